Source: an optimization exercise on an open RTL-to-GDS flow (aim: small area). Production flows keep margins and buffers that such runs may drop. The RTL was checked by simulation tests, not by an equivalence proof against the original design. Runs are listed by start time; runs that overlapped did not see each other's results, and the first one shown may already differ from the original design. Not every run is shown, and edits may drop behaviour that the tests do not exercise. The clock cells of runs 4 to 7 come from the design's own scripts or RTL, not from TritonCTS. The clock input has no modelled driver; a real chip could not lean on it and would need a root buffer or a full tree.

## design/flow/config.mk

```make
export PLATFORM = sky130hd
export DESIGN_NAME = lab7
export DESIGN_NICKNAME = lab7
export VERILOG_FILES = /design/flow/design.v
export SDC_FILE = /design/flow/constraint.sdc
export NUM_CORES = 4
export LEC_CHECK = 0
export CAP_MARGIN = 20
export CORE_MARGIN = 2
export CORE_UTILIZATION = 40
export SLEW_MARGIN = 20
```

## design/flow/design.v

```verilog
module SEG(
    input      [2:0] HEX,
    input      [3:0] num,
    output reg [6:0] HEX0_D,
    output reg [6:0] HEX1_D,
    output reg [6:0] HEX2_D,
    output reg [6:0] HEX3_D
);
    always @(*) begin
        HEX0_D = 7'b1111111;
        HEX1_D = 7'b1111111;
        HEX2_D = 7'b1111111;
        HEX3_D = 7'b1111111;
        case(HEX)
        0 : begin
            HEX1_D = 7'b1111111;
            HEX2_D = 7'b1111111;
            HEX3_D = 7'b1111111;
            case(num[3:0])
            4'h0 : HEX0_D = 7'b1000000;
            4'h1 : HEX0_D = 7'b1111001;
            4'h2 : HEX0_D = 7'b0100100;
            4'h3 : HEX0_D = 7'b0110000;
            4'h4 : HEX0_D = 7'b0011001;
            4'h5 : HEX0_D = 7'b0010010;
            4'h6 : HEX0_D = 7'b0000010;
            4'h7 : HEX0_D = 7'b1111000;
            4'h8 : HEX0_D = 7'b0000000;
            4'h9 : HEX0_D = 7'b0010000;
            4'hA : HEX0_D = 7'b0001000;
            4'hB : HEX0_D = 7'b0000011;
            4'hC : HEX0_D = 7'b1000110;
            4'hD : HEX0_D = 7'b0100001;
            4'hE : HEX0_D = 7'b0000110;
            4'hF : HEX0_D = 7'b0001110;
            endcase 
        end
        1 : begin
            HEX0_D = 7'b1111111;
            HEX2_D = 7'b1111111;
            HEX3_D = 7'b1111111;
            case(num[3:0])
            4'h0 : HEX1_D = 7'b1000000;
            4'h1 : HEX1_D = 7'b1111001;
            4'h2 : HEX1_D = 7'b0100100;
            4'h3 : HEX1_D = 7'b0110000;
            4'h4 : HEX1_D = 7'b0011001;
            4'h5 : HEX1_D = 7'b0010010;
            4'h6 : HEX1_D = 7'b0000010;
            4'h7 : HEX1_D = 7'b1111000;
            4'h8 : HEX1_D = 7'b0000000;
            4'h9 : HEX1_D = 7'b0010000;
            4'hA : HEX1_D = 7'b0001000;
            4'hB : HEX1_D = 7'b0000011;
            4'hC : HEX1_D = 7'b1000110;
            4'hD : HEX1_D = 7'b0100001;
            4'hE : HEX1_D = 7'b0000110;
            4'hF : HEX1_D = 7'b0001110;
            endcase 
        end
        2 : begin
            HEX0_D = 7'b1111111;
            HEX1_D = 7'b1111111;
            HEX3_D = 7'b1111111;
            case(num[3:0])
            4'h0 : HEX2_D = 7'b1000000;
            4'h1 : HEX2_D = 7'b1111001;
            4'h2 : HEX2_D = 7'b0100100;
            4'h3 : HEX2_D = 7'b0110000;
            4'h4 : HEX2_D = 7'b0011001;
            4'h5 : HEX2_D = 7'b0010010;
            4'h6 : HEX2_D = 7'b0000010;
            4'h7 : HEX2_D = 7'b1111000;
            4'h8 : HEX2_D = 7'b0000000;
            4'h9 : HEX2_D = 7'b0010000;
            4'hA : HEX2_D = 7'b0001000;
            4'hB : HEX2_D = 7'b0000011;
            4'hC : HEX2_D = 7'b1000110;
            4'hD : HEX2_D = 7'b0100001;
            4'hE : HEX2_D = 7'b0000110;
            4'hF : HEX2_D = 7'b0001110;
            endcase 
        end
        3 : begin
            HEX0_D = 7'b1111111;
            HEX1_D = 7'b1111111;
            HEX2_D = 7'b1111111;
            case(num[3:0])
            4'h0 : HEX3_D = 7'b1000000;
            4'h1 : HEX3_D = 7'b1111001;
            4'h2 : HEX3_D = 7'b0100100;
            4'h3 : HEX3_D = 7'b0110000;
            4'h4 : HEX3_D = 7'b0011001;
            4'h5 : HEX3_D = 7'b0010010;
            4'h6 : HEX3_D = 7'b0000010;
            4'h7 : HEX3_D = 7'b1111000;
            4'h8 : HEX3_D = 7'b0000000;
            4'h9 : HEX3_D = 7'b0010000;
            4'hA : HEX3_D = 7'b0001000;
            4'hB : HEX3_D = 7'b0000011;
            4'hC : HEX3_D = 7'b1000110;
            4'hD : HEX3_D = 7'b0100001;
            4'hE : HEX3_D = 7'b0000110;
            4'hF : HEX3_D = 7'b0001110;
            endcase 
        end
        default : ;
        endcase
    end
endmodule
module pulseKey (
    input       btn,
    input       clk,
    input       reset,
    output reg  keyPulse
);
    reg q_DFF, out;
    always @(posedge clk) begin
        if (reset) q_DFF <= 0;
        else       q_DFF <= btn;
    end
    always @(posedge clk) begin
        if (reset) keyPulse <= 0;
        else       keyPulse <= (q_DFF == 0) && (btn == 1);
    end
endmodule
module presclaer(
    input				CLK,
    input               rst,
    input      [31:0]	target,
	output reg [31:0]	cnt,
    output reg         	presclaerFlag,
	output reg			preCLK
);
	always @(posedge CLK) begin
        if (rst == 1) begin
            cnt <= 0;
            presclaerFlag <= 0;
        end
        else begin
            if(target > cnt) begin
                cnt <= cnt + 1;
                presclaerFlag <= 0;
            end
            else if (cnt >= target) begin
                cnt <= 0;
                presclaerFlag <= 1;
            end
        end
	end
	always @(posedge CLK) begin
		if (rst == 1) preCLK <= 0;
		else if (presclaerFlag == 1) preCLK <= preCLK ^ 1;
	end
endmodule
module lab7(
    input				CLOCK_50_2,
    input				RESET,
    input      [9:0]	SW,
    input 	   [9:0]    BUTTON,
    output          	presclaerFlag,
	output          	Alarm_flag,
	output reg [8:0]	smallSec,
	output reg [8:0]	sec,
	output reg [8:0]	min,
    output     [6:0] 	HEX0_D,
    output     [6:0] 	HEX1_D,
    output     [6:0] 	HEX2_D,
    output     [6:0] 	HEX3_D,
    output reg [9:0]    LEDG
);
	parameter target = 49;
	reg [10:0] Alr;
	reg [1:0] FSM_flag;
	reg [8:0] alr_sec, alr_min;
	reg [3:0] min_hex, secH_hex, secL_hex, smallSec_hex;
    wire [9:0] keyPulse;
    pulseKey i_pulseKey1(
        .btn        (BUTTON[1]),
        .clk        (CLOCK_50_2),
		.reset      (RESET),
        .keyPulse   (keyPulse[1])
    );
    pulseKey i_pulseKey2(
        .btn        (BUTTON[2]),
        .clk        (CLOCK_50_2),
		.reset      (RESET),
        .keyPulse   (keyPulse[2])
    );
	presclaer i_presclaer(
		.CLK			(CLOCK_50_2),
		.rst			(SW[9] | RESET),
		.target			(target),
		.cnt			(),
		.presclaerFlag	(presclaerFlag),
		.preCLK			()
	);
    SEG i_seg0(
        .HEX        (3'd0),
        .num        (smallSec_hex),
        .HEX0_D     (HEX0_D),
        .HEX1_D     (),
        .HEX2_D     (),
        .HEX3_D     ()
    );
    SEG i_seg1(
        .HEX        (3'd1),
        .num        (secL_hex),
        .HEX0_D     (),
        .HEX1_D     (HEX1_D),
        .HEX2_D     (),
        .HEX3_D     ()
    );
    SEG i_seg2(
        .HEX        (3'd2),
        .num        (secH_hex),
        .HEX0_D     (),
        .HEX1_D     (),
        .HEX2_D     (HEX2_D),
        .HEX3_D     ()
    );
    SEG i_seg3(
        .HEX        (3'd3),
        .num        (min_hex),
        .HEX0_D     (),
        .HEX1_D     (),
        .HEX2_D     (),
        .HEX3_D     (HEX3_D)
    );
	always @(posedge CLOCK_50_2) begin
		if (RESET) FSM_flag <= 3;
		else if (SW[8] == 1) FSM_flag <= 0;		 
		else if (SW[9] == 1) FSM_flag <= 1;	 
		else if ((min == alr_min) && (sec == alr_sec)) FSM_flag <= 2;
		else FSM_flag <= 3;
	end
	assign Alarm_flag = 1'b0;
	always @(posedge CLOCK_50_2) begin
		if (RESET) begin
			Alr = 11'h0;
			smallSec     <= 0;
			sec          <= 0;
			min          <= 0;
			alr_sec      <= 0;
			alr_min      <= 0;
			min_hex      <= 0;
			secH_hex     <= 0;
			secL_hex     <= 0;
			smallSec_hex <= 0;
		end
		else case (FSM_flag)
			0: begin
				Alr = 10'h0;
				if (keyPulse[2]) alr_min <= alr_min + 1;
				if (keyPulse[1]) alr_sec <= alr_sec + 1;
				if (alr_min >= 10) alr_min <= 0;
				if (alr_sec >= 60) alr_sec <= 0;
				min_hex		 <= alr_min;
				secH_hex	 <=	(alr_sec/10) % 10;
				secL_hex	 <=	alr_sec % 10;
			end
			1: begin
				Alr = 10'h0;
				if (keyPulse[2]) min <= min + 1;
				if (keyPulse[1]) sec <= sec + 1;
				if (min >= 10) min <= 0;
				if (sec >= 60) sec <= 0;
				min_hex		 <= min;
				secH_hex	 <=	(sec/10) % 10;
				secL_hex	 <=	sec % 10;
			end
			2 : begin
				Alr = 10'h3FF;
				sec <= alr_sec;
				min <= alr_min;
				min_hex		 <= min;
				secH_hex	 <=	(sec/10) % 10;
				secL_hex	 <=	sec % 10;
			end
			default: begin
				Alr = 10'h0;
				if (presclaerFlag == 1) smallSec <= smallSec + 1;
				if(smallSec >= 10) begin
					smallSec <= 0;
					sec <= sec + 1;
				end
				if (sec >= 60) begin
					sec <= 0;
					min <= min + 1;
				end
				if (min >= 10) min <= 0;
				min_hex		 <= min;
				secH_hex	 <=	(sec/10) % 10;
				secL_hex	 <=	sec % 10;
				smallSec_hex <=	smallSec;
			end
		endcase
		LEDG <= Alr[9:0];
	end
endmodule
```

## design/flow/constraint.sdc

```tcl
create_clock -name core_clock -period 8.0 [get_ports {CLOCK_50_2}]
set_input_delay 1.6000 -clock core_clock [delete_from_list [all_inputs] [get_ports {CLOCK_50_2}]]
set_output_delay 1.6000 -clock core_clock [all_outputs]
set_load 0.01 [all_outputs]
```

## design/flow/run.sh

```bash
#!/bin/bash
# synth_recipe.tcl (not shown) runs the flow's synth.tcl, then flattens the netlist and writes it again
# the make line also repeats each setting of config.mk as NAME=value (left out here)
make -C /OpenROAD-flow-scripts/flow DESIGN_CONFIG=/design/flow/config.mk WORK_HOME=/design/flow/orfs CLKGATE_MAP_FILE= SYNTH_SCRIPT=/design/flow/synth_recipe.tcl finish
```

==> summary.md, run 1 <==
| Metric | Value |
|---|---|
| Slew Limit Fails | `0` |
| Ys flop type | `dfxtp_1` |
| Clock tree buffer depth | `2` |
| I/O pin count | `between 80 and 90` |
| Post-cts sizing count | `0` |
| Clk Latency, worst-skew pair | `approximately 0.42 ns` |
| Setup TNS | `0 ns` |
| Min Tclk post-route | `about 7.4 ns` |
| Residual DRC | `0` |
| CTS tree | `built` |
| Synth Cell Area | `between 7000 and 8000 um2` |
| RePlAce Congestion | `roughly 0.84` |
| Post-CTS Setup Inserts | `0` |
| CP Capture Type | `register` |
| Total grt overflow | `0` |
| Fmax | `around 0.14 GHz` |
| Root Buffer | `clkbuf_16` |
| Clock Sinks | `117` |
| Cts hold-fix bufs | `0` |
| Sequential element share of the synthesized area | `between 20 and 30%` |
| Dpl ws | `a little over 0.7 ns` |
| Crit path kind | `register to register` |
| Final Hold Slack | `roughly 0.39 ns` |
| H-tree depth | `4` |
| Setup slack after layout | `0.633 ns` |
| CP peak stage delay | `approximately 0.50 ns` |
| CTS clk-pin slew, worst paths | `approximately 0.06 ns` |
| Starting DRT DRC Count | `~380` |
| Rows | `51` |
| Async SR Flop Fraction | `0%` |
| Critical path fanouts, max | `12` |
| Number of fill cells | `roughly 1900` |
| Pin count of the biggest net entering global routing | `between 50 and 60` |
| Ys Warns | `4` |
| Core ar. | `between 15000 and 20000 um2` |
| Most common cell after layout, fill and taps aside | `dfxtp_1` |
| Final worst path period share | `between 90% and 100%` |
| Vias/cell | `~5.5` |
| MaxCap Viol Count | `0` |
| Worst EP arrival | `7.66 ns` |
| Die H | `roughly 140 um` |
| Status | `complete, no violations` |
| Worst slew pin tran | `about 0.83 ns` |
| Final HPWL from detailed placement | `14400 um` |
| RSZ-0062 raised after global routing | `false` |
| Yosys reg bits | `roughly 120` |
| Syn_area_per_cell | `between 7 and 8 um2` |
| Net count, final | `around 1100` |
| Vias | `approximately 7300` |
| Layout area overhead | `20.4%` |
| Unique masters post-synth | `slightly above 90` |
| Die area | `about 21000 um2` |
| Number of synthesized flops with an enable pin | `0` |
| Routed WL per cell | `between 15 and 20 um` |
| Port-buffer cells | `71` |
| Vias in the first global route | `about 6700` |
| Starting density of the core | `roughly two fifths` |
| Crit start category | `register` |
| Max Used Layer | `met4` |
| DRT antenna net count | `0` |
| Most frequent cells in the layout | `dfxtp_1 (117), nor2_1 (105), nand2_1 (88)` |
| Master of the slowest instance on the critical path | `mux2_2` |
| HP Class | `register to register` |
| Post-Syn Instances | `about 990` |
| Routed wire length | `~20000 um` |
| DRT Pass-1 Iters | `5` |
| Relative slew slack | `around 44%` |
| Hold Vio Cnt, Final | `0` |
| Most used cell along the critical path | `inv_1` |
| Met3 Routed Length | `1040 um` |
| Met1 WL | `between 9000 and 10000 um` |
| Setup violators final | `0` |
| Initial antenna violation count | `0` |
| Ant diodes | `0` |
| Routed wire length on met2 | `a little over 9000 um` |
| Post-Route Skew | `0.0113 ns` |
| Share of layout cells above drive strength 1 | `8.90%` |
| First-pass GRT wire length | `roughly 33000 um` |
| Req. time, crit path | `between 8 and 9 ns` |
| TritonCTS Buffers | `17` |
| Worst reg-to-reg setup slack | `about 0.63 ns` |
| GRT Total Usage | `slightly below 20%` |
| Die width | `approximately 140 um` |
path summary, 6_finish.rpt:
kind	from	end	cells past startpoint
hold reg to reg	i_pulseKey2.q_DFF$_SDFF_PP0_	i_pulseKey2.keyPulse$_SDFF_PP0_	1
setup reg to reg	FSM_flag[0]$_SDFF_PP1_	HEX2_D[3]$_DFF_P_	32
setup / recovery	FSM_flag[0]$_SDFF_PP1_	HEX2_D[3]$_DFF_P_	32
hold / removal	i_pulseKey2.q_DFF$_SDFF_PP0_	i_pulseKey2.keyPulse$_SDFF_PP0_	1
worst max-delay path, delay by kind of cell (launching register included):
family,cells,cell delay [ns]
buffers and inverters,6,0.69
multiplexers,2,0.68
AO/OA/AOI/OAI,11,2.51
adder cells (fa/ha/maj),5,1.40
flip-flops,1,0.32
XOR/XNOR,2,0.34
AND/OR/NAND/NOR,6,1.28
through the flow:
| step | cells | utilization, % | cell area (um2) |
|---|---|---|---|
| after floorplan | 1014 | - | 7950 |
| after global placement | 1301 | 45.4 | 8770 |
| after detailed placement | 1301 | 45.4 | 8770 |
| after CTS | 1333 | 48.8 | 9440 |
| after global routing | 1333 | 48.9 | 9450 |
| final | 1333 | 48.9 | 9450 |
registers in the layout (all words and copies together) (netlist names):
register and cells:
smallSec 9, i_presclaer.cnt 32, smallSec_hex 4, i_pulseKey1.keyPulse 1, i_pulseKey2.keyPulse 1, LEDG 1
i_presclaer.presclaerFlag 1, i_pulseKey1.q_DFF 1, alr_sec 9, HEX2_D 7, i_pulseKey2.q_DFF 1, FSM_flag 2
min 9, alr_min 9, HEX0_D 7, sec 9, HEX3_D 7, HEX1_D 7
layer usage:
| metal | global-route usage [%] | vias to the layer above |
|---|---|---|
| li1 | - | 3677 |
| met1 | 26.0 | 3384 |
| met2 | 32.5 | 184 |
| met3 | 4.60 | 24 |
| met4 | 4.80 | 0 |
| met5 | 0 | - |
area by class of cell:
type	instances	area [um2]	share of cell area, %
clock inverter	13	220	2.33
sequential	117	2340	24.8
clock buffer	19	443	4.69
inverter	51	191	2.03
multi-input combinational	785	5120	54.2
tap	265	332	3.51
timing repair buffer	83	796	8.42
cells in the mapped netlist, drive strengths merged (6+ instances only):
cell type / number / area, um2
dfxtp: 117 / 2340
nor2: 105 / 394
nand2: 89 / 337
a21oi: 64 / 324
o21ai: 58 / 302
ha: 52 / 651
inv: 51 / 191
clkbuf: 35 / 131
nand3: 35 / 175
nor3: 29 / 150
mux2i: 28 / 313
xnor2: 27 / 236
buf: 26 / 170
o22ai: 21 / 138
a31oi: 19 / 119
nor4: 15 / 106
nand2b: 13 / 81.3
or2: 13 / 81.3
xor2: 13 / 114
nand4: 12 / 75.1
a22oi: 11 / 82.6
a211oi: 10 / 90.1
a311oi: 10 / 93.8
a21o: 8 / 60.1
and3: 8 / 50.1
nor2b: 7 / 43.8
and2: 6 / 37.5
mux2: 6 / 75.1
o211ai: 6 / 45.0
cells by family (layout without fill, tap and decap cells):
group                    Yosys count  after routing  synth area share (%)
AND/OR/NAND/NOR                  354            354                  21.7
adder cells (fa/ha/maj)           57             57                  8.94
multiplexers                      34             34                  4.94
buffers and inverters            112            166                  6.28
AO/OA/AOI/OAI                    273            273                  23.7
XOR/XNOR                          40             40                  4.46
flip-flops                       117            117                  29.8
other                              1             27                0.0478
Power of run 1 is not shown: the default activity estimate is doubtful for this run.
==> inputs of run 2 (changes only) <==
==> design/flow/design.v (replaced) <==
module SEG(
    input  [3:0] num,
    output [6:0] seg
);
    assign seg[0] = (~num[3] & ~num[2] & ~num[1] & num[0]) | (num[2] & ~num[1] & ~num[0]);
    assign seg[1] = (num[2] & ~num[1] & num[0]) | (num[2] & num[1] & ~num[0]);
    assign seg[2] = (~num[3] & ~num[2] & num[1] & ~num[0]);
    assign seg[3] = (~num[3] & ~num[2] & ~num[1] & num[0]) | (num[3] & num[1]) | (num[2] & ~num[1] & ~num[0]) | (num[2] & num[1] & num[0]);
    assign seg[4] = (num[0]) | (num[2] & ~num[1]);
    assign seg[5] = (~num[3] & ~num[2] & num[0]) | (~num[3] & ~num[2] & num[1]) | (num[1] & num[0]);
    assign seg[6] = (~num[3] & ~num[2] & ~num[1]) | (num[2] & num[1] & num[0]);
endmodule
module DIV5(
    input  [4:0] h,
    output [5:0] q
);
    assign q[0] = ~((h[3] & ~h[2] & ~h[1] & h[0]) | (h[4] & ~h[2] & h[0]) | (h[4] & h[3] & ~h[2] & ~h[1]) | (h[4] & h[3] & h[0]) | (~h[4] & ~h[3] & ~h[1] & ~h[0]) | (h[4] & ~h[3] & h[2] & ~h[0]) | (h[3] & h[2] & h[1]) | (~h[4] & ~h[3] & h[2] & h[0]) | (~h[4] & h[3] & h[2] & ~h[0]) | (~h[4] & ~h[2] & h[1] & ~h[0]));
    assign q[1] = (~h[4] & h[3] & ~h[1] & ~h[0]) | (~h[4] & h[3] & h[2] & ~h[1]) | (h[4] & ~h[3] & ~h[2] & ~h[1] & h[0]) | (h[4] & h[3] & h[1] & h[0]) | (h[3] & h[2] & ~h[1] & ~h[0]) | (h[4] & ~h[3] & h[1] & ~h[0]) | (~h[4] & ~h[3] & ~h[2] & h[1]) | (~h[3] & h[2] & h[1] & h[0]);
    assign q[2] = (~h[4] & ~h[3] & h[2] & ~h[1] & ~h[0]) | (~h[4] & h[3] & ~h[2] & ~h[1] & h[0]) | (h[4] & h[3] & ~h[2] & ~h[1] & ~h[0]) | (h[4] & ~h[3] & ~h[2] & h[1] & h[0]) | (h[4] & h[3] & h[2] & h[0]) | (~h[4] & h[3] & h[2] & h[1] & ~h[0]);
    assign q[3] = ~((~h[4] & ~h[3] & ~h[2]) | (~h[4] & ~h[2] & h[1]) | (~h[4] & h[3] & h[2] & ~h[1]) | (h[4] & ~h[3] & h[2]) | (h[4] & h[3] & ~h[2] & ~h[1] & ~h[0]) | (~h[3] & h[2] & ~h[1] & ~h[0]) | (h[3] & h[2] & h[1] & ~h[0]));
    assign q[4] = (~h[4] & h[3] & h[1]) | (~h[4] & h[3] & h[2]) | (h[4] & ~h[3] & ~h[2]) | (h[3] & h[2] & h[1]);
    assign q[5] = ~((~h[4]) | (~h[3] & ~h[2]));
endmodule
module SEGT(
    input  [2:0] num,
    output [6:0] seg
);
    assign seg[0] = (~num[2] & ~num[1] & num[0]) | (num[2] & ~num[1] & ~num[0]);
    assign seg[1] = ~((~num[2]) | (~num[1] & ~num[0]));
    assign seg[2] = (~num[2] & num[1] & ~num[0]);
    assign seg[3] = (~num[2] & ~num[1] & num[0]) | (num[2] & ~num[1] & ~num[0]);
    assign seg[4] = (num[0]) | (num[2] & ~num[1]);
    assign seg[5] = ~((~num[1] & ~num[0]) | (num[2]));
    assign seg[6] = (~num[2] & ~num[1]);
endmodule
module SEGO(
    input  [3:0] num,
    output [6:0] seg
);
    assign seg[0] = (~num[3] & ~num[2] & ~num[1] & num[0]) | (num[2] & ~num[1] & ~num[0]);
    assign seg[1] = (num[2] & ~num[1] & num[0]) | (num[2] & num[1] & ~num[0]);
    assign seg[2] = (~num[2] & num[1] & ~num[0]);
    assign seg[3] = (~num[3] & ~num[2] & ~num[1] & num[0]) | (num[2] & ~num[1] & ~num[0]) | (num[2] & num[1] & num[0]);
    assign seg[4] = (num[0]) | (num[2] & ~num[1]);
    assign seg[5] = (~num[3] & ~num[2] & num[0]) | (~num[2] & num[1]) | (num[1] & num[0]);
    assign seg[6] = (~num[3] & ~num[2] & ~num[1]) | (num[2] & num[1] & num[0]);
endmodule
module SECSEG(
    input  [5:0]  num,
    output [13:0] seg
);
    wire [5:0] q;
    DIV5 i_div5(.h(num[5:1]), .q(q));
    SEGO i_ones(.num({q[2:0], num[0]}), .seg(seg[6:0]));
    SEGT i_tens(.num(q[5:3]), .seg(seg[13:7]));
endmodule
module pulseKey (
    input       btn,
    input       clk,
    input       reset,
    output reg  keyPulse
);
    reg q_DFF;
    always @(posedge clk) begin
        if (reset) begin
            q_DFF    <= 1'b0;
            keyPulse <= 1'b0;
        end else begin
            q_DFF    <= btn;
            keyPulse <= ~q_DFF & btn;
        end
    end
endmodule
module presclaer(
    input       CLK,
    input       rst,
    output      presclaerFlag
);
    reg  [5:0] cnt;
    assign presclaerFlag = cnt[5] & cnt[4] & cnt[1];
    always @(posedge CLK) begin
        if (rst)                cnt <= 6'd0;
        else if (presclaerFlag) cnt <= 6'd1;
        else                    cnt <= cnt + 6'd1;
    end
endmodule
module lab7(
    input               CLOCK_50_2,
    input               RESET,
    input      [9:0]    SW,
    input      [9:0]    BUTTON,
    output              presclaerFlag,
    output              Alarm_flag,
    output     [8:0]    smallSec,
    output     [8:0]    sec,
    output     [8:0]    min,
    output     [6:0]    HEX0_D,
    output     [6:0]    HEX1_D,
    output     [6:0]    HEX2_D,
    output     [6:0]    HEX3_D,
    output     [9:0]    LEDG
);
    localparam [1:0] M_COUNT = 2'd0, M_ASET = 2'd1, M_TSET = 2'd2, M_ALARM = 2'd3;
    wire kp1, kp2;
    pulseKey i_pulseKey1(.btn(BUTTON[1]), .clk(CLOCK_50_2), .reset(RESET), .keyPulse(kp1));
    pulseKey i_pulseKey2(.btn(BUTTON[2]), .clk(CLOCK_50_2), .reset(RESET), .keyPulse(kp2));
    wire tick;
    presclaer i_presclaer(.CLK(CLOCK_50_2), .rst(SW[9] | RESET), .presclaerFlag(tick));
    assign presclaerFlag = tick;
    reg [1:0] mode;
    reg [3:0] ss, m, am;
    reg [2:0] st, ast;       
    reg [3:0] so, aso;       
    reg [3:0] ss_d, m_d;     
    reg [2:0] st_d;
    reg [3:0] so_d;
    reg       led;
    wire aset  = (mode == M_ASET);
    wire cnt   = (mode == M_COUNT);
    wire alarm = (mode == M_ALARM);
    wire [3:0] srcm  = aset ? am  : m;
    wire [2:0] srcst = aset ? ast : st;
    wire [3:0] srcso = aset ? aso : so;
    wire ss_wrap = ss[3] & ss[1];
    wire m_wrap  = srcm[3] & srcm[1];
    wire s_wrap  = srcst[2] & srcst[1];
    wire o_wrap  = srcso[3] & srcso[0];
    wire inc_s = cnt ? ss_wrap : kp1;
    wire inc_m = cnt ? s_wrap  : kp2;
    wire [3:0] nm  = m_wrap ? 4'd0 : srcm + inc_m;
    wire [2:0] nst = s_wrap ? 3'd0 : srcst + (inc_s & o_wrap);
    wire [3:0] nso = s_wrap ? 4'd0 : (inc_s ? (o_wrap ? 4'd0 : srcso + 4'd1) : srcso);
    always @(posedge CLOCK_50_2) begin
        if (RESET) mode <= M_COUNT;
        else if (SW[8]) mode <= M_ASET;
        else if (SW[9]) mode <= M_TSET;
        else if (m == am && st == ast && so == aso) mode <= M_ALARM;
        else mode <= M_COUNT;
    end
    always @(posedge CLOCK_50_2) begin
        if (RESET) begin
            ss <= 0; m <= 0; am <= 0; st <= 0; so <= 0; ast <= 0; aso <= 0;
            ss_d <= 0; m_d <= 0; st_d <= 0; so_d <= 0; led <= 0;
        end else begin
            led  <= alarm;
            m_d  <= srcm;
            st_d <= srcst;
            so_d <= srcso;
            case (mode)
            M_ASET: begin
                am  <= nm;
                ast <= nst;
                aso <= nso;
            end
            M_ALARM: begin
                m  <= am;
                st <= ast;
                so <= aso;
            end
            default: begin
                m  <= nm;
                st <= nst;
                so <= nso;
            end
            endcase
            if (cnt) begin
                ss   <= ss_wrap ? 4'd0 : ss + tick;
                ss_d <= ss;
            end
        end
    end
    SEG  i_seg0(.num(ss_d), .seg(HEX0_D));
    SEGO i_seg1(.num(so_d), .seg(HEX1_D));
    SEGT i_seg2(.num(st_d), .seg(HEX2_D));
    SEG  i_seg3(.num(m_d),  .seg(HEX3_D));
    wire [4:0] half = {st, 2'b00} + st + so[3:1];
    assign sec        = {3'd0, half, so[0]};
    assign smallSec   = {5'd0, ss};
    assign min        = {5'd0, m};
    assign LEDG       = {10{led}};
    assign Alarm_flag = 1'b0;
endmodule
--- a/design/flow/config.mk
+++ b/design/flow/config.mk
@@ -5,6 +5,7 @@
 export SDC_FILE = /design/flow/constraint.sdc
 export NUM_CORES = 4
 export LEC_CHECK = 0
+export ABC_AREA = 1
 export CAP_MARGIN = 20
 export CORE_MARGIN = 2
 export CORE_UTILIZATION = 40
==> run 2 against run 1 <==
First-iteration DRC count down 69%. Non-clock buffer count is 24 lower. Sequential share of layout area up 4.8 points.
==> summary.md, run 2 <==
| Metric | Value |
|---|---|
| DRT Pass-1 Iters | `4` |
| Routed wire length | `6650 um` |
| Yosys reg bits | `54` |
| CTS tree | `built` |
| Most common cell after layout, fill and taps aside | `nand2_1` |
| GRT Total Usage | `between 10% and 20%` |
| CP Capture Type | `output port` |
| Worst slew pin tran | `around 0.64 ns` |
| Fmax | `0.248 GHz` |
| Most common cell in the synthesized netlist | `nand2_1` |
| Clk Latency, worst-skew pair | `roughly 0.3 ns` |
| Worst Path Buf+Inv | `2` |
| Area of the multi-input gates | `between 1500 and 2000 um2` |
| Ant diodes | `0` |
| Master of the slowest instance on the critical path | `fa_1` |
| Placed cell area | `~3600 um2` |
| Core ar. | `around 7300 um2` |
| Vias | `roughly 2700` |
| Synth top cells by count | `nand2_1 (78), inv_1 (61), dfxtp_1 (54)` |
| I/O pin count | `a little under 90` |
| Final worst path period share | `between 50% and 60%` |
| Setup violators final | `0` |
| Synth Cell Area | `3070 um2` |
| Net count, final | `~510` |
| Post-synth top area cell | `dfxtp_1` |
| Share of layout cells above drive strength 1 | `4.00%` |
| Largest register FFs | `6` |
| Ys flop type | `dfxtp_1` |
| Total grt overflow | `0` |
| Post-Route Skew | `about 0.0075 ns` |
| Crit path kind | `register to output port` |
| Layout area overhead | `19.1%` |
| GRT met3 Usage | `a little under 3%` |
| Initial antenna violation count | `0` |
| H-tree depth | `2` |
| Unique masters post-synth | `37` |
| Die area | `~8400 um2` |
| Residual DRC | `0` |
| Ys Warns | `3` |
| Die H | `~92 um` |
| Sequential element share of the synthesized area | `35.2%` |
| Most frequent cells in the layout | `nand2_1 (78), inv_1 (61), clkdlybuf4s50_1 (58)` |
| Min Tclk post-route | `about 4 ns` |
| HP Class | `register to register` |
| Post-CTS Setup Inserts | `0` |
| Clock Sinks | `54` |
| Vias in the first global route | `2480` |
| Die width | `between 90 and 100 um` |
| RSZ-0062 raised after global routing | `false` |
| Starting density of the core | `roughly two fifths` |
| Pin count of the biggest net entering global routing | `38` |
| MaxCap Viol Count | `0` |
| Vias/cell | `~4.7` |
| Setup TNS | `0 ns` |
| Starting DRT DRC Count | `119` |
| Final HPWL from detailed placement | `4850 um` |
| Rows | `31` |
| Largest cells by area after synthesis | `dfxtp_1 (35%), nand2_1 (9.5%), inv_1 (7.5%)` |
| CTS clk-pin slew, worst paths | `0.09 ns` |
| DRT antenna net count | `0` |
| Syn_area_per_cell | `approximately 7.0 um2` |
| Clock tree buffer depth | `2` |
| Worst EP arrival | `between 2 and 2.5 ns` |
| RePlAce Congestion | `0.829` |
| Final Hold Slack | `just under 0.4 ns` |
| Req. time, crit path | `about 6.4 ns` |
| Async SR Flop Fraction | `0%` |
| Post-route design area | `~3700 um2` |
| Number of synthesized flops with an enable pin | `0` |
| GR peak layer | `met2` |
| Worst reg-to-reg setup slack | `roughly 5.0 ns` |
| Sequence of cells on the critical path | `fa_1 > inv_1 > fa_1 > xnor2_1 > clkdlybuf4s50_1` |
| Post-cts sizing count | `0` |
| CP peak stage delay | `between 0.5 and 0.6 ns` |
| Most used cell along the critical path | `fa_1` |
| Critical path's top delay family | `adder cells` |
| Number of fill cells | `716` |
| Status | `complete, no violations` |
| Root Buffer | `clkbuf_8` |
| Post-Syn Instances | `about 440` |
| Port-buffer cells | `58` |
| Cts hold-fix bufs | `0` |
| Grt met1 use | `between 20% and 30%` |
| Top reg by flops | `i_presclaer.cnt` |
| TritonCTS Buffers | `5` |
| Storage element area | `1080 um2` |
| Hold Vio Cnt, Final | `0` |
| Post-synth top area share | `about a third` |
| Slew Limit Fails | `0` |
| Crit start category | `register` |
| Critical path fanouts, max | `5` |
| Relative slew slack | `between 50 and 60%` |
| Met2 GRT Util | `a little over a quarter` |
| First-pass GRT wire length | `between 10000 and 15000 um` |
| Routed WL per cell | `approximately 12 um` |
[run 2: cell types whose count changed after synthesis, sizes merged, moves of 18 or more]
cell and delta:
ha -40, a21oi -41, o22ai -19, nor3 -23, xnor2 -19, dfxtp -63
nor2 -56, o21ai -18, mux2i -28, clkbuf -27
[run 2: per-layer routing]
layer	part of all wire, %	wire, um
met3	5.1	342
met4	0.86	57
met5	0	0
met2	46	3050
met1	48	3200
[run 2: path summary, 6_finish.rpt]
check / start / endpoint / cells past startpoint
worst max register to register: mode[0]$_SDFF_PP0_ / m[1]$_SDFFE_PP0P_ / 13
worst min register to register: i_pulseKey1.q_DFF$_SDFF_PP0_ / i_pulseKey1.keyPulse$_SDFF_PP0_ / 1
worst min-delay path: i_pulseKey1.q_DFF$_SDFF_PP0_ / i_pulseKey1.keyPulse$_SDFF_PP0_ / 1
worst max-delay path: st[2]$_SDFFE_PP0P_ / sec[4] / 5
[run 2: kinds of logic (layout without fill, tap and decap cells)]
group / count (synthesis) / count (layout) / share of synthesized area, %
other cells: 1 / 14 / 0.122
compound gates: 79 / 79 / 14.2
simple gates: 172 / 172 / 24.4
xor+xnor: 13 / 13 / 3.71
fa+ha+maj: 14 / 14 / 6.19
buf+inv: 103 / 129 / 16.2
flops: 54 / 54 / 35.2
[run 2: layout make-up]
class | instances | area share (%)
Tap cell | 99 | 3.39
Inverter | 64 | 6.57
Sequential cell | 54 | 29.6
Timing Repair Buffer | 59 | 16.1
Multi-Input combinational cell | 292 | 42.1
Clock buffer | 6 | 2.26
[run 2: through the flow]
stage               setup slack, ns  utilization (%)  cells
CTS                            3.93             49.9    574
finish                         3.96             49.9    574
floorplan                      4.79                -    449
global placement               4.30             48.7    568
global route                   3.85             49.9    574
detailed placement             4.27             48.7    568
Power of run 2 is not shown: the default activity estimate is doubtful for this run.
==> inputs of run 3 (changes only) <==
==> design/flow/flow/run.sh (new file) <==
#!/bin/bash
# Standard ORFS flow, except that the port buffers are buf_1 cells.
set -euo pipefail
bash standard.sh BUFFER_PORTS_ARGS="-buffer_cell sky130_fd_sc_hd__buf_1" finish > flow.log 2>&1
==> design/flow/standard.sh (new file) <==
#!/bin/bash
# synth_recipe.tcl (not shown) runs the flow's synth.tcl, then flattens the netlist and writes it again
# the make line also repeats each setting of config.mk as NAME=value (left out here)
make -C /OpenROAD-flow-scripts/flow DESIGN_CONFIG=/design/flow/config.mk WORK_HOME=/design/flow/orfs CLKGATE_MAP_FILE= SYNTH_SCRIPT=/design/flow/synth_recipe.tcl "${@:-finish}"
removed: design/flow/run.sh
==> run 3 against run 2 <==
Via count increased by 0.81%. Final cell count rose by 0.35%. Highest routed layer unchanged. Non-clock buffer count stayed put. Design area down 9.6%.
==> summary.md, run 3 <==
| Metric | Value |
|---|---|
| Status | `complete, no violations` |
| Layout area overhead | `7.66%` |
| Final HPWL from detailed placement | `4660 um` |
| Worst slew pin tran | `roughly 0.6 ns` |
| Routed WL per cell | `around 11 um` |
| Starting density of the core | `approximately two fifths` |
| FF-to-FF End | `m[1]$_SDFFE_PP0P_` |
| Yosys reg bits | `54` |
| XOR/XNOR Fraction of Synth Area | `around 3.7%` |
| Die area | `approximately 8400 um2` |
| Residual DRC | `0` |
| Hold Path Sink | `i_pulseKey2.keyPulse$_SDFF_PP0_` |
| HP Class | `register to register` |
| Synth Cell Area | `~3100 um2` |
| Relative slew slack | `between 50 and 60%` |
| Port-buffer cells | `58` |
| Clock tree buffer depth | `2` |
| Critical path fanouts, max | `5` |
| GRT Total Usage | `15.1%` |
| Hold Vio Cnt, Final | `0` |
| Total grt overflow | `0` |
| Net count, final | `roughly 500` |
| Number of synthesized flops with an enable pin | `0` |
| Vias in the first global route | `2324` |
| Starting DRT DRC Count | `129` |
| Most frequent cells in the layout | `nand2_1 (78), inv_1 (61), buf_1 (58)` |
| Worst EP arrival | `between 2 and 2.5 ns` |
| Synth top cells by count | `nand2_1 (78), inv_1 (61), dfxtp_1 (54)` |
| Routed wire length | `~6400 um` |
| Setup TNS | `0 ns` |
| Unique masters post-synth | `37` |
| Compound-Gate Fraction of Synth Area | `~14%` |
| H-tree depth | `2` |
| Most used cell along the critical path | `fa_1` |
| Ant diodes | `0` |
| Largest register FFs | `6` |
| Core Util, Final | `roughly 45%` |
| CP Capture Type | `output port` |
| Async SR Flop Fraction | `0%` |
| Most common cell after layout, fill and taps aside | `nand2_1` |
| Final worst path period share | `a little under half` |
| Post-Synth Adder-Cell Area | `under 10%` |
| Post-synth top area cell | `dfxtp_1` |
| Post-synthesis mux area share | `0%` |
| Initial antenna violation count | `0` |
| Top reg by flops | `i_presclaer.cnt` |
| CP peak stage delay | `approximately 0.57 ns` |
| CTS tree | `built` |
| DRT antenna net count | `0` |
| FF-to-FF Start | `mode[0]$_SDFF_PP0_` |
| I/O pin count | `a little under 90` |
| Die H | `between 90 and 100 um` |
| Ys Warns | `3` |
| Syn_area_per_cell | `around 7 um2` |
| Post-synth top area share | `35.2%` |
| RePlAce Congestion | `between 0.8 and 0.9` |
| RSZ-0062 raised after global routing | `false` |
| Slew Limit Fails | `0` |
| Worst reg-to-reg setup slack | `5.09 ns` |
| Core ar. | `roughly 7300 um2` |
| MaxCap Viol Count | `0` |
| First-pass GRT wire length | `between 10000 and 15000 um` |
| Sequence of cells on the critical path | `fa_1 > inv_1 > fa_1 > xnor2_1 > buf_1` |
| Ys flop type | `dfxtp_1` |
| Non-Filler Instances | `576` |
| Hold path start | `i_pulseKey2.q_DFF$_SDFF_PP0_` |
| Worst r2r path cells | `13` |
| TritonCTS Buffers | `5` |
| Post-Syn Instances | `between 400 and 500` |
| Crit start category | `register` |
| Cts hold-fix bufs | `0` |
| Most common cell in the synthesized netlist | `nand2_1` |
| Hold path cells | `1` |
| Vias | `2736` |
| Root Buffer | `clkbuf_8` |
| Master of the slowest instance on the critical path | `fa_1` |
| Share of layout cells above drive strength 1 | `under 10%` |
| DRT Pass-1 Iters | `4` |
| Rows | `31` |
| Placed Cells | `approximately 570` |
| Min Tclk post-route | `between 3 and 4 ns` |
| Clock Sinks | `54` |
| Pin count of the biggest net entering global routing | `38` |
| Post-cts sizing count | `0` |
| CTS clk-pin slew, worst paths | `~0.10 ns` |
| Post-Route Skew | `between 0.008 and 0.009 ns` |
| Simple-Gate Fraction of Synth Area | `between 20% and 30%` |
| Fmax | `~0.27 GHz` |
| Vias/cell | `approximately 4.8` |
| Crit path kind | `register to output port` |
| Die width | `91.6 um` |
| Post-route design area | `between 3000 and 4000 um2` |
| Setup violators final | `0` |
| Number of fill cells | `776` |
| Req. time, crit path | `6.40 ns` |
| Clk Latency, worst-skew pair | `around 0.31 ns` |
| Largest cells by area after synthesis | `dfxtp_1 (35%), nand2_1 (9.5%), inv_1 (7.5%)` |
| Placed cell area | `about 3200 um2` |
| Main combinational cell family by area after synthesis | `simple AND/OR/NAND/NOR gates` |
| Post-CTS Setup Inserts | `0` |
| Sequential element share of the synthesized area | `around a third` |
-- run 3: final cells by class --
class                           instances  area [um2]  area share, %
Clock buffer                            6        82.6           2.50
Inverter                               64         240           7.27
Tap cell                               99         124           3.75
Clock inverter                          2        12.5          0.379
Timing Repair Buffer                   59         225           6.81
Sequential cell                        54        1080           32.7
Multi-Input combinational cell        292        1540           46.6
-- run 3: worst max-delay path, delay by kind of cell (launching register included) --
kind / cells / cell delay [ns]
XOR/XNOR: 1 / 0.17
adder cells (fa/ha/maj): 2 / 1.01
buffers and inverters: 2 / 0.24
flip-flops: 1 / 0.39
-- run 3: cell families after synthesis --
| family | Yosys count |
|---|---|
| xor+xnor | 13 |
| compound gates | 79 |
| flops | 54 |
| fa+ha+maj | 14 |
| buf+inv | 103 |
| other cells | 1 |
| simple gates | 172 |
-- run 3: routing by layer --
layer  global-route usage (%)  vias to the layer above  wire [um]
met1                     20.2                     1219       3040
met3                     2.96                        5        386
met2                     25.1                       72       2890
met5                        0                        -          0
li1                         -                     1440          -
met4                     3.66                        0         58
-- run 3: worst max-delay path by stage --
stage                             from     end  slack, ns  cells past startpoint
global placement    st[2]$_SDFFE_PP0P_  sec[4]       4.68                      5
global route        st[2]$_SDFFE_PP0P_  sec[4]       4.14                      5
detailed placement  st[2]$_SDFFE_PP0P_  sec[4]       4.62                      5
finish              st[2]$_SDFFE_PP0P_  sec[4]       4.28                      5
floorplan           st[2]$_SDFFE_PP0P_  sec[4]       4.79                      4
CTS                 st[2]$_SDFFE_PP0P_  sec[4]       4.26                      5
-- run 3: per-stage QoR --
| step | hold WS (ns) | worst slack [ns] |
|---|---|---|
| 6_report | 0.393 | 4.28 |
| 5_1_grt | 0.405 | 4.14 |
| 4_1_cts | 0.398 | 4.26 |
| 3_5_place_dp | 0.383 | 4.62 |
| 3_3_place_gp | 0.381 | 4.68 |
| 2_1_floorplan | 0.373 | 4.79 |
Power of run 3 is not shown: the default activity estimate is doubtful for this run.
==> inputs of run 4 (changes only) <==
==> design/flow/design.v (replaced) <==
module SEG(
    input  [3:0] num,
    output [6:0] seg
);
    assign seg[0] = (~num[3] & ~num[2] & ~num[1] & num[0]) | (num[2] & ~num[1] & ~num[0]);
    assign seg[1] = (num[2] & ~num[1] & num[0]) | (num[2] & num[1] & ~num[0]);
    assign seg[2] = (~num[3] & ~num[2] & num[1] & ~num[0]);
    assign seg[3] = (~num[3] & ~num[2] & ~num[1] & num[0]) | (num[3] & num[1]) | (num[2] & ~num[1] & ~num[0]) | (num[2] & num[1] & num[0]);
    assign seg[4] = (num[0]) | (num[2] & ~num[1]);
    assign seg[5] = (~num[3] & ~num[2] & num[0]) | (~num[3] & ~num[2] & num[1]) | (num[1] & num[0]);
    assign seg[6] = (~num[3] & ~num[2] & ~num[1]) | (num[2] & num[1] & num[0]);
endmodule
module SEGO(
    input  [3:0] num,
    output [6:0] seg
);
    assign seg[0] = (~num[3] & ~num[2] & ~num[1] & num[0]) | (num[2] & ~num[1] & ~num[0]);
    assign seg[1] = (num[2] & ~num[1] & num[0]) | (num[2] & num[1] & ~num[0]);
    assign seg[2] = (~num[2] & num[1] & ~num[0]);
    assign seg[3] = (~num[3] & ~num[2] & ~num[1] & num[0]) | (num[2] & ~num[1] & ~num[0]) | (num[2] & num[1] & num[0]);
    assign seg[4] = (num[0]) | (num[2] & ~num[1]);
    assign seg[5] = (~num[3] & ~num[2] & num[0]) | (~num[2] & num[1]) | (num[1] & num[0]);
    assign seg[6] = (~num[3] & ~num[2] & ~num[1]) | (num[2] & num[1] & num[0]);
endmodule
module SEGT(
    input  [2:0] num,
    output [6:0] seg
);
    assign seg[0] = (~num[2] & ~num[1] & num[0]) | (num[2] & ~num[1] & ~num[0]);
    assign seg[1] = ~((~num[2]) | (~num[1] & ~num[0]));
    assign seg[2] = (~num[2] & num[1] & ~num[0]);
    assign seg[3] = (~num[2] & ~num[1] & num[0]) | (num[2] & ~num[1] & ~num[0]);
    assign seg[4] = (num[0]) | (num[2] & ~num[1]);
    assign seg[5] = ~((~num[1] & ~num[0]) | (num[2]));
    assign seg[6] = (~num[2] & ~num[1]);
endmodule
module SECSEG(
    input  [5:0]  num,
    output [13:0] seg
);
    wire [5:0] tens = num / 10;
    wire [5:0] ones = num % 10;
    SEGO i_ones(.num(ones[3:0]), .seg(seg[6:0]));
    SEGT i_tens(.num(tens[2:0]), .seg(seg[13:7]));
endmodule
module pulseKey (
    input       btn,
    input       clk,
    input       reset,
    output reg  keyPulse
);
    reg q_DFF;
    always @(posedge clk) begin
        if (reset) begin
            q_DFF    <= 1'b0;
            keyPulse <= 1'b0;
        end else begin
            q_DFF    <= btn;
            keyPulse <= ~q_DFF & btn;
        end
    end
endmodule
module presclaer(
    input       CLK,
    input       rst,
    output      presclaerFlag
);
    reg  [5:0] cnt;
    assign presclaerFlag = cnt[5] & cnt[4] & cnt[1];
    always @(posedge CLK) begin
        if (rst)                cnt <= 6'd0;
        else if (presclaerFlag) cnt <= 6'd1;
        else                    cnt <= cnt + 6'd1;
    end
endmodule
module lab7(
    input               CLOCK_50_2,
    input               RESET,
    input      [9:0]    SW,
    input      [9:0]    BUTTON,
    output              presclaerFlag,
    output              Alarm_flag,
    output     [8:0]    smallSec,
    output     [8:0]    sec,
    output     [8:0]    min,
    output     [6:0]    HEX0_D,
    output     [6:0]    HEX1_D,
    output     [6:0]    HEX2_D,
    output     [6:0]    HEX3_D,
    output     [9:0]    LEDG
);
    localparam [1:0] M_COUNT = 2'd0, M_ASET = 2'd1, M_TSET = 2'd2, M_ALARM = 2'd3;
    wire kp1, kp2;
    pulseKey i_pulseKey1(.btn(BUTTON[1]), .clk(CLOCK_50_2), .reset(RESET), .keyPulse(kp1));
    pulseKey i_pulseKey2(.btn(BUTTON[2]), .clk(CLOCK_50_2), .reset(RESET), .keyPulse(kp2));
    wire tick;
    presclaer i_presclaer(.CLK(CLOCK_50_2), .rst(SW[9] | RESET), .presclaerFlag(tick));
    assign presclaerFlag = tick;
    reg [1:0] mode;
    reg [3:0] ss, m, am;
    reg [5:0] s, as;
    reg [3:0] ss_d, m_d;     
    reg [5:0] s_d;
    reg       led;
    wire nr    = ~RESET;
    wire aset  = (mode == M_ASET);
    wire cnt   = (mode == M_COUNT);
    wire alarm = (mode == M_ALARM);
    wire sel_a = aset & nr;
    wire sel_t = ~aset & nr;
    wire [3:0] srcm = ({4{sel_a}} & am) | ({4{sel_t}} & m);
    wire [5:0] srcs = ({6{sel_a}} & as) | ({6{sel_t}} & s);
    wire ss_wrap = ss[3] & ss[1];
    wire m_wrap  = srcm[3] & srcm[1];
    wire s_wrap  = srcs[5] & srcs[4] & srcs[3] & srcs[2];
    wire inc_s = nr & (cnt ? ss_wrap : kp1);
    wire inc_m = nr & (cnt ? s_wrap  : kp2);
    wire [3:0] nm = m_wrap ? 4'd0 : srcm + inc_m;
    wire [5:0] ns = s_wrap ? 6'd0 : srcs + inc_s;
    wire hold_t  = aset & nr;        
    wire load_t  = alarm & nr;       
    wire step_a  = aset | RESET;     
    wire ss_clr  = RESET | (cnt & ss_wrap);
    wire ss_inc  = cnt & tick;
    wire ssd_new = cnt & nr;
    wire ssd_old = ~cnt & nr;
    always @(posedge CLOCK_50_2) begin
        if (RESET) mode <= M_COUNT;
        else if (SW[8]) mode <= M_ASET;
        else if (SW[9]) mode <= M_TSET;
        else if (m == am && s == as) mode <= M_ALARM;
        else mode <= M_COUNT;
    end
    always @(posedge CLOCK_50_2) begin
        led  <= alarm & nr;
        m_d  <= srcm;
        s_d  <= srcs;
        m    <= hold_t ? m : (load_t ? am : nm);
        s    <= hold_t ? s : (load_t ? as : ns);
        am   <= step_a ? nm : am;
        as   <= step_a ? ns : as;
        ss   <= ss_clr ? 4'd0 : ss + ss_inc;
        ss_d <= ({4{ssd_new}} & ss) | ({4{ssd_old}} & ss_d);
    end
    SEG    i_seg0(.num(ss_d), .seg(HEX0_D));
    SECSEG i_seg12(.num(s_d), .seg({HEX2_D, HEX1_D}));
    SEG    i_seg3(.num(m_d),  .seg(HEX3_D));
    assign smallSec   = {5'd0, ss};
    assign sec        = {3'd0, s};
    assign min        = {5'd0, m};
    assign LEDG       = {10{led}};
    assign Alarm_flag = 1'b0;
endmodule
==> design/flow/flow/run.sh (replaced) <==
#!/bin/bash
# Standard ORFS flow with these changes:
#  - the combinational logic of the standard synthesis is re-mapped for area
#    (flip-flops untouched, see resyn.tcl);
#  - port buffers are buf_1 cells; the constant outputs share one tie cell;
#  - the clock tree is one clock buffer (clkbuf.tcl) instead of TritonCTS's
#    H-tree; the rest of the CTS step (timing repair) is unchanged.
set -euo pipefail
HERE=$(pwd)
R=$HERE/orfs/results/$FLOW_PLATFORM/lab7/base
ARGS=(BUFFER_PORTS_ARGS="-buffer_cell sky130_fd_sc_hd__buf_1" SKIP_REPAIR_TIE_FANOUT=1)

bash standard.sh synth > synth.log 2>&1
export LIB=$FLOW_HOME/platforms/sky130hd/lib/sky130_fd_sc_hd__tt_025C_1v80.lib
export DONT_USE=$(grep -A40 "DONT_USE_CELLS" $FLOW_HOME/platforms/sky130hd/config.mk | grep -o "sky130_fd_sc_hd__[a-z0-9_]*" | sed 's/^/-dont_use /' | tr '\n' ' ')
export IN=$R/1_2_yosys.std.v OUT=$R/1_2_yosys.v ABCS=$HERE/flow/resyn.abc
cp $R/1_2_yosys.v $IN
yosys -c flow/resyn.tcl > resyn.log 2>&1
rm -f $R/1_synth.odb $R/1_synth.sdc

bash standard.sh "${ARGS[@]}" place > place.log 2>&1

rm -rf scripts_x; cp -r $FLOW_HOME/scripts scripts_x
grep -q '^log_cmd clock_tree_synthesis {\*}$cts_args$' scripts_x/cts.tcl
sed -i 's|^log_cmd clock_tree_synthesis {\*}$cts_args$|source $::env(CLKBUF_TCL)|' scripts_x/cts.tcl
export CLKBUF_TCL=$HERE/flow/clkbuf.tcl CLK_NET=CLOCK_50_2 CLK_BUF=${CLK_BUF:-sky130_fd_sc_hd__clkbuf_8} CLK_NCLUSTER=${CLK_NCLUSTER:-3}
bash standard.sh "${ARGS[@]}" SCRIPTS_DIR=$HERE/scripts_x cts > cts.log 2>&1

bash standard.sh "${ARGS[@]}" finish > finish.log 2>&1
==> design/flow/flow/clkbuf.tcl (new file) <==
# Clock tree for a small design: the flip-flops are split by position into
# CLK_NCLUSTER groups (k-means), and each group gets one clock buffer at its
# centre, driven straight from the clock port. Every register is one buffer
# away from the port, so no register's clock is delayed on purpose.
set block [ord::get_db_block]
set dbu [$block getDbUnitsPerMicron]
set k $::env(CLK_NCLUSTER)
set pins {}
set xs {}
set ys {}
foreach p [get_pins -of_objects [get_nets $::env(CLK_NET)]] {
  if {[get_property $p direction] != "input"} { continue }
  set bb [[[sta::sta_to_db_pin $p] getInst] getBBox]
  lappend pins $p
  lappend xs [expr {([$bb xMin] + [$bb xMax]) / 2.0 / $dbu}]
  lappend ys [expr {([$bb yMin] + [$bb yMax]) / 2.0 / $dbu}]
}
set n [llength $pins]
# k-means, seeded with points spread along x
set order [lsort -real -indices $xs]
set cx {}; set cy {}
for {set c 0} {$c < $k} {incr c} {
  set i [lindex $order [expr {int(($c + 0.5) * $n / $k)}]]
  lappend cx [lindex $xs $i]; lappend cy [lindex $ys $i]
}
for {set it 0} {$it < 50} {incr it} {
  set assign {}
  for {set i 0} {$i < $n} {incr i} {
    set best 0; set bd 1e30
    for {set c 0} {$c < $k} {incr c} {
      set d [expr {pow([lindex $xs $i] - [lindex $cx $c], 2) + pow([lindex $ys $i] - [lindex $cy $c], 2)}]
      if {$d < $bd} { set bd $d; set best $c }
    }
    lappend assign $best
  }
  for {set c 0} {$c < $k} {incr c} {
    set sx 0; set sy 0; set m 0
    for {set i 0} {$i < $n} {incr i} {
      if {[lindex $assign $i] == $c} {
        set sx [expr {$sx + [lindex $xs $i]}]; set sy [expr {$sy + [lindex $ys $i]}]; incr m
      }
    }
    if {$m > 0} { lset cx $c [expr {$sx / $m}]; lset cy $c [expr {$sy / $m}] }
  }
}
for {set c 0} {$c < $k} {incr c} {
  set loads {}
  for {set i 0} {$i < $n} {incr i} {
    if {[lindex $assign $i] == $c} { lappend loads [lindex $pins $i] }
  }
  if {[llength $loads] == 0} { continue }
  puts "clock buffer $c: $::env(CLK_BUF), [llength $loads] sinks at [lindex $cx $c] [lindex $cy $c]"
  insert_buffer -buffer_cell $::env(CLK_BUF) -net $::env(CLK_NET) -load_pins $loads \
    -location [list [lindex $cx $c] [lindex $cy $c]] -buffer_name clkbuf_root_$c -net_name clknet_root_$c
}
set port_net [$block findNet $::env(CLK_NET)]
$port_net setSigType CLOCK
set nport 0
foreach it [$port_net getITerms] {
  incr nport
  [[[$it getInst] findITerm X] getNet] setSigType CLOCK
}
puts "clock port drives $nport cell pins"
if {$nport > 4} { error "clock port drives more than 4 cell pins" }
global_connect
set_propagated_clock [all_clocks]
==> design/flow/flow/resyn.abc (new file) <==
strash
&get -n
&deepsyn -T 30
&dch -f
&nf -R 1000
&put
dnsize -c
==> design/flow/flow/resyn.tcl (new file) <==
# Re-map the combinational logic of the standard synthesis for area.
# The flip-flops are kept as black boxes, so their instances and names stay
# exactly as the standard synthesis made them.
yosys read_liberty -ignore_miss_func $::env(LIB)
yosys blackbox sky130_fd_sc_hd__*df* sky130_fd_sc_hd__dl* sky130_fd_sc_hd__conb_1
yosys read_verilog $::env(IN)
yosys hierarchy -top $::env(FLOW_TOP)
yosys flatten
yosys opt_clean
yosys abc -script $::env(ABCS) -liberty $::env(LIB) {*}$::env(DONT_USE)
yosys opt_clean -purge
yosys setattr -mod -unset blackbox
yosys stat -liberty $::env(LIB)
yosys write_verilog -noattr -noexpr -nohex -nodec $::env(OUT)
==> run 4 against run 3 <==
Worst hold slack got worse by 0.0061 ns. Utilization rose by 3.3 points. Design area fell by 18%. Synthesized area decreased by 24%. Sequential cell count down 3. Maximum frequency down 30%. Sequential share of layout area increased by 13 points. Critical path type is now input port to register.
==> summary.md, run 4 <==
| Metric | Value |
|---|---|
| Fmax | `~0.19 GHz` |
| Post-CTS Setup Inserts | `0` |
| Crit path kind | `input port to register` |
| Layout area overhead | `15.2%` |
| Ys Warns | `3` |
| Most common cell after layout, fill and taps aside | `buf_1` |
| Clk Latency, worst-skew pair | `0.16 ns` |
| Post-Syn Instances | `260` |
| Setup TNS | `0 ns` |
| Die H | `between 80 and 90 um` |
| Starting DRT DRC Count | `between 100 and 150` |
| Starting density of the core | `42.0%` |
| Min Tclk post-route | `around 5.3 ns` |
| Area of the multi-input gates | `about 1000 um2` |
| DRT antenna net count | `0` |
| Initial antenna violation count | `0` |
| Die area | `~6500 um2` |
| RSZ-0062 raised after global routing | `false` |
| Master of the slowest instance on the critical path | `clkinv_1` |
| Pin count of the biggest net entering global routing | `20` |
| Number of fill cells | `between 500 and 600` |
| Dpl ws | `approximately 2.5 ns` |
| First-pass GRT wire length | `between 8000 and 9000 um` |
| Setup slack after layout | `2.70 ns` |
| Crit start category | `input port` |
| Critical path's top delay family | `simple AND/OR/NAND/NOR gates` |
| Worst slew pin tran | `approximately 0.63 ns` |
| Cts hold-fix bufs | `0` |
| RePlAce Congestion | `between 0.7 and 0.8` |
| Rows | `27` |
| HP Class | `register to register` |
| Syn_area_per_cell | `approximately 9.0 um2` |
| Hold Vio Cnt, Final | `0` |
| Final worst path period share | `approximately 66%` |
| CP peak stage delay | `0.59 ns` |
| Most frequent cells in the layout | `buf_1 (58), nor2_1 (38), dfxtp_1 (31)` |
| Storage element area | `1220 um2` |
| Core ar. | `~5600 um2` |
| CTS clk-pin slew, worst paths | `between 0.1 and 0.15 ns` |
| Most used cell along the critical path | `nor2_1` |
| Final HPWL from detailed placement | `around 3600 um` |
| Vias | `between 1500 and 2000` |
| Residual DRC | `0` |
| Vias/cell | `5.01` |
| Post-Route Skew | `between 0.02 and 0.03 ns` |
| Vias in the first global route | `~1700` |
| Worst EP arrival | `about 5.2 ns` |
| Routed WL per cell | `11.9 um` |
| Final Hold Slack | `0.387 ns` |
| Routed wire length | `between 4000 and 5000 um` |
| GRT Total Usage | `between 15 and 20%` |
| Relative slew slack | `57.9%` |
| Worst Path Buf+Inv | `3` |
| DRT Pass-1 Iters | `4` |
| Total grt overflow | `0` |
| Synth Cell Area | `roughly 2300 um2` |
| Die width | `a little over 80 um` |
| Placed Cells | `around 390` |
| Req. time, crit path | `just under 8 ns` |
| CP Capture Type | `register` |
| Slew Limit Fails | `0` |
| I/O pin count | `89` |
| Port-buffer cells | `just under 60` |
| Non-Filler Instances | `394` |
| Ant diodes | `0` |
| Setup violators final | `0` |
| Sequence of cells on the critical path | `buf_1 > nor3b_1 > buf_4 > nor2_1 > clkinv_1 > o22ai_1 > nand3_1 > nor2_1 > a22o_1 > nand2_1 > nor2_1 > xnor2_1 > nor2_1 > nand2_1 > nand2_1` |
| Critical path fanouts, max | `13` |
| Share of layout cells above drive strength 1 | `between 1 and 1.5%` |
| MaxCap Viol Count | `0` |
| Status | `complete, no violations` |
| Post-cts sizing count | `0` |
| Net count, final | `346` |
==> run 4: path summary, 6_finish.rpt <==
| path | start | end | slack (ns) | cells after the start |
|---|---|---|---|---|
| max | RESET | m[2]$_DFFE_PN_ | 2.70 | 15 |
| min | i_pulseKey2.q_DFF$_SDFF_PP0_ | i_pulseKey2.keyPulse$_SDFF_PP0_ | 0.39 | 1 |
| max reg2reg | mode[0]$_SDFF_PP0_ | m[2]$_DFFE_PN_ | 4.15 | 14 |
| min reg2reg | i_pulseKey2.q_DFF$_SDFF_PP0_ | i_pulseKey2.keyPulse$_SDFF_PP0_ | 0.39 | 1 |
==> run 4: stage by stage <==
stage | area, um2 | util [%]
after floorplan | 2340 | -
after global placement | 2660 | 47.7
after detailed placement | 2660 | 47.7
after CTS | 2700 | 48.4
after global routing | 2700 | 48.4
final | 2700 | 48.4
==> run 4: area by class of cell, without the clock buffers <==
| class | instances | area share, % |
|---|---|---|
| multi-input cells | 188 | 38.6 |
| well taps | 72 | 3.34 |
| flip-flops and latches | 51 | 45.2 |
| repair buffers | 59 | 8.34 |
| inverters | 21 | 2.92 |
==> run 4: metal layers <==
metal | track usage, % | routed length, um | part of all wire, % | up-vias
met5 | 0 | 0 | 0 | -
met4 | 1.36 | 55 | 1.2 | 0
met3 | 1.24 | 269 | 5.7 | 5
met2 | 23.5 | 2010 | 43 | 50
met1 | 24.0 | 2370 | 50 | 869
li1 | - | - | - | 1048
==> run 4: worst reg2reg max path: cells and delay by family, from the launching register on <==
kind,cells,cell delay [ns]
flip-flops,1,0.35
AND/OR/NAND/NOR,9,1.58
XOR/XNOR,1,0.15
AO/OA/AOI/OAI,2,0.75
buffers and inverters,2,0.78
Power of run 4 is not shown: the default activity estimate is doubtful for this run.
==> inputs of run 5 (changes only) <==
--- a/design/flow/design.v
+++ b/design/flow/design.v
@@ -111,19 +111,27 @@
     wire [3:0] srcm = ({4{sel_a}} & am) | ({4{sel_t}} & m);
     wire [5:0] srcs = ({6{sel_a}} & as) | ({6{sel_t}} & s);
     wire ss_wrap = ss[3] & ss[1];
-    wire m_wrap  = srcm[3] & srcm[1];
-    wire s_wrap  = srcs[5] & srcs[4] & srcs[3] & srcs[2];
-    wire inc_s = nr & (cnt ? ss_wrap : kp1);
-    wire inc_m = nr & (cnt ? s_wrap  : kp2);
-    wire [3:0] nm = m_wrap ? 4'd0 : srcm + inc_m;
-    wire [5:0] ns = s_wrap ? 6'd0 : srcs + inc_s;
-    wire hold_t  = aset & nr;        
+    wire m_wrap  = m[3] & m[1];
+    wire s_wrap  = s[5] & s[4] & s[3] & s[2];
+    wire am_wrap = am[3] & am[1];
+    wire as_wrap = as[5] & as[4] & as[3] & as[2];
+    wire tset    = (mode == M_TSET);
+    wire step_t  = tset | cnt;
+    wire inc_s   = nr & (cnt ? ss_wrap : tset & kp1);
+    wire inc_m   = nr & (cnt ? s_wrap  : tset & kp2);
+    wire clr_s   = RESET | (step_t & s_wrap);
+    wire clr_m   = RESET | (step_t & m_wrap);
+    wire inc_as  = nr & aset & kp1;
+    wire inc_am  = nr & aset & kp2;
+    wire clr_as  = RESET | (aset & as_wrap);
+    wire clr_am  = RESET | (aset & am_wrap);
     wire load_t  = alarm & nr;       
-    wire step_a  = aset | RESET;     
     wire ss_clr  = RESET | (cnt & ss_wrap);
     wire ss_inc  = cnt & tick;
     wire ssd_new = cnt & nr;
     wire ssd_old = ~cnt & nr;
+    wire [3:0] nm = clr_m ? 4'd0 : m + inc_m;
+    wire [5:0] ns = clr_s ? 6'd0 : s + inc_s;
     always @(posedge CLOCK_50_2) begin
         if (RESET) mode <= M_COUNT;
         else if (SW[8]) mode <= M_ASET;
@@ -135,10 +143,10 @@
         led  <= alarm & nr;
         m_d  <= srcm;
         s_d  <= srcs;
-        m    <= hold_t ? m : (load_t ? am : nm);
-        s    <= hold_t ? s : (load_t ? as : ns);
-        am   <= step_a ? nm : am;
-        as   <= step_a ? ns : as;
+        m    <= load_t ? am : nm;
+        s    <= load_t ? as : ns;
+        am   <= clr_am ? 4'd0 : am + inc_am;
+        as   <= clr_as ? 6'd0 : as + inc_as;
         ss   <= ss_clr ? 4'd0 : ss + ss_inc;
         ss_d <= ({4{ssd_new}} & ss) | ({4{ssd_old}} & ss_d);
     end
==> run 5 against run 4 <==
Design area down 2.5%. Highest routed layer unchanged. Via count up 8.1%. Critical path type is now register to output port. Routed wire length up 7.9%. Clock skew down 0.018 ns.
==> summary.md, run 5 <==
| Metric | Value |
|---|---|
| Hold Path Sink | `i_pulseKey1.keyPulse$_SDFF_PP0_` |
| Worst EP arrival | `just under 3 ns` |
| Core ar. | `roughly 5500 um2` |
| GRT Total Usage | `between 10% and 20%` |
| Die width | `slightly below 80 um` |
| Die area | `6290 um2` |
| Worst reg-to-reg setup slack | `between 5 and 6 ns` |
| Worst r2r path cells | `9` |
| Layout area overhead | `16.1%` |
| RePlAce Congestion | `0.838` |
| Cts hold-fix bufs | `0` |
| Initial antenna violation count | `0` |
| Slew Limit Fails | `0` |
| Critical path's top delay family | `simple AND/OR/NAND/NOR gates` |
| Final HPWL from detailed placement | `3730 um` |
| DRT antenna net count | `0` |
| Port-buffer cells | `58` |
| Starting DRT DRC Count | `slightly above 90` |
| Die H | `79.3 um` |
| Pin count of the biggest net entering global routing | `19` |
| Relative slew slack | `52.2%` |
| Ys Warns | `3` |
| Critical path fanouts, max | `4` |
| Min Tclk post-route | `around 4.5 ns` |
| Crit path kind | `register to output port` |
| Starting density of the core | `41.2%` |
| Synth Cell Area | `roughly 2300 um2` |
| DRT Pass-1 Iters | `4` |
| Setup violators final | `0` |
| CP peak stage delay | `between 0.3 and 0.4 ns` |
| Post-Route Skew | `between 0.01 and 0.015 ns` |
| Placed Cells | `~400` |
| Routed WL per cell | `12.6 um` |
| HP Class | `register to register` |
| Syn_area_per_cell | `between 8 and 9 um2` |
| FF-to-FF End | `s[4]$_DFF_P_` |
| Vias/cell | `5.30` |
| Non-Filler Instances | `between 400 and 500` |
| Hold path cells | `1` |
| Master of the slowest instance on the critical path | `dfxtp_1` |
| Vias | `about 2100` |
| Hold path start | `i_pulseKey1.q_DFF$_SDFF_PP0_` |
| Placed cell area | `roughly 2600 um2` |
| FF-to-FF Start | `mode[1]$_SDFF_PP0_` |
| Post-CTS Setup Inserts | `0` |
| Net count, final | `between 300 and 400` |
| Fmax | `~0.22 GHz` |
| Post-route design area | `2630 um2` |
| Worst Path Buf+Inv | `1` |
| First-pass GRT wire length | `roughly 8400 um` |
| Post-cts sizing count | `0` |
| Most common cell after layout, fill and taps aside | `buf_1` |
| Total grt overflow | `0` |
| Crit start category | `register` |
| Setup TNS | `0 ns` |
| Clk Latency, worst-skew pair | `0.16 ns` |
| I/O pin count | `just under 90` |
| MaxCap Viol Count | `0` |
| Most used cell along the critical path | `nor2_1` |
| Hold Vio Cnt, Final | `0` |
| CP Capture Type | `output port` |
| Residual DRC | `0` |
| Rows | `27` |
| Most frequent cells in the layout | `buf_1 (58), dfxtp_1 (51), nor2_1 (34)` |
| Share of layout cells above drive strength 1 | `approximately 1.5%` |
| Ant diodes | `0` |
| Vias in the first global route | `roughly 1800` |
| Final worst path period share | `approximately 57%` |
| RSZ-0062 raised after global routing | `false` |
| Sequence of cells on the critical path | `nand2b_1 > nor2_1 > nor3_1 > nor2_1 > nor2_1 > o22ai_1 > o31ai_1 > o21ai_0 > nand2_1 > xor2_1 > nand2b_1 > nand2b_1 > a21boi_0 > o21bai_1 > nor2_1 > buf_1` |
| Post-Syn Instances | `~270` |
| Status | `complete, no violations` |
| Req. time, crit path | `between 6 and 7 ns` |
| CTS clk-pin slew, worst paths | `approximately 0.11 ns` |
| Worst slew pin tran | `approximately 0.72 ns` |
| Routed wire length | `5070 um` |
## run 5: cell count changes in the layout (fill, tap and decap cells not counted), sizes merged, moves of 3 or more
cell / previous run / this run
o21bai: 0 / 3
nor2: 38 / 34
o22ai: 6 / 1
nor2b: 5 / 9
dfxtp: 31 / 51
a22oi: 4 / 0
clkinv: 21 / 12
a21oi: 26 / 21
xnor2: 8 / 11
a22o: 9 / 17
edfxtp: 20 / 0
nor3: 10 / 13
and3: 6 / 9
## run 5: final cells by class, without the clock buffers
| cell class | instances | area [um2] |
|---|---|---|
| multi-input combinational | 204 | 1200 |
| fill | 551 | 2880 |
| timing repair buffer | 60 | 233 |
| sequential | 51 | 1020 |
| inverter | 12 | 45.0 |
| tap | 72 | 90.1 |
## run 5: how the worst max path moves through the flow
stage,startpoint,endpoint,depth (start not counted)
finish,s_d[3]$_DFF_P_,HEX1_D[1],16
global route,s_d[3]$_DFF_P_,HEX1_D[1],15
CTS,s_d[3]$_DFF_P_,HEX1_D[1],15
detailed placement,s_d[3]$_DFF_P_,HEX1_D[1],15
global placement,s_d[3]$_DFF_P_,HEX1_D[1],16
floorplan,s_d[3]$_DFF_P_,HEX1_D[1],14
## run 5: through the flow
stage	setup slack (ns)	hold slack (ns)	util [%]
floorplan	3.77	0.367	-
global placement	3.72	0.371	47.0
detailed placement	3.67	0.371	47.0
CTS	3.47	0.387	47.8
global route	2.98	0.399	47.8
finish	3.45	0.387	47.8
## run 5: routing by layer
layer | GRT usage, % | up-vias | part of all wire [%]
met1 | 21.6 | 995 | 47
met2 | 28.5 | 54 | 48
met4 | 1.03 | 0 | 0.81
met5 | 0 | - | 0
li1 | - | 1080 | -
met3 | 1.14 | 3 | 4.9
Power of run 5 is not shown: the default activity estimate is doubtful for this run.
==> inputs of run 6 (changes only) <==
--- a/design/flow/design.v
+++ b/design/flow/design.v
@@ -89,7 +89,7 @@
     output     [6:0]    HEX3_D,
     output     [9:0]    LEDG
 );
-    localparam [1:0] M_COUNT = 2'd0, M_ASET = 2'd1, M_TSET = 2'd2, M_ALARM = 2'd3;
+    localparam [1:0] M_COUNT = 2'd0, M_ASET = 2'd1, M_TSET = 2'd3, M_ALARM = 2'd2;
     wire kp1, kp2;
     pulseKey i_pulseKey1(.btn(BUTTON[1]), .clk(CLOCK_50_2), .reset(RESET), .keyPulse(kp1));
     pulseKey i_pulseKey2(.btn(BUTTON[2]), .clk(CLOCK_50_2), .reset(RESET), .keyPulse(kp2));
==> run 6 against run 5 <==
Final cell count fell by 1.5%. Clock skew rose by 0.0081 ns. Utilization fell by 0.37 points. Still clean. First-iteration DRC count rose by 16%. Worst hold slack improved by 0.00092 ns. Die area fell by 0.89%. Critical path depth fell by 2. Synthesized area fell by 0.94%. Sequential cell count did not move. Routed wire length fell by 6.2%.
==> summary.md, run 6 <==
| Metric | Value |
|---|---|
| Fmax | `between 0.2 and 0.25 GHz` |
| Worst EP arrival | `between 3 and 4 ns` |
| DRT Pass-1 Iters | `4` |
| Placed cell area | `2550 um2` |
| Max Used Layer | `met4` |
| Hold path cells | `1` |
| Setup violators final | `0` |
| Synth Cell Area | `about 2200 um2` |
| CP peak stage delay | `between 0.4 and 0.5 ns` |
| Initial antenna violation count | `0` |
| I/O pin count | `between 80 and 90` |
| Starting density of the core | `a little over 40%` |
| Die width | `around 79 um` |
| Routed wire length | `roughly 4800 um` |
| Setup TNS | `0 ns` |
| Syn_area_per_cell | `about 8.5 um2` |
| Dpl ws | `3.52 ns` |
| CTS clk-pin slew, worst paths | `approximately 0.10 ns` |
| Final HPWL from detailed placement | `approximately 3600 um` |
| Post-cts sizing count | `0` |
| RePlAce Congestion | `0.810` |
| CP Capture Type | `output port` |
| Master of the slowest instance on the critical path | `or3_1` |
| Hold path start | `i_pulseKey2.q_DFF$_SDFF_PP0_` |
| Net count, final | `roughly 350` |
| Hold Path Sink | `i_pulseKey2.keyPulse$_SDFF_PP0_` |
| GRT Total Usage | `between 10 and 15%` |
| DRT antenna net count | `0` |
| Worst slew pin tran | `a little over 1 ns` |
| Status | `complete, no violations` |
| Min Tclk post-route | `about 4.7 ns` |
| Die area | `roughly 6200 um2` |
| Pin count of the biggest net entering global routing | `20` |
| Layout area overhead | `15.5%` |
| Met3 Routed Length | `between 300 and 400 um` |
| Vias in the first global route | `1775` |
| Sequence of cells on the critical path | `nor2b_1 > a21oi_1 > nand2_1 > o21ai_0 > a21oi_1 > nand3b_1 > o211ai_1 > nor2b_1 > xnor2_1 > or3_1 > a21boi_0 > a31o_1 > nor2b_1 > buf_1` |
| Ys Warns | `3` |
| Clk Latency, worst-skew pair | `roughly 0.16 ns` |
| Critical path's top delay family | `simple AND/OR/NAND/NOR gates` |
| Share of layout cells above drive strength 1 | `less than 1%` |
| Most used cell along the critical path | `nor2b_1` |
| Slew Limit Fails | `0` |
| RSZ-0062 raised after global routing | `false` |
| Routed wire length on met2 | `2150 um` |
| Routed WL per cell | `between 10 and 15 um` |
| Crit start category | `register` |
| Post-route design area | `around 2600 um2` |
| MaxCap Viol Count | `0` |
| Post-Syn Instances | `263` |
| Vias | `2092` |
| Port-buffer cells | `58` |
| Final worst path period share | `roughly 58%` |
| Hold Vio Cnt, Final | `0` |
| Worst r2r path cells | `7` |
| Setup slack after layout | `about 3.3 ns` |
| Post-Route Skew | `between 0.015 and 0.02 ns` |
| Req. time, crit path | `around 6.4 ns` |
| Residual DRC | `0` |
| Non-Filler Instances | `between 300 and 400` |
| Relative slew slack | `32.6%` |
| Critical path fanouts, max | `6` |
| Ant diodes | `0` |
| Most common cell after layout, fill and taps aside | `buf_1` |
| First-pass GRT wire length | `7850 um` |
| Most frequent cells in the layout | `buf_1 (58), dfxtp_1 (51), nor2_1 (28), nand2_1 (28), a21oi_1 (22)` |
| Crit path kind | `register to output port` |
| Cts hold-fix bufs | `0` |
| Placed Cells | `between 300 and 400` |
| Core ar. | `roughly 5500 um2` |
| Rows | `27` |
| Worst reg-to-reg setup slack | `5.34 ns` |
| Met1 WL | `roughly 2200 um` |
| FF-to-FF Start | `mode[0]$_SDFF_PP0_` |
| Total grt overflow | `0` |
| Vias/cell | `around 5.3` |
| Die H | `roughly 80 um` |
| FF-to-FF End | `as[4]$_SDFF_PP0_` |
| Worst Path Buf+Inv | `1` |
| Starting DRT DRC Count | `about 110` |
| Number of fill cells | `567` |
| HP Class | `register to register` |
| Post-CTS Setup Inserts | `0` |
==> run 6: worst reg2reg max path: cells and delay by family, from the launching register on <==
family / cells / cell delay [ns]
AOI/OAI and AO/OA: 1 / 0.17
and+or+nand+nor: 6 / 2.01
DFF: 1 / 0.40
==> run 6: worst max-delay path by stage <==
stage                         startpoint  cells after the start  slack (ns)   endpoint
final                     s_d[5]$_DFF_P_                     14        3.34  HEX1_D[1]
after global routing      s_d[5]$_DFF_P_                     14        3.04  HEX1_D[1]
after CTS                 s_d[5]$_DFF_P_                     14        3.32  HEX1_D[1]
after detailed placement  s_d[5]$_DFF_P_                     14        3.52  HEX1_D[1]
after global placement    s_d[5]$_DFF_P_                     14        3.54  HEX1_D[1]
after floorplan           s_d[5]$_DFF_P_                     13        3.64  HEX1_D[1]
==> run 6: area by class of cell, without the clock buffers <==
class | count | area (um2) | area share, %
Inverter | 9 | 33.8 | 1.30
Multi-Input combinational cell | 203 | 1190 | 45.9
Sequential cell | 51 | 1020 | 39.3
Tap cell | 72 | 90.1 | 3.47
Timing Repair Buffer | 58 | 218 | 8.39
==> run 6: per-stage QoR <==
stage | hold WS, ns | util, %
2_1_floorplan | 0.367 | -
3_3_place_gp | 0.371 | 46.7
3_5_place_dp | 0.373 | 46.7
4_1_cts | 0.389 | 47.4
5_1_grt | 0.406 | 47.4
6_report | 0.388 | 47.4
==> run 6: metal layers <==
metal | vias to the layer above | global-route usage, %
met3 | 6 | 1.48
met1 | 946 | 19.6
li1 | 1072 | -
met4 | 0 | 2.24
met5 | - | 0
met2 | 68 | 26.7
Power of run 6 is not shown: the default activity estimate is doubtful for this run.
==> inputs of run 7 (changes only) <==
--- a/design/flow/flow/run.sh
+++ b/design/flow/flow/run.sh
@@ -1,7 +1,7 @@
 #!/bin/bash
 # Standard ORFS flow with these changes:
 #  - the combinational logic of the standard synthesis is re-mapped for area
-#    (flip-flops untouched, see resyn.tcl);
+#    (flip-flops untouched, see resyn.tcl), the smallest of NSEED ABC runs;
 #  - port buffers are buf_1 cells; the constant outputs share one tie cell;
 #  - the clock tree is one clock buffer (clkbuf.tcl) instead of TritonCTS's
 #    H-tree; the rest of the CTS step (timing repair) is unchanged.
@@ -13,9 +13,23 @@
 bash standard.sh synth > synth.log 2>&1
 export LIB=$FLOW_HOME/platforms/sky130hd/lib/sky130_fd_sc_hd__tt_025C_1v80.lib
 export DONT_USE=$(grep -A40 "DONT_USE_CELLS" $FLOW_HOME/platforms/sky130hd/config.mk | grep -o "sky130_fd_sc_hd__[a-z0-9_]*" | sed 's/^/-dont_use /' | tr '\n' ' ')
-export IN=$R/1_2_yosys.std.v OUT=$R/1_2_yosys.v ABCS=$HERE/flow/resyn.abc
-cp $R/1_2_yosys.v $IN
-yosys -c flow/resyn.tcl > resyn.log 2>&1
+# resyn.abc with deepsyn random seeds 0..NSEED-1, 4 at a time; keep the smallest
+cp $R/1_2_yosys.v $R/1_2_yosys.std.v
+NSEED=${NSEED:-32}
+mkdir -p resyn
+for ((i = 0; i < NSEED; i++)); do
+  sed "s/&deepsyn -J 200 -T 60/\\&deepsyn -J 200 -T 60 -S $i/" flow/resyn.abc > resyn/s$i.abc
+  IN=$R/1_2_yosys.std.v OUT=$HERE/resyn/s$i.v ABCS=$HERE/resyn/s$i.abc \
+    yosys -c flow/resyn.tcl > resyn/s$i.log 2>&1 &
+  if (( (i + 1) % 4 == 0 )); then wait || true; fi
+done
+wait || true
+best=$(for ((i = 0; i < NSEED; i++)); do
+  a=$(grep -o "Chip area for module '\\\\lab7': [0-9.]*" resyn/s$i.v.stat | awk '{print $NF}')
+  [[ -n "$a" ]] && echo "$a $i"
+done | sort -n | tee resyn/areas.txt | head -1 | awk '{print $2}')
+echo "best seed: $best" >> resyn/areas.txt
+cp resyn/s$best.v $R/1_2_yosys.v
 rm -f $R/1_synth.odb $R/1_synth.sdc
 
 bash standard.sh "${ARGS[@]}" place > place.log 2>&1
==> design/flow/flow/resyn.abc (replaced) <==
strash
&get -n
&deepsyn -J 200 -T 60
&dch -f
&nf -R 1000
&put
dnsize -c
--- a/design/flow/flow/resyn.tcl
+++ b/design/flow/flow/resyn.tcl
@@ -10,5 +10,5 @@
 yosys abc -script $::env(ABCS) -liberty $::env(LIB) {*}$::env(DONT_USE)
 yosys opt_clean -purge
 yosys setattr -mod -unset blackbox
-yosys stat -liberty $::env(LIB)
+yosys tee -o $::env(OUT).stat stat -liberty $::env(LIB)
 yosys write_verilog -noattr -noexpr -nohex -nodec $::env(OUT)
==> run 7 against run 6 <==
Still clean. Utilization rose by 0.11 points. Synthesized area is 0.45% lower. Via count about the same. Sequential cell count unchanged. Setup slack better by 0.48 ns. Global-route usage up 0.38 points. Final cell count did not move. First-iteration DRC count did not move. Routed wire length is 3.5% higher. Worst hold slack worse by 0.0016 ns. Critical path type unchanged. Largest cell class unchanged. Highest routed layer unchanged.
==> summary.md, run 7 <==
| Metric | Value |
|---|---|
| Worst EP arrival | `around 2.6 ns` |
| Most common cell after layout, fill and taps aside | `buf_1` |
| Die width | `roughly 79 um` |
| Setup violators final | `0` |
| Ant diodes | `0` |
| Slew Limit Fails | `0` |
| First-pass GRT wire length | `around 8000 um` |
| Critical path's top delay family | `compound AO/OA/AOI/OAI gates` |
| Final worst path period share | `a little over half` |
| Port-buffer cells | `between 50 and 60` |
| Worst slew pin tran | `between 0.7 and 0.8 ns` |
| Vias | `2094` |
| Layout area overhead | `15.6%` |
| Vias/cell | `roughly 5.3` |
| Total grt overflow | `0` |
| Final Hold Slack | `just under 0.4 ns` |
| Worst Path Buf+Inv | `1` |
| Relative slew slack | `about 51%` |
| Share of layout cells above drive strength 1 | `less than 1%` |
| Post-Route Skew | `about 0.012 ns` |
| Routed wire length | `approximately 4900 um` |
| Post-cts sizing count | `0` |
| Hold Vio Cnt, Final | `0` |
| Crit path kind | `register to output port` |
| HP Class | `register to register` |
| Routed WL per cell | `12.4 um` |
| Residual DRC | `0` |
| Initial antenna violation count | `0` |
| Vias in the first global route | `approximately 1800` |
| Starting DRT DRC Count | `roughly 110` |
| GRT Total Usage | `15.2%` |
| Post-CTS Setup Inserts | `0` |
| Number of fill cells | `approximately 550` |
| CTS clk-pin slew, worst paths | `between 0.1 and 0.15 ns` |
| RSZ-0062 raised after global routing | `false` |
| Critical path fanouts, max | `8` |
| Setup TNS | `0 ns` |
| Die H | `between 70 and 80 um` |
| Ys Warns | `3` |
| Fmax | `0.239 GHz` |
| Most used cell along the critical path | `nor2_1` |
| MaxCap Viol Count | `0` |
| Final HPWL from detailed placement | `3660 um` |
| DRT antenna net count | `0` |
| Req. time, crit path | `around 6.4 ns` |
| CP peak stage delay | `~0.47 ns` |
| Synth Cell Area | `roughly 2200 um2` |
| RePlAce Congestion | `between 0.7 and 0.8` |
| Master of the slowest instance on the critical path | `dfxtp_1` |
| Starting density of the core | `between 40% and 50%` |
| Post-Syn Instances | `~260` |
| Rows | `27` |
| Net count, final | `roughly 350` |
| Min Tclk post-route | `around 4.2 ns` |
| Clk Latency, worst-skew pair | `roughly 0.16 ns` |
| Status | `complete, no violations` |
| Pin count of the biggest net entering global routing | `20` |
| CP Capture Type | `output port` |
| Syn_area_per_cell | `8.50 um2` |
| DRT Pass-1 Iters | `4` |
| Die area | `6200 um2` |
| Core ar. | `between 5000 and 6000 um2` |
| I/O pin count | `approximately 90` |
| Cts hold-fix bufs | `0` |
| Sequence of cells on the critical path | `nor2_1 > nor2_1 > a21oi_1 > and3b_1 > a41o_1 > a211o_1 > or2_0 > a21boi_0 > a21oi_1 > nor2_1 > buf_1` |
| Most frequent cells in the layout | `buf_1 (58), dfxtp_1 (51), nor2_1 (34)` |
| Crit start category | `register` |
-- run 7: layout make-up, without the clock buffers --
type | instances | area (um2) | share of cell area [%]
repair buffers | 58 | 218 | 8.42
multi-input cells | 206 | 1190 | 46.1
inverters | 6 | 22.5 | 0.871
well taps | 72 | 90.1 | 3.48
flip-flops and latches | 51 | 1020 | 39.5
-- run 7: path summary, 6_finish.rpt --
check	startpoint	to	slack [ns]	depth (start not counted)
max	s_d[5]$_DFF_P_	HEX1_D[6]	3.82	11
min	i_pulseKey1.q_DFF$_SDFF_PP0_	i_pulseKey1.keyPulse$_SDFF_PP0_	0.39	1
max reg2reg	mode[0]$_SDFF_PP0_	as[4]$_SDFF_PP0_	6.02	6
min reg2reg	i_pulseKey1.q_DFF$_SDFF_PP0_	i_pulseKey1.keyPulse$_SDFF_PP0_	0.39	1
-- run 7: through the flow --
step | utilization, % | instance area, um2 | cells | setup WS (ns)
finish | 47.5 | 2580 | 396 | 3.82
global route | 47.5 | 2580 | 396 | 3.61
CTS | 47.5 | 2580 | 396 | 3.86
detailed placement | 46.8 | 2540 | 393 | 4.07
global placement | 46.8 | 2540 | 393 | 4.10
floorplan | - | 2240 | 263 | 3.99
-- run 7: metal layers --
metal	share of wire, %	track usage [%]	wire length, um	vias to the layer above
met5	0	0	0	-
met2	42	25.6	2060	67
met1	50	21.7	2480	938
met4	0.89	1.58	44	0
met3	6.9	1.70	342	5
li1	-	-	-	1084
Power of run 7 is not shown: the default activity estimate is doubtful for this run.

## afterwards: timing with drivers on the ports
In the flow no input, the clock included, has a driving cell. The finished layouts below were timed again as built, in two steps.
Step 1: set_driving_cell puts a clkbuf_16 on CLOCK_50_2 and a buf_2 on each other input, an assumption about the parent block.
Step 2, shift: input delay + t, output delay - t, t = (earliest + latest rising clock arrival at the registers) / 2. This alone moves slack from input paths to output paths.
Three values: no drivers, after step 1, after step 2; two values: the first two.
| run | t, ns | setup WS [ns] | cell pins on the clock port's net |
|---|---|---|---|
| run 1 | 0.451 | 0.633 / 0.633 / 0.633 | 1 |
| run 2 | 0.327 | 3.964 / 3.935 / 4.262 | 1 |
| run 3 | 0.334 | 4.281 / 4.251 / 4.584 | 1 |
| run 4 | 0.198 | 2.704 / 2.731 / 2.533 | 3 |
| run 5 | 0.205 | 3.454 / 3.406 / 3.611 | 3 |
| run 6 | 0.201 | 3.337 / 3.289 / 3.489 | 3 |
| run 7 | 0.202 | 3.818 / 3.771 / 3.973 | 3 |
After both steps every run listed still meets setup and hold. For run 4, which loses most, drivers alone change the setup slack by +0.027 ns; drivers and shift together by -0.171 ns.
